Source: an optimization exercise on an open RTL-to-GDS flow (aim: small area). Production flows keep margins and buffers that such runs may drop. At most, simulation tests tie the RTL to the original design; equivalence was not proved. Order is by start time. A run may have started before the one above it ended, and the first run may already hold edits. The series may have gaps, and a smaller design here may also do less where the tests do not look. The RTL of run 4 was laid out without a check of its function. Power figures rest on the tool's default switching activity, not on a simulated workload.

$ cat design/flow/run.sh
#!/bin/bash
# synth_recipe.tcl (not shown) runs the flow's synth.tcl, then flattens the netlist and writes it again
# the make line also repeats each setting of config.mk as NAME=value (left out here)
make -C /OpenROAD-flow-scripts/flow DESIGN_CONFIG=/design/flow/config.mk WORK_HOME=/design/flow/orfs CLKGATE_MAP_FILE= SYNTH_SCRIPT=/design/flow/synth_recipe.tcl finish
$ cat design/flow/config.mk
export PLATFORM = sky130hd
export DESIGN_NAME = VerilogFile
export DESIGN_NICKNAME = VerilogFile
export VERILOG_FILES = /design/flow/design.v
export SDC_FILE = /design/flow/constraint.sdc
export NUM_CORES = 4
export LEC_CHECK = 0
export CAP_MARGIN = 20
export CORE_MARGIN = 2
export CORE_UTILIZATION = 40
export SLEW_MARGIN = 20
$ cat design/flow/constraint.sdc
create_clock -name core_clock -period 10.0 [get_ports {clock}]
set_input_delay 2.0000 -clock core_clock [delete_from_list [all_inputs] [get_ports {clock}]]
set_output_delay 2.0000 -clock core_clock [all_outputs]
set_load 0.01 [all_outputs]
$ cat design/flow/design.v
module StateMain(
     input clock,
     input reset,
     input StrobeIn,
     input LDistIn,
     input RDistIn,
     output [15:0] LED,
     output reg IN1,
     output reg IN2,
     output reg IN3,
     output reg IN4,
     output PWM,
     input colorsense, 
     output reg [1:0] filter_select,  
     output reg [2:0] color_out,
     output reg [3:0] an,
     output reg [6:0] seg
     );
localparam TURN_CYCLES    = 14000;    
localparam STROBE_CYCLES  = 999;      
localparam PWM_PERIOD     = 16666;    
localparam COLOR_WINDOW   = 5000;     
localparam FLICKER_CYCLES = 2000;     
localparam DISP_CYCLES    = 20000;    
parameter S0 = 0,  
          S1 = 1,  
          S2 = 2,  
          S3 = 3,  
          S4 = 4;  
reg [3:0] state;
reg [30:0] TurnCounter;
reg [15:11] LEDstate;
reg [10:9] LEDstrobe;
reg [1:0] strobe;
reg [7:0] PWMVal;
assign LED = {LEDstate, LEDstrobe, 9'b0};
reg [27:0] StrobeCounter;
reg [10:0]morse;
reg flip;
parameter GO = 11'b11101110100, STOP = 11'b10101000000, PAUSE = 11'b10111011101, RESUME = 11'b10111010000;
     always @ (posedge clock) begin
       if (reset) begin
          state <= S0;
          TurnCounter <= 0;
          LEDstate <= 0;
          IN1 <= 0;
          IN2 <= 0;
          IN3 <= 0;
          IN4 <= 0;
          PWMVal <= 0;
       end
       else
          case(state)
               S0:  
                    if(strobe==2'b10) begin  
                        state <= S2;  
                    end
                    else begin
                        LEDstate <= 5'b10000;  
                        IN1 <= 1;
                        IN3 <= 0;
                        IN2 <= 0;
                        IN4 <= 1;
                        PWMVal <= 0;
                    end
               S1:  
                    if(strobe==2'b11) begin  
                        state <= S2;  
                    end
                    else begin
                        LEDstate <= 5'b01000;  
                        IN1 <= 1;
                        IN3 <= 0;
                        IN2 <= 0;
                        IN4 <= 1;
                        PWMVal <= 0;
                    end
               S2:  
                    if(strobe==2'b00) begin    
                        state <= S0;
                    end
                    else if(strobe==2'b01) begin
                        state <= S1;  
                    end
                    else if(LDistIn==1) begin
                        state <= S3;  
                    end
                    else if(RDistIn==1) begin
                        state <= S4;  
                    end
                    else begin
                        LEDstate <= 5'b00100;  
                        IN1 <= 1;
                        IN2 <= 0;
                        IN3 <= 0;
                        IN4 <= 1;
                        PWMVal <= 50;
                    end
                 S3: 
                        begin
                        LEDstate <= 5'b00010;  
                        IN1 <= 0;
                        IN2 <= 1;
                        IN3 <= 0;
                        IN4 <= 1;
                        PWMVal <= 35;
                        if(TurnCounter>=TURN_CYCLES) begin  
                             TurnCounter <= 0;  
                             state <= S2;  
                             end
                        else begin
                             TurnCounter <= TurnCounter +1;
                             end
                         end
                 S4: 
                        begin
                        LEDstate <= 5'b00001;  
                        IN1 <= 1;
                        IN2 <= 0;
                        IN3 <= 1;
                        IN4 <= 0;
                        PWMVal <= 35;
                        if(TurnCounter>=TURN_CYCLES) begin  
                             TurnCounter <= 0;  
                             state <= S2;  
                             end
                        else begin
                             TurnCounter <= TurnCounter +1;
                             end
                         end
                 default: ;
          endcase
     end
wire flip_rise = (StrobeCounter > STROBE_CYCLES) && !flip;
wire [10:0] morse_next = {morse[9:0], StrobeIn};
always@(posedge clock) begin
    if (reset) begin
         StrobeCounter <= 0;
         flip <= 0;
    end
    else if(StrobeCounter > STROBE_CYCLES)
         begin
            StrobeCounter <= 0;
            flip <= !flip;
         end
    else
            StrobeCounter <= StrobeCounter + 1;
 end
    always@ (posedge clock) begin
        if (reset) begin
            morse <= 0;
            strobe <= 2'b10;
            LEDstrobe <= 0;
        end
        else if (flip_rise) begin
            morse <= morse_next;
            case(morse_next)
               STOP:
                    begin
                    strobe <= 2'b00;
                    LEDstrobe <= 2'b00;
                    morse <= 0;
                    end
               PAUSE:
                    begin
                    strobe <= 2'b01;
                    LEDstrobe <= 2'b01;
                    morse <= 0;
                    end
               GO:
                    begin
                    strobe <= 2'b10;
                    LEDstrobe <= 2'b10;
                    morse <= 0;
                    end
               RESUME:
                    begin
                    strobe <= 2'b11;
                    LEDstrobe <= 2'b11;
                    morse <= 0;
                    end
               default: ;
            endcase
        end
    end
reg[20:0]counter; 
reg[20:0]width;  
reg PWMtemp;
always@(posedge clock)begin
        if (reset) begin
            counter <= 0;
            PWMtemp <= 0;
        end
        else begin
            if(counter == PWM_PERIOD)
                counter <= 0;
            else
                counter <= counter +1;
            if(counter < width)
                PWMtemp <= 1;
            else
                PWMtemp <= 0;
        end
    end
    always@(posedge clock)begin
        if (reset)
            width <= 0;
        else
        case(PWMVal)
                7'd0:width <= 21'd0;          
                7'd5:width <= 21'd833;        
                7'd10:width <= 21'd1666;      
                7'd15:width <= 21'd2499;      
                7'd20:width <= 21'd3333;      
                7'd25:width <= 21'd4166;      
                7'd30:width <= 21'd4999;      
                7'd35:width <= 21'd5833;      
                7'd40:width <= 21'd6666;      
                7'd45:width <= 21'd7499;      
                7'd50:width <= 21'd8333;      
                7'd55:width <= 21'd9166;      
                7'd60:width <= 21'd9999;      
                7'd65:width <= 21'd10833;     
                7'd70:width <= 21'd11666;     
                7'd75:width <= 21'd12500;     
                7'd80:width <= 21'd13333;     
                7'd85:width <= 21'd14166;     
                7'd90:width <= 21'd15000;     
                7'd95:width <= 21'd15833;     
                7'b100:width <= 21'd16665;    
                default: ;
        endcase
 end
 assign PWM = PWMtemp;
reg sig_dly;
reg [20:0] freq_count; 
reg [26:0] clr_counter;  
reg enable;
reg done;
reg all_filters_done;
reg [20:0] frequency;
reg [1:0] filter_count;
reg [20:0] red_freq;
reg [20:0] blue_freq;
reg [20:0] clear_freq;
reg [20:0] green_freq;
wire pe;
always @(posedge clock)
    if (reset) sig_dly <= 0;
    else sig_dly <= colorsense;
assign pe = colorsense & ~sig_dly;
always @ (posedge clock)
          if (reset)
          begin
               frequency <= 0;
               freq_count <= 0;
               clr_counter <= 0;
               done <= 0;
               filter_count <= 0;
          end
          else if(~enable)
          begin
               frequency <= 0;
               freq_count <= 0;
               clr_counter <= 0;
               done <= 0;
          end
          else begin
               if (clr_counter < COLOR_WINDOW)
               begin
                    clr_counter <= clr_counter + 1;
                    if(pe)
                    begin
                        freq_count <= freq_count + 1;
                    end
               end
               else begin
                    frequency <= freq_count * 20;
                    freq_count <= 0;
                    clr_counter <= 0;
                    done <= 1;
                    filter_count <= filter_count +1;
               end
          end
always @ (posedge clock)
begin
    if (reset) begin
        filter_select <= 2'b00;
        red_freq <= 0;
        blue_freq <= 0;
        clear_freq <= 0;
        green_freq <= 0;
        enable <= 1;
        all_filters_done <= 0;
        color_out <= 3'b000;
    end
    else begin
            all_filters_done <= 0;
            case(filter_count)
                    1:
                        begin
                        if (done)
                        begin
                            filter_select <= 2'b01;  
                            red_freq <= frequency;
                            enable <= 0;
                        end
                        else enable <= 1;
                        end
                    2:
                        begin
                        if (done)
                        begin
                            filter_select <= 2'b10; 
                            blue_freq <= frequency;
                            enable <=0;
                        end
                        else enable <= 1;
                        end
                    3:
                        begin
                        if (done)
                        begin
                            filter_select <= 2'b11; 
                            clear_freq <= frequency;
                            enable <=0;
                        end
                        else enable <= 1;
                        end
                    0:
                        begin
                        if (done)
                        begin
                            filter_select <= 2'b00;  
                            green_freq <= frequency;
                            enable <= 0;
                            all_filters_done <= 1;
                        end
                        else enable <= 1;
                        end
            endcase
    if (all_filters_done)
    begin
        if (red_freq < 4500 && blue_freq < 4500 && clear_freq < 9000 && green_freq < 4200)
            begin
                color_out <= 3'b000;   
            end
            else if (green_freq > (red_freq - 1000) && green_freq > (blue_freq - 500))
            begin
                if ((green_freq > 6000))
                color_out <= 3'b100;
            end
            else if (red_freq > blue_freq && red_freq > green_freq)
            begin
                if ((red_freq > 9000)&&(green_freq < 7000)&&(blue_freq < 7000))
                color_out <= 3'b001;
            end
            else if (blue_freq > red_freq && blue_freq > green_freq)
            begin
                if ((blue_freq > 6500)&&(red_freq < 5000))
                color_out <= 3'b010;
            end
            else
            begin
                color_out <= 3'b000;
            end
        enable <= 1;
    end
    end
end
 reg [10:0] count;    
 always @ (posedge clock)
   if (reset) count <= 0;
   else count <= count + 1;
     wire [1:0] refresh;
     assign refresh = count[10:9];
     reg [1:0] DispState;
     reg [30:0] DispCounter;  
     reg [30:0] FlickerCounter;  
     reg [2:0] LatentDispColor;  
     always @ (posedge clock)begin  
       if (reset) begin
            DispState <= 0;
            DispCounter <= 0;
            FlickerCounter <= 0;
            LatentDispColor <= 0;
       end
       else
        case(DispState)
            0:
                    if(color_out==3'b001||color_out==3'b010||color_out==3'b100) begin
                        LatentDispColor <= color_out;
                        DispState <= 1;
                    end
                    else begin
                        DispState<=0;
                    end
            1:
                        if(FlickerCounter>=FLICKER_CYCLES) begin
                             if(color_out==3'b001||color_out==3'b010||color_out==3'b100) begin
                                LatentDispColor <= color_out;
                                DispState <= 2;
                             end
                             else begin
                             FlickerCounter <= 0;  
                             DispState <= 0;
                             end
                        end
                        else begin
                             FlickerCounter <= FlickerCounter +1;
                        end
            2:
                        if(DispCounter>=DISP_CYCLES) begin  
                             DispCounter <= 0;  
                             LatentDispColor <= 0;
                             DispState <= 0;
                        end
                        else begin
                             DispCounter <= DispCounter +1;
                        end
            default: ;
        endcase
     end
     always @ (posedge clock)begin
     if (reset) begin
          an <= 4'b1111;
          seg <= 7'b0000000;
     end
     else if ((strobe==2'b10 || strobe==2'b11) && (DispState==2 && LatentDispColor==3'b001))begin  
          case(refresh)
          2'b00: begin an <= 4'b0111; seg <= 7'b0101111; end
          2'b01: begin an <= 4'b1011; seg <= 7'b0000110; end
          2'b10: begin an <= 4'b1101; seg <= 7'b0100001; end
          2'b11: begin an <= 4'b1110; seg <= 7'b1111111; end
          endcase
          end
       else if ((strobe==2'b10 || strobe==2'b11) && (DispState==2 && LatentDispColor==3'b010))begin  
          case(refresh)
          2'b00: begin an <= 4'b0111; seg <= 7'b0000011; end
          2'b01: begin an <= 4'b1011; seg <= 7'b1000111; end
          2'b10: begin an <= 4'b1101; seg <= 7'b1100011; end
          2'b11: begin an <= 4'b1110; seg <= 7'b0000110; end
          endcase
          end
        else if ((strobe==2'b10 || strobe==2'b11) && (DispState==2 && LatentDispColor==3'b100))begin  
          case(refresh)
          2'b00: begin an <= 4'b0111; seg <= 7'b0010000; end
          2'b01: begin an <= 4'b1011; seg <= 7'b0101111; end
          2'b10: begin an <= 4'b1101; seg <= 7'b0101011; end
          2'b11: begin an <= 4'b1110; seg <= 7'b1111111; end
          endcase
          end
          else begin
          case(refresh)
          2'b00: begin an <= 4'b0111; seg <= 7'b0000000; end
          2'b01: begin an <= 4'b1011; seg <= 7'b0000000; end
          2'b10: begin an <= 4'b1101; seg <= 7'b0000000; end
          2'b11: begin an <= 4'b1110; seg <= 7'b0000000; end
          endcase
          end
      end
endmodule
module VerilogFile(
input SW0,
input SW1,
input clock,
input reset,
output IN1,
output IN2,
output IN3,
output IN4,
output PWMA,
output PWMB,
output [15:0] LED,
output[3:0] an,
output[6:0] seg,
input LDistIn,
input RDistIn,
input StrobeIn,
output [1:0]filter_select,
input colorsense,
output [2:0] color_out
);
StateMain u4(.clock(clock),.reset(reset),.IN1(IN1),.IN2(IN2),.IN3(IN3),.IN4(IN4),.LDistIn(LDistIn),.RDistIn(RDistIn),.LED(LED),.StrobeIn(StrobeIn),.PWM(PWMA),
.filter_select(filter_select),.colorsense(colorsense),.color_out(color_out),.an(an),.seg(seg));
assign PWMB = PWMA;
endmodule
==> metrics.md, run 1 <==
| Metric | Value |
|---|---|
| Status | no timing/DRC/antenna violations |
| Clock buffer depth | 3 |
| CP arrival | 4850 ps |
| Post-synth EDFFs | 0 |
| # port buffers | 34 |
| Peak fanout along the critical path | 7 |
| Max_cap viols | 0 |
| Sequential share of the synthesized area | 39.97% |
| H-tree levels | 2 |
| TritonCTS clock tree | done |
| Worst rel slew slack | 37.15% |
| Clock transition at the registers of the reported paths | 60 ps |
| Worst Setup SP | u4.red_freq[3]$_SDFFE_PP0P_ |
| Rows | 76 |
| Top_reg_cell synth | dfxtp_1 |
| RSZ-0062 raised after global routing | no |
| Starting DRT DRC Count | 884 |
| Cell Area, Placed | 18510 sq um |
| Final Skew | 16.24 ps |
| Pwr Density | 155.7 nW/um^2 |
| Least-Margin Pin Slew | 929.6 ps |
| Crit share post-route | 43.96% |
| Ratio of cells with drive above 1 in the final layout | 4.531% |
| Synth Area per Inst | 8.501 sq um |
| DRT antenna net count | 0 |
| Startpoint Class | register |
| Vias in the first global route | 13654 |
| Synth Cell Area | 17630 sq um |
| Routed WL per cell | 14.52 um |
| Via density | 5.206 |
| Achievable frequency | 0.2275 GHz |
| Most frequent cells in the layout | dfxtp_1, nand2_1, nor2_1 |
| # hold bufs at CTS | 0 |
| DIE WIDTH | 213.9 um |
| Core area | 43270 sq um |
| Period minus WS final | 4396 ps |
| Leakage power | 7.921 nW |
| Yosys reg bits | 352 |
| Remaining DRCs | 0 |
| GP Congestion | 0.8895 |
| Post-CTS setup buffer count | 0 |
| Initial antenna violation count | 0 |
| R2r startpoint | u4.red_freq[3]$_SDFFE_PP0P_ |
| Setup TNS | 0 ps |
| Top cell type by total area after synthesis | dfxtp_1 |
| WP data required | 10450 ps |
| Cell family with most CP delay | simple AND/OR/NAND/NOR gates |
| Die footprint | 45770 sq um |
| Pin count of the biggest net entering global routing | 83 |
| WS Path Type | register to register |
| Post-CTS sizing | 0 |
| First-pass GRT wire length | 66810 um |
| HPWL Detailed | 28330 um |
| Most common cell after layout, fill and taps aside | dfxtp_1 |
| Mapped Cells | 2074 |
| Post-synthesis async set-or-reset flop share | 0% |
| Synth-to-layout area growth | 13.16% |
| Clk Latency, worst-skew pair | 580 ps |
| CP max stage cell | nor4_1 |
| Hold Crit Class | register to register |
| Synth top area share | 39.97% |
| Synth cell types | 81 |
| Gr usage total | 17.27% |
| CP Buf/Inv Count | 1 |
| CTS buffer count | 40 |
| Initial Util | 40.75% |
| Yosys warns | 1 |
| Crit-path cells | inv_1, ha_1, and3b_1, a21boi_1, nor3b_1, xnor2_1, ha_1, nand2_1, nor4_1, nand4b_1, nand4_1, a211o_1, o21ai_1, a31o_2, mux2_1 |
| Worst Setup End Kind | register |
| Nets | 2284 |
| Vias after detailed routing | 14192 |
| ANT cells | 0 |
| Num ports | 46 |
| Main area contributors after synthesis | dfxtp_1, ha_1, a21oi_1 |
| Worst hold start | u4.flip$_SDFFE_PP0N_ |
| 1st-pass router iterations | 5 |
| Root Driver | clkbuf_16 |
| Slew Limit Fails | 0 |
| CP max stage delay | 610 ps |
| Clk sinks | 352 |
| Final Hold Viols | 0 |
| Grt ovf | 0 |
| Peak VDD IR | 0.0001362 V |
| Setup violators final | 0 |
| # fillers | 4193 |
| WL final | 39590 um |
| Die height | 213.9 um |
| Crit path top cell by count | ha_1 |
| Post-route cell area | 19950 sq um |
-- kinds of logic after synthesis --
kind of cell,share of synthesized area (%)
AOI/OAI and AO/OA,14.18
muxes,1.313
and+or+nand+nor,23.50
xor gates and xnor gates,5.166
DFF,39.97
adders and majority gates,11.89
buffers and inverters,3.953
other,0.02127
-- synth_stat cells, types with 5 or more instances --
library cell and n:
nor3_1 32, and4_1 12, xnor2_1 57, dfxtp_1 352
clkbuf_1 67, or3_1 21, a21o_1 23, o21a_1 6
nand2_1 252, nor4b_1 5, a22oi_1 13, nor3b_1 5
o211ai_1 8, nand3_1 62, o31ai_1 5, xor2_1 47
buf_4 12, a221oi_1 6, nor2_1 227, and3_1 41
or4_1 11, nand3b_1 9, nor2b_1 16, a311oi_1 11
ha_1 166, and2_1 43, nand4_1 33, nor3b_2 6
a211oi_1 13, buf_2 5, a21oi_1 189, nand2b_1 12
nor4_1 37, a31oi_1 17, inv_1 78, o31a_1 5
o21ai_1 11, o21ai_0 65, mux2i_1 22
-- power by group --
part | switching [mW] | internal (mW) | total (mW)
Combinational | 0.0846 | 0.0414 | 0.126
Clock | 0.604 | 0.934 | 1.54
Sequential | 0.0182 | 1.42 | 1.44
Total | 0.706 | 2.40 | 3.11
-- through the flow --
| step | setup slack, ps | instances | power [mW] | util (%) | hold slack (ps) |
|---|---|---|---|---|---|
| floorplan | 6427 | 2114 | 1.565 | - | 410.8 |
| global placement | 5634 | 2651 | 1.597 | 42.79 | 429.1 |
| detailed placement | 5639 | 2651 | 1.600 | 42.79 | 441.0 |
| CTS | 5616 | 2725 | 3.155 | 46.08 | 452.5 |
| global route | 5401 | 2726 | 3.231 | 46.11 | 470.1 |
| finish | 5604 | 2726 | 3.106 | 46.11 | 447.7 |
-- worst register-to-register path: stages, from the launching register on --
cell and delay [ps]:
dfxtp_1 370, inv_1 140, ha_1 270, and3b_1 270
a21boi_1 430, nor3b_1 300, xnor2_1 100, ha_1 330
nand2_1 90, nor4_1 610, nand4b_1 260, nand4_1 160
a211o_1 230, o21ai_1 140, a31o_2 280, mux2_1 310
-- per-layer routing --
metal / vias up / global-route usage, % / share of wire [%]
li1: 7317 / - / -
met1: 6637 / 22.76 / 48
met2: 186 / 28.54 / 46
met3: 52 / 3.195 / 3.8
met4: 0 / 5.548 / 2.4
met5: - / 0 / 0
-- path summary, 6_finish.rpt --
| path | endpoint | slack, ps | cells after the start |
|---|---|---|---|
| setup / recovery | u4.color_out[0]$_SDFFE_PP0P_ | 5600 | 15 |
| hold / removal | u4.flip$_SDFFE_PP0N_ | 450 | 2 |
| setup reg to reg | u4.color_out[0]$_SDFFE_PP0P_ | 5600 | 15 |
| hold reg to reg | u4.flip$_SDFFE_PP0N_ | 450 | 2 |
-- sequential cells by signal, summed over array words and instances, names as in the netlist, 4 cells and up --
name and count:
u4.counter 21, u4.an 4, u4.FlickerCounter 31, u4.StrobeCounter 28
u4.count 11, u4.freq_count 19, u4.red_freq 19, u4.blue_freq 19
u4.seg 7, u4.TurnCounter 31, u4.frequency 19, u4.clear_freq 18
u4.LEDstate 4, u4.green_freq 19, u4.morse 10, u4.DispCounter 31
u4.clr_counter 27
-- cell type report --
| type | instances | area (sq um) | area share (%) |
|---|---|---|---|
| multi-input combinational | 1592 | 10050 | 50.36 |
| sequential | 352 | 7047 | 35.32 |
| clock buffer | 58 | 1180 | 5.914 |
| tap | 585 | 732.0 | 3.669 |
| timing repair buffer | 39 | 386.6 | 1.938 |
| inverter | 84 | 315.3 | 1.580 |
| clock inverter | 16 | 242.7 | 1.217 |
==> run 2: changes to the inputs <==
==> design/flow/design.v (replaced) <==
module StateMain(
     input clock,
     input reset,
     input StrobeIn,
     input LDistIn,
     input RDistIn,
     output [15:0] LED,
     output IN1,
     output IN2,
     output IN3,
     output IN4,
     output PWM,
     input colorsense,
     output reg [1:0] filter_select,
     output [2:0] color_out,
     output [3:0] an,
     output [6:0] seg
     );
reg [10:0] bt;
wire bt_end = bt[10] & bt[9] & bt[8] & bt[7] & bt[6] & bt[4] & bt[0];  
reg [9:0] morse;
wire [10:0] mnext = {morse, StrobeIn};
reg [1:0] strobe;    
reg       cmd_seen;  
always @(posedge clock) begin
    if (reset | bt_end) bt <= (reset ? 11'd1001 : 11'd0);
    else bt <= bt + 11'd1;
end
wire m_stop   = (mnext == 11'b10101000000);
wire m_pause  = (mnext == 11'b10111011101);
wire m_go     = (mnext == 11'b11101110100);
wire m_resume = (mnext == 11'b10111010000);
wire m_any = m_stop | m_pause | m_go | m_resume;
always @(posedge clock) begin
    if (reset) begin
        morse <= 10'd0;
        strobe <= 2'b10;
        cmd_seen <= 1'b0;
    end else if (bt_end) begin
        morse <= m_any ? 10'd0 : mnext[9:0];
        if (m_any) begin
            strobe <= {m_go | m_resume, m_pause | m_resume};
            cmd_seen <= 1'b1;
        end
    end
end
localparam S0 = 3'd0, S1 = 3'd1, S2 = 3'd2, S3 = 3'd3, S4 = 3'd4;
reg [2:0] state;
localparam OR = 3'd5;
reg [2:0] ostate;
reg [13:0] tc;
wire tc_end = tc[13] & tc[12] & tc[10] & tc[9] & tc[7] & tc[5] & tc[4];  
wire turning = (state == S3) | (state == S4);
always @(posedge clock) begin
    if (reset) begin
        state <= S0;
        ostate <= OR;
    end else case (state)
        S0: if (strobe == 2'b10) state <= S2; else ostate <= S0;
        S1: if (strobe == 2'b11) state <= S2; else ostate <= S1;
        S2: if (strobe == 2'b00) state <= S0;
            else if (strobe == 2'b01) state <= S1;
            else if (LDistIn) state <= S3;
            else if (RDistIn) state <= S4;
            else ostate <= S2;
        default: begin
            ostate <= state;
            if (tc_end) state <= S2;
        end
    endcase
end
always @(posedge clock) begin
    if (reset | ~turning | tc_end) tc <= 14'd0;
    else tc <= tc + 14'd1;
end
assign LED[15] = (ostate == S0);
assign LED[14] = (ostate == S1);
assign LED[13] = (ostate == S2);
assign LED[12] = (ostate == S3);
assign LED[11] = (ostate == S4);
assign LED[10:9] = cmd_seen ? strobe : 2'b00;
assign LED[8:0] = 9'b0;
assign IN1 = (ostate == S0) | (ostate == S1) | (ostate == S2) | (ostate == S4);
assign IN2 = (ostate == S3);
assign IN3 = (ostate == S4);
assign IN4 = (ostate == S0) | (ostate == S1) | (ostate == S2) | (ostate == S3);
reg [1:0] wsel;  
reg [14:0] pc;
reg pwm_r;
wire pc_end = pc[14] & pc[8] & pc[4] & pc[3] & pc[1];  
always @(posedge clock) begin
    if (reset) begin
        wsel <= 2'd0;
        pc <= 15'd0;
        pwm_r <= 1'b0;
    end else begin
        wsel <= (ostate == S2) ? 2'd2 : (ostate == S3 || ostate == S4) ? 2'd1 : 2'd0;
        pc <= pc_end ? 15'd0 : pc + 15'd1;
        pwm_r <= (wsel == 2'd1) ? (pc < 15'd5833) : (wsel == 2'd2) ? (pc < 15'd8333) : 1'b0;
    end
end
assign PWM = pwm_r;
reg sig_dly;
wire pe = colorsense & ~sig_dly;
reg [12:0] cw;           
reg [11:0] fc;           
reg [11:0] rc, bc;       
reg clr_lo;              
reg [1:0] cc;            
wire cw_count = ~(cw[12] & cw[9] & cw[8] & cw[7] & cw[3]);  
wire cw_5001 = ~cw_count & ~cw[1] & cw[0];
wire cw_5002 = ~cw_count & cw[1] & ~cw[0];
wire cw_5003 = ~cw_count & cw[1] & cw[0];
wire decide = cw_5002 & (filter_select == 2'b00);
wire [11:0] g = fc;
wire ground = (rc < 225) && (bc < 225) && clr_lo && (g < 210);
wire gwin = (rc >= 50) && (g + 12'd50 > rc) && (bc >= 25) && (g + 12'd25 > bc);
wire rwin = (rc > bc) && (rc > g);
wire bwin = (bc > rc) && (bc > g);
reg [1:0] cc_new;
always @* begin
    cc_new = cc;
    if (ground) cc_new = 2'd0;
    else if (gwin) begin if (g > 300) cc_new = 2'd3; end
    else if (rwin) begin if (rc > 450 && g < 350 && bc < 350) cc_new = 2'd1; end
    else if (bwin) begin if (bc > 325 && rc < 250) cc_new = 2'd2; end
    else cc_new = 2'd0;
end
always @(posedge clock) begin
    sig_dly <= reset ? 1'b0 : colorsense;
    if (cw == 13'd0) fc <= {11'd0, pe};
    else if (cw_count) fc <= fc + {11'd0, pe};
    if (cw_5001) begin
        if (filter_select == 2'b00) rc <= fc;
        if (filter_select == 2'b01) bc <= fc;
        if (filter_select == 2'b10) clr_lo <= (fc < 450);
    end
    if (reset) begin
        cw <= 13'd0;
        filter_select <= 2'b00;
        cc <= 2'd0;
    end else begin
        cw <= (decide | cw_5003) ? 13'd0 : cw + 13'd1;
        if (cw_5001) filter_select <= filter_select + 2'd1;
        if (decide) cc <= cc_new;
    end
end
assign color_out = {cc == 2'd3, cc == 2'd2, cc == 2'd1};
localparam A0 = 2'd0, A1 = 2'd1, F1 = 2'd2, D2 = 2'd3;
reg [1:0] ds;
reg [14:0] dx;       
reg [1:0] ldc;       
reg [1:0] sel;       
reg [10:0] rcnt;     
reg rflag;           
wire cv = (cc != 2'd0);
wire f_end = dx[10] & dx[9] & dx[8] & dx[7] & dx[6] & dx[4];    
wire d_end = dx[14] & dx[11] & dx[10] & dx[9] & dx[5];          
always @(posedge clock) begin
    rflag <= reset;
    if (reset) begin
        ds <= A0;
        dx <= 15'd0;
        sel <= 2'd0;
        rcnt <= 11'h7ff;
    end else begin
        rcnt <= rcnt + 11'd1;
        sel <= (strobe[1] && ds == D2) ? ldc : 2'd0;
        case (ds)
            A0: begin dx <= 15'd0; if (cv) ds <= F1; end
            A1: if (cv) begin ds <= F1; dx <= 15'd2000; end
            F1: if (f_end) begin
                    dx <= 15'd0;
                    if (cv) begin ds <= D2; ldc <= cc; end
                    else ds <= A0;
                end else dx <= dx + 15'd1;
            D2: if (d_end) begin dx <= 15'd0; ds <= A1; end
                else dx <= dx + 15'd1;
        endcase
    end
end
wire [1:0] rf = rcnt[10:9];
assign an = rflag ? 4'b1111 :
            (rf == 2'd0) ? 4'b0111 : (rf == 2'd1) ? 4'b1011 : (rf == 2'd2) ? 4'b1101 : 4'b1110;
reg [6:0] seg_c;
always @* begin
    case ({sel, rf})
        4'b01_00: seg_c = 7'b0101111;
        4'b01_01: seg_c = 7'b0000110;
        4'b01_10: seg_c = 7'b0100001;
        4'b01_11: seg_c = 7'b1111111;
        4'b10_00: seg_c = 7'b0000011;
        4'b10_01: seg_c = 7'b1000111;
        4'b10_10: seg_c = 7'b1100011;
        4'b10_11: seg_c = 7'b0000110;
        4'b11_00: seg_c = 7'b0010000;
        4'b11_01: seg_c = 7'b0101111;
        4'b11_10: seg_c = 7'b0101011;
        4'b11_11: seg_c = 7'b1111111;
        default:  seg_c = 7'b0000000;
    endcase
end
assign seg = seg_c;
endmodule
module VerilogFile(
input SW0,
input SW1,
input clock,
input reset,
output IN1,
output IN2,
output IN3,
output IN4,
output PWMA,
output PWMB,
output [15:0] LED,
output[3:0] an,
output[6:0] seg,
input LDistIn,
input RDistIn,
input StrobeIn,
output [1:0]filter_select,
input colorsense,
output [2:0] color_out
);
StateMain u4(.clock(clock),.reset(reset),.IN1(IN1),.IN2(IN2),.IN3(IN3),.IN4(IN4),.LDistIn(LDistIn),.RDistIn(RDistIn),.LED(LED),.StrobeIn(StrobeIn),.PWM(PWMA),
.filter_select(filter_select),.colorsense(colorsense),.color_out(color_out),.an(an),.seg(seg));
assign PWMB = PWMA;
endmodule
==> run 2 against run 1 <==
Compared with the run above: hold slack worse by 33 ps; register-to-register slack better by 820 ps; power is 53% lower; maximum frequency is 4.5% higher; worst setup slack better by 190 ps; die area is 51% lower; global-route usage is 0.26 points higher; sequential power is 54% lower; count of clock-buffer cells in the layout is 40 lower; sequential share of layout area is 1.5 points lower; via count is 52% lower; clock skew is 5.8 ps lower; largest power group is now registers; highest routed layer unchanged.
==> metrics.md, run 2 <==
| Metric | Value |
|---|---|
| TritonCTS clock tree | done (unchanged) |
| Synth Area per Inst | 8.854 sq um (was 8.501 sq um) |
| RSZ-0062 raised after global routing | no (unchanged) |
| Die height | 150.5 um (was 213.9 um) |
| 1st-pass router iterations | 5 (unchanged) |
| ANT cells | 0 (unchanged) |
| Synth cell types | 70 (was 81) |
| Via density | 5.283 (was 5.206) |
| Mapped Cells | 969 (was 2074) |
| Least-Margin Pin Slew | 843.1 ps (was 929.6 ps) |
| Dpl cells | 1249 (was 2651) |
| Core area | 21020 sq um (was 43270 sq um) |
| Most common cell after layout, fill and taps aside | dfxtp_1 (unchanged) |
| WP data required | 8000 ps (was 10450 ps) |
| Final Skew | 10.40 ps (was 16.24 ps) |
| # hold bufs at CTS | 0 (unchanged) |
| Top_reg_cell synth | dfxtp_1 (unchanged) |
| Root Driver | clkbuf_16 (unchanged) |
| DIE WIDTH | 150.5 um (was 213.9 um) |
| Vias in the first global route | 6378 (was 13654) |
| WL final | 19010 um (was 39590 um) |
| Pwr Density | 148.7 nW/um^2 (was 155.7 nW/um^2) |
| Peak VDD IR | 0.0001232 V (was 0.0001362 V) |
| Cell family with most CP delay | buffers and inverters (was simple AND/OR/NAND/NOR gates) |
| Commonest cells in the synthesized netlist | dfxtp_1, nor2_1, ha_1, nand2_1, nand3_1 (was dfxtp_1, nand2_1, nor2_1, a21oi_1, ha_1) |
| Synth top area share | 28.47% (was 39.97%) |
| DRT antenna net count | 0 (unchanged) |
| Post-synth EDFFs | 28 (was 0) |
| Starting DRT DRC Count | 414 (was 884) |
| CP max stage cell | clkdlybuf4s50_1 (was nor4_1) |
| CP arrival | 2210 ps (was 4850 ps) |
| Hold Crit Class | register to register (unchanged) |
| Vias after detailed routing | 6768 (was 14192) |
| Status | no timing/DRC/antenna violations (unchanged) |
| Initial antenna violation count | 0 (unchanged) |
| # port buffers | 34 (unchanged) |
| Period minus WS final | 4209 ps (was 4396 ps) |
| Leakage power | 3.831 nW (was 7.921 nW) |
| Sequential share of the synthesized area | 38.27% (was 39.97%) |
| Remaining DRCs | 0 (unchanged) |
| Synth-to-layout area growth | 13.30% (was 13.16%) |
| Gr usage total | 17.53% (was 17.27%) |
| Final Hold Viols | 0 (unchanged) |
| WS Path Type | register to output pin (was register to register) |
| Num ports | 46 (unchanged) |
| Initial Util | 40.81% (was 40.75%) |
| Max_cap viols | 0 (unchanged) |
| Routed WL per cell | 14.84 um (was 14.52 um) |
| Worst rel slew slack | 43.32% (was 37.15%) |
| Grt ovf | 0 (unchanged) |
| Post-CTS sizing | 0 (unchanged) |
| CTS buffer count | 17 (was 40) |
| Setup TNS | 0 ps (unchanged) |
| Pin count of the biggest net entering global routing | 30 (was 83) |
| Top cell type by total area after synthesis | dfxtp_1 (unchanged) |
| Slew Limit Fails | 0 (unchanged) |
| Power Total | 1.445 mW (was 3.106 mW) |
| Setup violators final | 0 (unchanged) |
| Ratio of cells with drive above 1 in the final layout | 5.268% (was 4.531%) |
| Worst Setup End Kind | output pin (was register) |
| Yosys warns | 1 (unchanged) |
| Crit share post-route | 42.09% (was 43.96%) |
| HPWL Detailed | 13780 um (was 28330 um) |
| GP Congestion | 0.9013 (was 0.8895) |
| H-tree levels | 4 (was 2) |
| Rows | 53 (was 76) |
| Clock transition at the registers of the reported paths | 60 ps (about the same) |
| Clock buffer depth | 2 (was 3) |
| Yosys reg bits | 150 (was 352) |
| Achievable frequency | 0.2376 GHz (was 0.2275 GHz) |
| Most frequent cells in the layout | dfxtp_1, nor2_1, ha_1 (was dfxtp_1, nand2_1, nor2_1) |
| Synth Cell Area | 8579 sq um (was 17630 sq um) |
| Die footprint | 22640 sq um (was 45770 sq um) |
| Fin cells | 1281 (was 2726) |
| Startpoint Class | register (unchanged) |
| Nets | 1083 (was 2284) |
| CP max stage delay | 580 ps (was 610 ps) |
| Hold_ws | 414.8 ps (was 447.7 ps) |
| Clk sinks | 150 (was 352) |
| Post-synthesis async set-or-reset flop share | 0% (unchanged) |
| Peak fanout along the critical path | 7 (unchanged) |
| Post-CTS setup buffer count | 0 (unchanged) |
| Main area contributors after synthesis | dfxtp_1, ha_1, edfxtp_1 (was dfxtp_1, ha_1, a21oi_1) |
| Most common cell in the netlist | dfxtp_1 (unchanged) |
| Clk Latency, worst-skew pair | 430 ps (was 580 ps) |
| First-pass GRT wire length | 31410 um (was 66810 um) |
| Crit-path cells | inv_1, ha_1, mux2i_1, nand2_1, o31ai_1, clkdlybuf4s50_1 (was inv_1, ha_1, and3b_1, a21boi_1, nor3b_1, xnor2_1, ha_1, nand2_1, nor4_1, nand4b_1, nand4_1, a211o_1, o21ai_1, a31o_2, mux2_1) |
| Top flop regs | u4.dx: 15 flops, u4.pc: 15 flops, u4.tc: 14 flops (was u4.DispCounter: 31 flops, u4.FlickerCounter: 31 flops, u4.TurnCounter: 31 flops) |
| CP Buf/Inv Count | 2 (was 1) |
[run 2: area by class of cell]
class	instances	area [sq um]
Clock buffer	18	439.2
Clock inverter	14	165.2
Fill cell	2061	11300
Inverter	61	231.5
Multi-Input combinational cell	727	4902
Sequential cell	150	3283
Tap cell	275	344.1
Timing Repair Buffer	36	355.3
[run 2: cells by family (layout without fill, tap and decap cells)]
family | Yosys count | after routing | synth area share (%)
and+or+nand+nor | 372 | 372 | 21.93
AOI/OAI and AO/OA | 180 | 180 | 14.20
DFF | 150 | 150 | 38.27
buffers and inverters | 100 | 129 | 4.944
adders and majority gates | 82 | 82 | 11.96
xor gates and xnor gates | 80 | 80 | 8.167
muxes | 4 | 4 | 0.4813
other | 1 | 9 | 0.04371
[run 2: per-stage QoR]
stage               instance area, sq um  utilization, %  setup slack (ps)
finish                              9721           46.24              5791
global placement                    9116           43.37              5904
global route                        9721           46.24              5635
detailed placement                  9116           43.37              5914
CTS                                 9721           46.24              5753
floorplan                           8610               -              6627
[run 2: worst paths after layout]
kind | start | to | slack (ps) | cells after the start
min reg2reg | u4.rcnt[0]$_SDFF_PP1_ | u4.rcnt[0]$_SDFF_PP1_ | 410 | 1
max reg2reg | u4.fc[2]$_SDFFE_PP0N_ | u4.cc[0]$_SDFFE_PP0P_ | 6420 | 14
max | u4.rcnt[9]$_SDFF_PP1_ | seg[0] | 5790 | 6
min | u4.rcnt[0]$_SDFF_PP1_ | u4.rcnt[0]$_SDFF_PP1_ | 410 | 1
[run 2: where the power goes]
part           total [mW]  switching, mW  leakage [nW]  internal, mW
Sequential          0.666         0.0305          1.24         0.635
Combinational       0.128         0.0663          2.30        0.0620
Clock               0.651          0.270         0.292         0.381
Total                1.45          0.367          3.83          1.08
[run 2: per-layer routing]
layer  up-vias  routed length, um  track usage, %
met1      3154               9161           23.28
met3        21                687           4.000
met5         -                  0               0
li1       3490                  -               -
met4         0                242           4.623
met2       103               8915           28.73
==> run 3: changes to the inputs <==
==> design/flow/flow/run.sh (new file) <==
#!/bin/bash
# Standard layout with minimum-size port buffers and a lighter clock tree.
set -e
export BUFFER_PORTS_ARGS="-buffer_cell sky130_fd_sc_hd__buf_1"
export CTS_ARGS="-sink_clustering_enable -repair_clock_nets -dont_use_dummy_load -buf_list sky130_fd_sc_hd__clkbuf_8"
bash standard.sh > standard.log 2>&1
==> design/flow/standard.sh (new file) <==
#!/bin/bash
# synth_recipe.tcl (not shown) runs the flow's synth.tcl, then flattens the netlist and writes it again
# the make line also repeats each setting of config.mk as NAME=value (left out here)
make -C /OpenROAD-flow-scripts/flow DESIGN_CONFIG=/design/flow/config.mk WORK_HOME=/design/flow/orfs CLKGATE_MAP_FILE= SYNTH_SCRIPT=/design/flow/synth_recipe.tcl "${@:-finish}"
removed: design/flow/run.sh
==> run 3 against run 2 <==
Compared with the run above: core utilization fell by 2.8 points; critical path depth unchanged; power decreased by 22%; largest power group unchanged; count of clock-buffer cells in the layout decreased by 1; routed wire length down 2.6%; clock power is 47% lower; register-to-register slack worse by 40 ps; critical endpoint is now seg[3]; synthesized cell count unchanged.
==> metrics.md, run 3 <==
| Metric | Value |
|---|---|
| CP Buf/Inv Count | 3 (was 2) |
| Nets | 1083 (unchanged) |
| Peak VDD IR | 0.00006509 V (was 0.0001232 V) |
| CTS buffer count | 17 (unchanged) |
| Post-synth EDFFs | 28 (unchanged) |
| Crit-path cells | inv_1, ha_1, inv_1, o21ai_0, a21oi_1, buf_1 (was inv_1, ha_1, mux2i_1, nand2_1, o31ai_1, clkdlybuf4s50_1) |
| Final Skew | 24.98 ps (was 10.40 ps) |
| RSZ-0062 raised after global routing | no (unchanged) |
| Post-CTS sizing | 0 (unchanged) |
| Mapped Cells | 969 (unchanged) |
| Yosys reg bits | 150 (unchanged) |
| Routed WL per cell | 14.63 um (was 14.84 um) |
| Yosys warns | 1 (unchanged) |
| Vias in the first global route | 6188 (was 6378) |
| Commonest cells in the synthesized netlist | dfxtp_1, nor2_1, ha_1, nand2_1, nand3_1 (unchanged) |
| Clock buffer depth | 2 (unchanged) |
| Hold Crit Class | register to register (unchanged) |
| Clk sinks | 150 (unchanged) |
| PnR worst setup slack | 6151 ps (was 5791 ps) |
| Main area contributors after synthesis | dfxtp_1, ha_1, edfxtp_1 (unchanged) |
| GP Congestion | 0.9113 (was 0.9013) |
| Setup TNS | 0 ps (unchanged) |
| Remaining DRCs | 0 (unchanged) |
| Vias after detailed routing | 6770 (was 6768) |
| Cell family with most CP delay | flip-flops (was buffers and inverters) |
| CP arrival | 1850 ps (was 2210 ps) |
| M3 GR Usage | 3.121% (was 4.000%) |
| CP max stage delay | 490 ps (was 580 ps) |
| Num ports | 46 (unchanged) |
| ANT cells | 0 (unchanged) |
| # fillers | 2133 (was 2061) |
| Synth-to-layout area growth | 6.504% (was 13.30%) |
| Ratio of cells with drive above 1 in the final layout | 3.835% (was 5.268%) |
| Synth top area share | 28.47% (unchanged) |
| WP data required | 8000 ps (about the same) |
| H-tree levels | 4 (unchanged) |
| Initial Util | 40.81% (unchanged) |
| HPWL Detailed | 13730 um (was 13780 um) |
| Via density | 5.348 (was 5.283) |
| # port buffers | 34 (unchanged) |
| Initial antenna violation count | 0 (unchanged) |
| Final Hold Viols | 0 (unchanged) |
| Root Driver | clkbuf_8 (was clkbuf_16) |
| Post-synthesis async set-or-reset flop share | 0% (unchanged) |
| Achievable frequency | 0.2598 GHz (was 0.2376 GHz) |
| Most frequent cells in the layout | dfxtp_1, nor2_1, ha_1 (unchanged) |
| # hold bufs at CTS | 0 (unchanged) |
| Die footprint | 22640 sq um (unchanged) |
| Clock transition at the registers of the reported paths | 80 ps (was 60 ps) |
| Starting DRT DRC Count | 366 (was 414) |
| Die height | 150.5 um (unchanged) |
| Top Usage Layer GRT | met2 (unchanged) |
| Multi-input gate area | 4902 sq um (unchanged) |
| Dpl cells | 1249 (unchanged) |
| Pre-CTS setup slack | 6298 ps (was 5914 ps) |
| Leakage power | 3.579 nW (was 3.831 nW) |
| Crit share post-route | 38.49% (was 42.09%) |
| Synth Cell Area | 8579 sq um (unchanged) |
| 1st-pass router iterations | 5 (unchanged) |
| Startpoint Class | register (unchanged) |
| Synth cell types | 70 (unchanged) |
| Status | no timing/DRC/antenna violations (unchanged) |
| Slew Limit Fails | 0 (unchanged) |
| Post-CTS setup buffer count | 0 (unchanged) |
| Top_reg_cell synth | dfxtp_1 (unchanged) |
| Met2 Use GR | 27.18% (was 28.73%) |
| Grt met1 use | 23.48% (was 23.28%) |
| WS Path Type | register to output pin (unchanged) |
| Register area | 3283 sq um (unchanged) |
| Top flop regs | u4.dx: 15 flops, u4.pc: 15 flops, u4.tc: 14 flops (unchanged) |
| WL final | 18520 um (was 19010 um) |
| Rows | 53 (unchanged) |
| Pin count of the biggest net entering global routing | 30 (unchanged) |
| Worst Setup End Kind | output pin (unchanged) |
| Most common cell in the netlist | dfxtp_1 (unchanged) |
| Grt ovf | 0 (unchanged) |
| Top cell type by total area after synthesis | dfxtp_1 (unchanged) |
| Fin cells | 1266 (was 1281) |
| Core area | 21020 sq um (unchanged) |
| DRT antenna net count | 0 (unchanged) |
| Synth Area per Inst | 8.854 sq um (unchanged) |
| Least-Margin Pin Slew | 845.6 ps (was 843.1 ps) |
| CP max stage cell | dfxtp_1 (was clkdlybuf4s50_1) |
| First-pass GRT wire length | 30550 um (was 31410 um) |
| Pwr Density | 123.2 nW/um^2 (was 148.7 nW/um^2) |
| Worst rel slew slack | 43.16% (was 43.32%) |
| DIE WIDTH | 150.5 um (unchanged) |
| Period minus WS final | 3849 ps (was 4209 ps) |
| Most common cell after layout, fill and taps aside | dfxtp_1 (unchanged) |
| Gr usage total | 16.94% (was 17.53%) |
| Hold_ws | 414.3 ps (was 414.8 ps) |
| Sequential share of the synthesized area | 38.27% (unchanged) |
| TritonCTS clock tree | done (unchanged) |
| Peak fanout along the critical path | 7 (unchanged) |
| Max_cap viols | 0 (unchanged) |
| Crit path top cell by count | inv_1 |
| Power Total | 1.126 mW (was 1.445 mW) |
| Setup violators final | 0 (unchanged) |
| Clk Latency, worst-skew pair | 430 ps (about the same) |
run 3: cell counts after synthesis:
No cell type changed its count.
run 3: path summary, 6_finish.rpt:
| path | endpoint | start | slack, ps | cells past startpoint |
|---|---|---|---|---|
| setup reg to reg | u4.cc[0]$_SDFFE_PP0P_ | u4.fc[2]$_SDFFE_PP0N_ | 6380 | 14 |
| hold reg to reg | u4.rcnt[0]$_SDFF_PP1_ | u4.rcnt[0]$_SDFF_PP1_ | 410 | 1 |
| setup / recovery | seg[3] | u4.rcnt[9]$_SDFF_PP1_ | 6150 | 6 |
| hold / removal | u4.rcnt[0]$_SDFF_PP1_ | u4.rcnt[0]$_SDFF_PP1_ | 410 | 1 |
run 3: worst reg2reg max path: cells and delay by family (launching register included):
kind,cells,cell delay (ps)
DFF,1,660
AOI/OAI and AO/OA,5,1020
adders and majority gates,2,710
and+or+nand+nor,6,1020
xor gates and xnor gates,1,90
run 3: final cells by class:
class	instances	area share, %
multi-input combinational	727	53.65
sequential	150	35.93
tap	275	3.766
clock buffer	17	2.561
inverter	61	2.533
timing repair buffer	36	1.561
run 3: logic make-up after synthesis:
kind of cell | synth area share, %
AOI/OAI and AO/OA | 14.20
xor gates and xnor gates | 8.167
buffers and inverters | 4.944
other | 0.04371
DFF | 38.27
adders and majority gates | 11.96
muxes | 0.4813
and+or+nand+nor | 21.93
run 3: power breakdown:
part	switching [mW]	total, mW	internal [mW]
logic	0.0658	0.119	0.0531
clock network	0.192	0.342	0.150
registers	0.0302	0.665	0.635
run 3: through the flow:
step | cell area (sq um) | util, %
after floorplan | 8610 | -
after global placement | 8904 | 42.35
after detailed placement | 8904 | 42.35
after CTS | 9138 | 43.47
after global routing | 9138 | 43.47
final | 9138 | 43.47
run 3: routing by layer:
metal	share of wire [%]	up-vias	wire length, um
met4	0.78	0	144
met2	46	132	8580
met3	4.8	15	880
met5	0	-	0
li1	-	3468	-
met1	48	3155	8915
==> run 4: changes to the inputs <==
==> design/flow/design.v (replaced) <==
module StateMain(
     input clock,
     input reset,
     input StrobeIn,
     input LDistIn,
     input RDistIn,
     output [15:0] LED,
     output IN1,
     output IN2,
     output IN3,
     output IN4,
     output PWM,
     input colorsense,
     output [1:0] filter_select,
     output [2:0] color_out,
     output [3:0] an,
     output [6:0] seg
     );
wire [1:0] strobe;
wire [1:0] cc;
strobe_dec u_sd(.clock(clock), .reset(reset), .StrobeIn(StrobeIn),
                .strobe(strobe), .led_strobe(LED[10:9]));
drive u_dr(.clock(clock), .reset(reset), .strobe(strobe), .LDistIn(LDistIn), .RDistIn(RDistIn),
           .led_state(LED[15:11]), .IN1(IN1), .IN2(IN2), .IN3(IN3), .IN4(IN4), .PWM(PWM));
colour u_co(.clock(clock), .reset(reset), .colorsense(colorsense),
            .filter_select(filter_select), .cc(cc));
display u_di(.clock(clock), .reset(reset), .cc(cc), .strobe_hi(strobe[1]), .an(an), .seg(seg));
assign color_out = {cc == 2'd3, cc == 2'd2, cc == 2'd1};
assign LED[8:0] = 9'b0;
endmodule
module strobe_dec(input clock, input reset, input StrobeIn,
                  output reg [1:0] strobe, output [1:0] led_strobe);
localparam BT_T = 11'h7ff;    
localparam BT_S = 11'h3fd;    
localparam BT_R = 11'h281;    
reg [10:0] bt;
wire bt_end = &bt;
reg [9:0] morse;
wire [10:0] mnext = {morse, StrobeIn};
reg       cmd_seen;  
always @(posedge clock) begin
    if (reset) bt <= BT_R;
    else if (bt_end) bt <= BT_S;
    else bt <= {bt[9:0], bt[10] ^ bt[8]};
end
wire m_stop   = (mnext == 11'b10101000000);
wire m_pause  = (mnext == 11'b10111011101);
wire m_go     = (mnext == 11'b11101110100);
wire m_resume = (mnext == 11'b10111010000);
wire m_any = m_stop | m_pause | m_go | m_resume;
always @(posedge clock) begin
    if (reset) begin
        morse <= 10'd0;
        strobe <= 2'b10;
        cmd_seen <= 1'b0;
    end else if (bt_end) begin
        morse <= m_any ? 10'd0 : mnext[9:0];
        if (m_any) begin
            strobe <= {m_go | m_resume, m_pause | m_resume};
            cmd_seen <= 1'b1;
        end
    end
end
assign led_strobe = cmd_seen ? strobe : 2'b00;
endmodule
module drive(input clock, input reset, input [1:0] strobe, input LDistIn, input RDistIn,
             output [15:11] led_state, output IN1, output IN2, output IN3, output IN4,
             output PWM);
localparam S0 = 3'd0, S1 = 3'd1, S2 = 3'd2, S3 = 3'd3, S4 = 3'd4;
reg [2:0] state;
localparam OR = 3'd5;
reg [2:0] ostate;
localparam TC_T = 14'h3fff;
localparam TC_S = 14'h29d5;
reg [13:0] tc;
wire tc_end = &tc;
wire turning = (state == S3) | (state == S4);
always @(posedge clock) begin
    if (reset) begin
        state <= S0;
        ostate <= OR;
    end else case (state)
        S0: if (strobe == 2'b10) state <= S2; else ostate <= S0;
        S1: if (strobe == 2'b11) state <= S2; else ostate <= S1;
        S2: if (strobe == 2'b00) state <= S0;
            else if (strobe == 2'b01) state <= S1;
            else if (LDistIn) state <= S3;
            else if (RDistIn) state <= S4;
            else ostate <= S2;
        default: begin
            ostate <= state;
            if (tc_end) state <= S2;
        end
    endcase
end
always @(posedge clock) begin
    if (reset | ~turning | tc_end) tc <= TC_S;
    else tc <= {tc[12:0], tc[13] ^ tc[4] ^ tc[2] ^ tc[0]};
end
assign led_state[15] = (ostate == S0);
assign led_state[14] = (ostate == S1);
assign led_state[13] = (ostate == S2);
assign led_state[12] = (ostate == S3);
assign led_state[11] = (ostate == S4);
assign IN1 = (ostate == S0) | (ostate == S1) | (ostate == S2) | (ostate == S4);
assign IN2 = (ostate == S3);
assign IN3 = (ostate == S4);
assign IN4 = (ostate == S0) | (ostate == S1) | (ostate == S2) | (ostate == S3);
reg [1:0] wsel;  
localparam PC_T  = 14'h3fff;
localparam PC_SA = 14'h2606;  
localparam PC_SB = 14'h0545;  
localparam PC_SC = 14'h3d65;  
reg [13:0] pc;
reg [1:0] rg;    
reg pwm_r;
wire pc_end = &pc;
always @(posedge clock) begin
    if (reset) begin
        wsel <= 2'd0;
        pc <= PC_SA;
        rg <= 2'b00;
        pwm_r <= 1'b0;
    end else begin
        wsel <= (ostate == S2) ? 2'd2 : (ostate == S3 || ostate == S4) ? 2'd1 : 2'd0;
        if (pc_end) begin
            pc <= rg[1] ? PC_SA : rg[0] ? PC_SC : PC_SB;
            rg <= {rg[0], ~rg[1] & ~rg[0]};
        end else
            pc <= {pc[12:0], pc[13] ^ pc[4] ^ pc[2] ^ pc[0]};
        pwm_r <= ~rg[1] & (wsel[1] | (wsel[0] & ~rg[0]));
    end
end
assign PWM = pwm_r;
endmodule
module colour(input clock, input reset, input colorsense,
              output reg [1:0] filter_select, output reg [1:0] cc);
reg sig_dly;
wire pe = colorsense & ~sig_dly;
reg [12:0] cw;           
reg [11:0] rc, bc;       
reg [8:0] fc;            
reg f_ground, f_ok, f_redin, f_rgtb, f_bgtr, f_bluein;
wire cw_count = ~(cw[12] & cw[9] & cw[8] & cw[7] & cw[3]);  
wire cw_5001 = ~cw_count & ~cw[1] & cw[0];
wire cw_5002 = ~cw_count & cw[1] & ~cw[0];
wire cw_5003 = ~cw_count & cw[1] & cw[0];
wire decide = cw_5002 & (filter_select == 2'b00);
wire wrap = decide | cw_5003;
wire cnt_pe = cw_count & pe;
wire rz = (rc == 12'd0);
wire bz = (bc == 12'd0);
wire green = (filter_select == 2'b11);
wire ground = f_ground && (fc < 210);
wire gwin = f_ok && (rc < 50) && (bc < 25);
wire rwin = f_rgtb && !rz;
wire bwin = f_bgtr && !bz;
reg [1:0] cc_new;
always @* begin
    cc_new = cc;
    if (ground) cc_new = 2'd0;
    else if (gwin) begin if (fc > 300) cc_new = 2'd3; end
    else if (rwin) begin if (f_redin && fc < 350) cc_new = 2'd1; end
    else if (bwin) begin if (f_bluein) cc_new = 2'd2; end
    else cc_new = 2'd0;
end
wire r_up = cnt_pe & (filter_select == 2'b00);
wire b_up = cnt_pe & (filter_select == 2'b01);
wire r_dn = cnt_pe & green & ~rz;
wire b_dn = cnt_pe & green & ~bz;
reg [11:0] rt, bt; integer i;
always @* begin
    rt[0] = r_up | r_dn; bt[0] = b_up | b_dn;
    for (i = 1; i < 12; i = i + 1) begin
        rt[i] = rt[i-1] & (rc[i-1] ^ green);
        bt[i] = bt[i-1] & (bc[i-1] ^ green);
    end
end
reg [8:0] ft;
always @* begin
    ft[0] = cnt_pe & ~(&fc);
    for (i = 1; i < 9; i = i + 1) ft[i] = ft[i-1] & fc[i-1];
end
always @(posedge clock) begin
    if (cw_5001 && filter_select == 2'b10) begin
        f_ground <= (rc < 225) && (bc < 225) && (fc < 450);
        f_ok <= (rc >= 50) && (bc >= 25);
        f_redin <= (rc > 450) && (bc < 350);
        f_rgtb <= rc > bc;
        f_bgtr <= bc > rc;
        f_bluein <= (bc > 325) && (rc < 250);
    end
    if (reset) begin
        sig_dly <= 1'b0;
        cw <= 13'd0;
        filter_select <= 2'b00;
        cc <= 2'd0;
    end else begin
        sig_dly <= colorsense;
        cw <= wrap ? 13'd0 : cw + 13'd1;
        if (cw_5001) filter_select <= filter_select + 2'd1;
        if (decide) cc <= cc_new;
    end
    if (reset | wrap) fc <= 9'd0; else fc <= fc ^ ft;
    if (reset | decide) begin rc <= 12'd0; bc <= 12'd0; end
    else begin rc <= rc ^ rt; bc <= bc ^ bt; end
end
endmodule
module display(input clock, input reset, input [1:0] cc, input strobe_hi,
               output [3:0] an, output [6:0] seg);
localparam A0 = 2'd0, A1 = 2'd1, F1 = 2'd2, D2 = 2'd3;
localparam DX_T  = 15'h7fff;
localparam DX_SF = 15'h1504;
localparam DX_SD = 15'h61df;
reg [1:0] ds;
reg [14:0] dx;
reg [1:0] ldc;       
reg [1:0] sel;       
reg [8:0] pre;       
reg [1:0] rf;        
reg rflag;           
wire cv = (cc != 2'd0);
wire dx_end = &dx;
wire pre_end = &pre;
always @(posedge clock) begin
    rflag <= reset;
    if (reset) begin
        ds <= A0;
        sel <= 2'd0;
        pre <= 9'h1ff;
        rf <= 2'b11;
    end else begin
        pre <= {pre[7:0], pre[8] ^ pre[4] ^ (pre[7:0] == 8'd0)};
        if (pre_end) rf <= rf + 2'd1;
        sel <= (strobe_hi && ds == D2) ? ldc : 2'd0;
        case (ds)
            A0: if (cv) ds <= F1;
            A1: if (cv) ds <= F1;
            F1: if (dx_end) begin
                    if (cv) begin ds <= D2; ldc <= cc; end
                    else ds <= A0;
                end
            D2: if (dx_end) ds <= A1;
        endcase
    end
    case (ds)
        A0: dx <= DX_SF;
        A1: dx <= DX_T;
        F1: dx <= dx_end ? DX_SD : {dx[13:0], dx[14] ^ dx[13]};
        D2: dx <= {dx[13:0], dx[14] ^ dx[13]};
    endcase
end
assign an = rflag ? 4'b1111 :
            (rf == 2'd0) ? 4'b0111 : (rf == 2'd1) ? 4'b1011 : (rf == 2'd2) ? 4'b1101 : 4'b1110;
reg [6:0] seg_c;
always @* begin
    case ({sel, rf})
        4'b01_00: seg_c = 7'b0101111;
        4'b01_01: seg_c = 7'b0000110;
        4'b01_10: seg_c = 7'b0100001;
        4'b01_11: seg_c = 7'b1111111;
        4'b10_00: seg_c = 7'b0000011;
        4'b10_01: seg_c = 7'b1000111;
        4'b10_10: seg_c = 7'b1100011;
        4'b10_11: seg_c = 7'b0000110;
        4'b11_00: seg_c = 7'b0010000;
        4'b11_01: seg_c = 7'b0101111;
        4'b11_10: seg_c = 7'b0101011;
        4'b11_11: seg_c = 7'b1111111;
        default:  seg_c = 7'b0000000;
    endcase
end
assign seg = seg_c;
endmodule
module VerilogFile(
input SW0,
input SW1,
input clock,
input reset,
output IN1,
output IN2,
output IN3,
output IN4,
output PWMA,
output PWMB,
output [15:0] LED,
output[3:0] an,
output[6:0] seg,
input LDistIn,
input RDistIn,
input StrobeIn,
output [1:0]filter_select,
input colorsense,
output [2:0] color_out
);
StateMain u4(.clock(clock),.reset(reset),.IN1(IN1),.IN2(IN2),.IN3(IN3),.IN4(IN4),.LDistIn(LDistIn),.RDistIn(RDistIn),.LED(LED),.StrobeIn(StrobeIn),.PWM(PWMA),
.filter_select(filter_select),.colorsense(colorsense),.color_out(color_out),.an(an),.seg(seg));
assign PWMB = PWMA;
endmodule
==> design/flow/flow/run.sh (replaced) <==
#!/bin/bash
# Standard layout with minimum-size port buffers and a lighter clock tree.
set -e
export BUFFER_PORTS_ARGS="-buffer_cell sky130_fd_sc_hd__buf_1"
export CTS_ARGS="-sink_clustering_enable -repair_clock_nets -dont_use_dummy_load -buf_list {sky130_fd_sc_hd__clkbuf_4 sky130_fd_sc_hd__clkbuf_8}"
bash standard.sh > standard.log 2>&1
==> run 4 against run 3 <==
Compared with the run above: die area shrank 17%; power shrank 0.41%; critical path depth grew 7; non-clock buffer count grew 1; count of clock-buffer cells in the layout is the same; cell area shrank 17%; sequential power grew 0.6%.
==> metrics.md, run 4 <==
| Metric | Value |
|---|---|
| Clock buffer depth | 2 (unchanged) |
| Clk Latency, worst-skew pair | 440 ps (was 430 ps) |
| ANT cells | 0 (unchanged) |
| Hold Path Sink | u4.u_dr.tc[4]$_SDFF_PP1_ (was u4.rcnt[0]$_SDFF_PP1_) |
| Hold Crit Class | register to register (unchanged) |
| First-pass GRT wire length | 21790 um (was 30550 um) |
| Peak VDD IR | 0.00008405 V (was 0.00006509 V) |
| WP data required | 10330 ps (was 8000 ps) |
| R2R depth | 12 (was 14) |
| Top_reg_cell synth | dfxtp_1 (unchanged) |
| Setup violators final | 0 (unchanged) |
| Pwr Density | 148.5 nW/um^2 (was 123.2 nW/um^2) |
| Status | no timing/DRC/antenna violations (unchanged) |
| DRT antenna net count | 0 (unchanged) |
| Remaining DRCs | 0 (unchanged) |
| Post-synthesis async set-or-reset flop share | 0% (unchanged) |
| Pin count of the biggest net entering global routing | 55 (was 30) |
| HPWL Detailed | 9049 um (was 13730 um) |
| Cell family with most CP delay | adder cells (was flip-flops) |
| Via density | 5.002 (was 5.348) |
| TritonCTS clock tree | done (unchanged) |
| R2R setup slack | 7130 ps (was 6380 ps) |
| Root Driver | clkbuf_8 (unchanged) |
| Slew Limit Fails | 0 (unchanged) |
| Final Skew | 24.32 ps (was 24.98 ps) |
| RSZ-0062 raised after global routing | no (unchanged) |
| Setup TNS | 0 ps (unchanged) |
| Post-synth EDFFs | 8 (was 28) |
| Grt ovf | 0 (unchanged) |
| R2r startpoint | u4.u_co.cw[7]$_SDFF_PP0_ (was u4.fc[2]$_SDFFE_PP0N_) |
| CP arrival | 4270 ps (was 1850 ps) |
| Period minus WS final | 3944 ps (was 3849 ps) |
| Reg-to-reg endpoint | u4.u_co.fc[7]$_SDFF_PP0_ (was u4.cc[0]$_SDFFE_PP0P_) |
| Sequential share of the synthesized area | 44.48% (was 38.27%) |
| WL final | 12690 um (was 18520 um) |
| Crit path top cell by count | ha_1 (was inv_1) |
| Rows | 48 (was 53) |
| # hold bufs at CTS | 0 (unchanged) |
| Leakage power | 2.940 nW (was 3.579 nW) |
| CP max stage cell | a311oi_4 (was dfxtp_1) |
| CP Buf/Inv Count | 2 (was 3) |
| Synth top area share | 41.08% (was 28.47%) |
| Synth Area per Inst | 8.979 sq um (was 8.854 sq um) |
| 1st-pass router iterations | 5 (unchanged) |
| Gr usage total | 14.42% (was 16.94%) |
| Vias after detailed routing | 5157 (was 6770) |
| Initial Util | 40.86% (was 40.81%) |
| Starting DRT DRC Count | 224 (was 366) |
| Core area | 17300 sq um (was 21020 sq um) |
| Die footprint | 18750 sq um (was 22640 sq um) |
| Synth-to-layout area growth | 6.870% (was 6.504%) |
| Max_cap viols | 0 (unchanged) |
| Post-CTS setup buffer count | 0 (unchanged) |
| WS Path Type | input port to register (was register to output pin) |
| Commonest cells in the synthesized netlist | dfxtp_1, nand2_1, nor2_1, a21oi_1, ha_1 (was dfxtp_1, nor2_1, ha_1, nand2_1, nand3_1) |
| Hold Path Depth | 1 (unchanged) |
| Peak fanout along the critical path | 7 (unchanged) |
| Startpoint Class | input port (was register) |
| Most common cell after layout, fill and taps aside | dfxtp_1 (unchanged) |
| Main area contributors after synthesis | dfxtp_1, ha_1, nand2_1 (was dfxtp_1, ha_1, edfxtp_1) |
| Post-CTS sizing | 0 (unchanged) |
| Vias in the first global route | 4702 (was 6188) |
| Initial antenna violation count | 0 (unchanged) |
| Clock transition at the registers of the reported paths | 70 ps (was 80 ps) |
| Yosys warns | 4 (was 1) |
| Crit-path cells | buf_1, inv_1, a311oi_4, o31a_2, ha_1, ha_1, ha_1, ha_1, ha_1, ha_1, ha_1, ha_1, and2_1 (was inv_1, ha_1, inv_1, o21ai_0, a21oi_1, buf_1) |
| Post-layout util | 43.66% (was 43.47%) |
| Worst Setup End Kind | register (was output pin) |
| Worst hold start | u4.u_dr.tc[3]$_SDFF_PP0_ (was u4.rcnt[0]$_SDFF_PP1_) |
| Max reg flops | 15 |
| Achievable frequency | 0.2535 GHz (was 0.2598 GHz) |
| Die height | 136.9 um (was 150.5 um) |
| Nets | 849 (was 1083) |
| DIE WIDTH | 136.9 um (was 150.5 um) |
| Mapped Cells | 787 (was 969) |
| Worst rel slew slack | 48.87% (was 43.16%) |
| Clk sinks | 153 (was 150) |
| Top flop regs | u4.u_di.dx: 15 flops, u4.u_dr.pc: 14 flops, u4.u_dr.tc: 14 flops (was u4.dx: 15 flops, u4.pc: 15 flops, u4.tc: 14 flops) |
| Yosys reg bits | 153 (was 150) |
| CTS buffer count | 17 (unchanged) |
| Final Hold Viols | 0 (unchanged) |
| Synth Cell Area | 7067 sq um (was 8579 sq um) |
| Routed WL per cell | 12.31 um (was 14.63 um) |
| H-tree levels | 4 (unchanged) |
| Most common cell in the netlist | dfxtp_1 (unchanged) |
| Ratio of cells with drive above 1 in the final layout | 6.700% (was 3.835%) |
| # port buffers | 34 (unchanged) |
| GP Congestion | 0.8382 (was 0.9113) |
| Synth cell types | 68 (was 70) |
| Least-Margin Pin Slew | 764.2 ps (was 845.6 ps) |
| Most flop-heavy register | u4.u_di.dx |
| Crit share post-route | 39.44% (was 38.49%) |
| Num ports | 46 (unchanged) |
| CP max stage delay | 510 ps (was 490 ps) |
| Top cell type by total area after synthesis | dfxtp_1 (unchanged) |
| Most frequent cells in the layout | dfxtp_1, nand2_1, nor2_1 (was dfxtp_1, nor2_1, ha_1) |
## run 4: cell types whose count changed after synthesis, sizes merged, moves of 10 or more
cell / previous run / this run
a21oi: 50 / 34
and2: 12 / 27
and3: 23 / 7
dfxtp: 122 / 145
edfxtp: 28 / 8
ha: 82 / 33
inv: 60 / 31
nand2: 67 / 81
nand2b: 8 / 27
nand3: 54 / 24
nor2: 98 / 76
or2: 4 / 14
xnor2: 48 / 25
## run 4: worst reg2reg max path, cell delays in order (launching register included)
cell and delay [ps]:
dfxtp_1 390, and3_4 240, a311oi_4 170, o31a_2 170, ha_1 200, ha_1 200
ha_1 190, ha_1 190, ha_1 200, ha_1 200, ha_1 190, ha_1 280
and2_1 130
## run 4: worst max-delay path by stage
stage                                     from  slack [ps]                       end  depth (start not counted)
floorplan                           colorsense        5860  u4.u_co.fc[7]$_SDFF_PP0_                         12
global placement                    colorsense        5610  u4.u_co.fc[8]$_SDFF_PP0_                         14
detailed placement                  colorsense        5580  u4.u_co.fc[7]$_SDFF_PP0_                         13
CTS                 u4.u_di.rf[0]$_SDFFE_PP1P_        6050                    seg[6]                          5
global route                        colorsense        5860  u4.u_co.fc[8]$_SDFF_PP0_                         14
finish                              colorsense        6060  u4.u_co.fc[7]$_SDFF_PP0_                         13
## run 4: through the flow
step	instances	total power, mW	setup WS, ps	cell area [sq um]	hold slack [ps]
2_1_floorplan	795	0.7706	5859	7097	410.5
3_3_place_gp	1014	0.7968	5606	7318	418.0
3_5_place_dp	1014	0.7967	5579	7318	428.6
4_1_cts	1031	1.141	6055	7552	428.5
5_1_grt	1031	1.187	5859	7552	459.0
6_report	1031	1.121	6056	7552	425.3
## run 4: final cells by class
class                   count  area [sq um]
fillers                  1700          9744
multi-input cells         568          3626
flip-flops and latches    153          3143
well taps                 225         281.5
clock buffers              17         234.0
repair buffers             37         151.4
inverters                  31         116.4
## run 4: metal layers
| metal | global-route usage, % | vias up | wire length, um |
|---|---|---|---|
| li1 | - | 2715 | - |
| met1 | 18.95 | 2359 | 6433 |
| met2 | 22.94 | 69 | 5628 |
| met3 | 4.037 | 14 | 467 |
| met4 | 4.639 | 0 | 162 |
| met5 | 0 | - | 0 |
## run 4: cell families after synthesis
kind of cell               count (synthesis)  share of synthesized area [%]
DFF                                      153                          44.48
AOI/OAI and AO/OA                        128                          13.03
buffers and inverters                     74                          4.639
muxes                                      8                          1.151
xor gates and xnor gates                  54                          6.693
other                                      1                        0.05307
adders and majority gates                 33                          5.843
and+or+nand+nor                          336                          24.11
## run 4: power breakdown
group	internal [mW]	switching [mW]
clock network	0.150	0.189
registers	0.641	0.0281
logic	0.0490	0.0641
total	0.840	0.282
==> run 5: changes to the inputs <==
--- a/design/flow/design.v
+++ b/design/flow/design.v
@@ -106,29 +106,32 @@
 assign IN2 = (ostate == S3);
 assign IN3 = (ostate == S4);
 assign IN4 = (ostate == S0) | (ostate == S1) | (ostate == S2) | (ostate == S3);
-reg [1:0] wsel;  
 localparam PC_T  = 14'h3fff;
 localparam PC_SA = 14'h2606;  
 localparam PC_SB = 14'h0545;  
 localparam PC_SC = 14'h3d65;  
+localparam PC_R  = 14'h0c0c;  
 reg [13:0] pc;
 reg [1:0] rg;    
+reg p;
 reg pwm_r;
 wire pc_end = &pc;
+wire c50 = (ostate == S2);
+wire c35 = (ostate == S3) | (ostate == S4);
 always @(posedge clock) begin
     if (reset) begin
-        wsel <= 2'd0;
-        pc <= PC_SA;
+        pc <= PC_R;
         rg <= 2'b00;
+        p <= 1'b0;
         pwm_r <= 1'b0;
     end else begin
-        wsel <= (ostate == S2) ? 2'd2 : (ostate == S3 || ostate == S4) ? 2'd1 : 2'd0;
         if (pc_end) begin
             pc <= rg[1] ? PC_SA : rg[0] ? PC_SC : PC_SB;
             rg <= {rg[0], ~rg[1] & ~rg[0]};
         end else
             pc <= {pc[12:0], pc[13] ^ pc[4] ^ pc[2] ^ pc[0]};
-        pwm_r <= ~rg[1] & (wsel[1] | (wsel[0] & ~rg[0]));
+        p <= ~rg[1] & (c50 | (c35 & ~rg[0]));
+        pwm_r <= p;
     end
 end
 assign PWM = pwm_r;
@@ -137,43 +140,56 @@
               output reg [1:0] filter_select, output reg [1:0] cc);
 reg sig_dly;
 wire pe = colorsense & ~sig_dly;
-reg [12:0] cw;           
-reg [11:0] rc, bc;       
-reg [8:0] fc;            
-reg f_ground, f_ok, f_redin, f_rgtb, f_bgtr, f_bluein;
-wire cw_count = ~(cw[12] & cw[9] & cw[8] & cw[7] & cw[3]);  
-wire cw_5001 = ~cw_count & ~cw[1] & cw[0];
-wire cw_5002 = ~cw_count & cw[1] & ~cw[0];
-wire cw_5003 = ~cw_count & cw[1] & cw[0];
-wire decide = cw_5002 & (filter_select == 2'b00);
+localparam CW_S = 13'h1f0b;
+reg [12:0] cw;
+reg gp;
+wire cw_end = &cw;
+wire cw_5001 = gp & cw[2] & ~cw[1];
+wire cw_5002 = gp & cw[3] & ~cw[2];
+wire cw_5003 = gp & ~cw[3];
+wire w_red   = (filter_select == 2'b00);
+wire w_blue  = (filter_select == 2'b01);
+wire w_clear = (filter_select == 2'b10);
+wire w_green = (filter_select == 2'b11);
+wire decide = cw_5002 & w_red;         
 wire wrap = decide | cw_5003;
-wire cnt_pe = cw_count & pe;
-wire rz = (rc == 12'd0);
-wire bz = (bc == 12'd0);
-wire green = (filter_select == 2'b11);
-wire ground = f_ground && (fc < 210);
-wire gwin = f_ok && (rc < 50) && (bc < 25);
-wire rwin = f_rgtb && !rz;
-wire bwin = f_bgtr && !bz;
+wire cnt_pe = ~gp & pe;
+reg [11:0] rc, bc;
+reg [8:0] fc;            
+reg f_ground, f_ok, f_redin, f_bluein;  
+reg f_rgtb, f_bgtr;      
+localparam [11:0] SAT = 12'd903;
+wire r_sat = (rc == SAT);
+wire b_sat = (bc == SAT);
+wire r_one = &rc;
+wire b_one = &bc;
+wire inv = cw_5003 & w_clear;           
+function ltf; input [11:0] x, k; integer i; reg r; begin
+  r = 1'b0;
+  for (i = 0; i < 12; i = i + 1) r = (~x[i] & k[i]) | ((~x[i] | k[i]) & r);
+  ltf = r; end endfunction
+wire ground = f_ground && ltf({3'b0,fc}, 12'd210);
+wire gwin = f_ok && !ltf(rc, 12'd854) && !ltf(SAT, rc) && !ltf(bc, 12'd879) && !ltf(SAT, bc);
+wire rwin = f_rgtb && !r_sat;
+wire bwin = f_bgtr && !b_sat;
 reg [1:0] cc_new;
 always @* begin
     cc_new = cc;
     if (ground) cc_new = 2'd0;
-    else if (gwin) begin if (fc > 300) cc_new = 2'd3; end
-    else if (rwin) begin if (f_redin && fc < 350) cc_new = 2'd1; end
+    else if (gwin) begin if (ltf(12'd300, {3'b0,fc})) cc_new = 2'd3; end
+    else if (rwin) begin if (f_redin && ltf({3'b0,fc}, 12'd350)) cc_new = 2'd1; end
     else if (bwin) begin if (f_bluein) cc_new = 2'd2; end
     else cc_new = 2'd0;
 end
-wire r_up = cnt_pe & (filter_select == 2'b00);
-wire b_up = cnt_pe & (filter_select == 2'b01);
-wire r_dn = cnt_pe & green & ~rz;
-wire b_dn = cnt_pe & green & ~bz;
+wire race = ~gp & w_clear;
+wire r_inc = (cnt_pe & w_red) | race | (cnt_pe & w_green & ~r_sat);
+wire b_inc = (cnt_pe & w_blue) | race | (cnt_pe & w_green & ~b_sat);
 reg [11:0] rt, bt; integer i;
 always @* begin
-    rt[0] = r_up | r_dn; bt[0] = b_up | b_dn;
+    rt[0] = r_inc; bt[0] = b_inc;
     for (i = 1; i < 12; i = i + 1) begin
-        rt[i] = rt[i-1] & (rc[i-1] ^ green);
-        bt[i] = bt[i-1] & (bc[i-1] ^ green);
+        rt[i] = rt[i-1] & rc[i-1];
+        bt[i] = bt[i-1] & bc[i-1];
     end
 end
 reg [8:0] ft;
@@ -182,28 +198,36 @@
     for (i = 1; i < 9; i = i + 1) ft[i] = ft[i-1] & fc[i-1];
 end
 always @(posedge clock) begin
-    if (cw_5001 && filter_select == 2'b10) begin
-        f_ground <= (rc < 225) && (bc < 225) && (fc < 450);
-        f_ok <= (rc >= 50) && (bc >= 25);
-        f_redin <= (rc > 450) && (bc < 350);
-        f_rgtb <= rc > bc;
-        f_bgtr <= bc > rc;
-        f_bluein <= (bc > 325) && (rc < 250);
+    if (cw_5001 && w_blue) begin
+        f_ground <= ltf(rc, 12'd225) && ltf(bc, 12'd225);
+        f_ok <= !ltf(rc, 12'd50) && !ltf(bc, 12'd25);
+        f_redin <= ltf(12'd450, rc) && ltf(bc, 12'd350);
+        f_bluein <= ltf(12'd325, bc) && ltf(rc, 12'd250);
+    end
+    if (cw_5001 && w_clear && !ltf({3'b0,fc}, 12'd450)) f_ground <= 1'b0;
+    if (inv) begin
+        f_rgtb <= 1'b0;
+        f_bgtr <= 1'b0;
+    end else if (race) begin
+        if (r_one & ~b_one & ~f_rgtb) f_bgtr <= 1'b1;
+        if (b_one & ~r_one & ~f_bgtr) f_rgtb <= 1'b1;
     end
     if (reset) begin
         sig_dly <= 1'b0;
-        cw <= 13'd0;
+        cw <= CW_S;
+        gp <= 1'b0;
         filter_select <= 2'b00;
         cc <= 2'd0;
     end else begin
         sig_dly <= colorsense;
-        cw <= wrap ? 13'd0 : cw + 13'd1;
-        if (cw_5001) filter_select <= filter_select + 2'd1;
+        cw <= wrap ? CW_S : {cw[11:0], cw[12] ^ cw[9]};
+        if (cw_end) gp <= 1'b1; else if (wrap) gp <= 1'b0;
+        if (cw_5001) filter_select <= {filter_select[1] ^ filter_select[0], ~filter_select[0]};
         if (decide) cc <= cc_new;
     end
     if (reset | wrap) fc <= 9'd0; else fc <= fc ^ ft;
     if (reset | decide) begin rc <= 12'd0; bc <= 12'd0; end
-    else begin rc <= rc ^ rt; bc <= bc ^ bt; end
+    else begin rc <= rc ^ (rt | {12{inv}}); bc <= bc ^ (bt | {12{inv}}); end
 end
 endmodule
 module display(input clock, input reset, input [1:0] cc, input strobe_hi,
@@ -215,7 +239,7 @@
 reg [1:0] ds;
 reg [14:0] dx;
 reg [1:0] ldc;       
-reg [1:0] sel;       
+reg show_d;          
 reg [8:0] pre;       
 reg [1:0] rf;        
 reg rflag;           
@@ -226,13 +250,13 @@
     rflag <= reset;
     if (reset) begin
         ds <= A0;
-        sel <= 2'd0;
+        show_d <= 1'b0;
         pre <= 9'h1ff;
         rf <= 2'b11;
     end else begin
         pre <= {pre[7:0], pre[8] ^ pre[4] ^ (pre[7:0] == 8'd0)};
         if (pre_end) rf <= rf + 2'd1;
-        sel <= (strobe_hi && ds == D2) ? ldc : 2'd0;
+        show_d <= strobe_hi && ds == D2;
         case (ds)
             A0: if (cv) ds <= F1;
             A1: if (cv) ds <= F1;
@@ -254,7 +278,7 @@
             (rf == 2'd0) ? 4'b0111 : (rf == 2'd1) ? 4'b1011 : (rf == 2'd2) ? 4'b1101 : 4'b1110;
 reg [6:0] seg_c;
 always @* begin
-    case ({sel, rf})
+    case ({ldc, rf})
         4'b01_00: seg_c = 7'b0101111;
         4'b01_01: seg_c = 7'b0000110;
         4'b01_10: seg_c = 7'b0100001;
@@ -270,7 +294,7 @@
         default:  seg_c = 7'b0000000;
     endcase
 end
-assign seg = seg_c;
+assign seg = {7{show_d}} & seg_c;
 endmodule
 module VerilogFile(
 input SW0,
==> design/flow/flow/run.sh (replaced) <==
#!/bin/bash
# Standard ORFS layout, with: the standard synthesis's combinational logic
# re-mapped by ABC for area (registers untouched), minimum-size port
# buffers, and a clock tree of clkbuf_8 without dummy loads.
set -euo pipefail
F=$(pwd)/flow
R=orfs/results/sky130hd/VerilogFile/base
export LIB=$FLOW_HOME/platforms/sky130hd/lib/sky130_fd_sc_hd__tt_025C_1v80.lib
export BUFFER_PORTS_ARGS="-buffer_cell sky130_fd_sc_hd__buf_1"
export CTS_ARGS="-sink_clustering_enable -repair_clock_nets -dont_use_dummy_load -buf_list sky130_fd_sc_hd__clkbuf_8"
bash standard.sh synth > synth.log 2>&1
cp $R/1_2_yosys.v std_netlist.v
if DONTUSE=$F/dont_use_args.txt IN=std_netlist.v OUT=$(pwd)/remap_netlist.v yosys -c $F/remap.tcl > remap.log 2>&1 \
   && GOLD=std_netlist.v GATE=remap_netlist.v yosys -c $F/eqchk.tcl > eqchk.log 2>&1 \
   && ! grep -q '[:/]' <(grep -o '\\[^ ]*' remap_netlist.v); then
  cp remap_netlist.v $R/1_2_yosys.v
  rm -f $R/1_synth.odb $R/1_synth.sdc
  echo "using re-mapped netlist" > remap_used.txt
else
  echo "using standard netlist" > remap_used.txt
fi
bash standard.sh finish > finish.log 2>&1
==> design/flow/flow/dont_use_args.txt (new file) <==
-dont_use sky130_fd_sc_hd__lpflow_bleeder_1 -dont_use sky130_fd_sc_hd__lpflow_clkbufkapwr_1 -dont_use sky130_fd_sc_hd__lpflow_clkbufkapwr_16 -dont_use sky130_fd_sc_hd__lpflow_clkbufkapwr_2 -dont_use sky130_fd_sc_hd__lpflow_clkbufkapwr_4 -dont_use sky130_fd_sc_hd__lpflow_clkbufkapwr_8 -dont_use sky130_fd_sc_hd__lpflow_clkinvkapwr_1 -dont_use sky130_fd_sc_hd__lpflow_clkinvkapwr_16 -dont_use sky130_fd_sc_hd__lpflow_clkinvkapwr_2 -dont_use sky130_fd_sc_hd__lpflow_clkinvkapwr_4 -dont_use sky130_fd_sc_hd__lpflow_clkinvkapwr_8 -dont_use sky130_fd_sc_hd__lpflow_decapkapwr_12 -dont_use sky130_fd_sc_hd__lpflow_decapkapwr_3 -dont_use sky130_fd_sc_hd__lpflow_decapkapwr_4 -dont_use sky130_fd_sc_hd__lpflow_decapkapwr_6 -dont_use sky130_fd_sc_hd__lpflow_decapkapwr_8 -dont_use sky130_fd_sc_hd__lpflow_inputiso0n_1 -dont_use sky130_fd_sc_hd__lpflow_inputiso0p_1 -dont_use sky130_fd_sc_hd__lpflow_inputiso1n_1 -dont_use sky130_fd_sc_hd__lpflow_inputiso1p_1 -dont_use sky130_fd_sc_hd__lpflow_inputisolatch_1 -dont_use sky130_fd_sc_hd__lpflow_isobufsrc_1 -dont_use sky130_fd_sc_hd__lpflow_isobufsrc_16 -dont_use sky130_fd_sc_hd__lpflow_isobufsrc_2 -dont_use sky130_fd_sc_hd__lpflow_isobufsrc_4 -dont_use sky130_fd_sc_hd__lpflow_isobufsrc_8 -dont_use sky130_fd_sc_hd__lpflow_isobufsrckapwr_16 -dont_use sky130_fd_sc_hd__lpflow_lsbuf_lh_hl_isowell_tap_1 -dont_use sky130_fd_sc_hd__lpflow_lsbuf_lh_hl_isowell_tap_2 -dont_use sky130_fd_sc_hd__lpflow_lsbuf_lh_hl_isowell_tap_4 -dont_use sky130_fd_sc_hd__lpflow_lsbuf_lh_isowell_4 -dont_use sky130_fd_sc_hd__lpflow_lsbuf_lh_isowell_tap_1 -dont_use sky130_fd_sc_hd__lpflow_lsbuf_lh_isowell_tap_2 -dont_use sky130_fd_sc_hd__lpflow_lsbuf_lh_isowell_tap_4 -dont_use sky130_fd_sc_hd__probe_p_8 -dont_use sky130_fd_sc_hd__probec_p_8 
==> design/flow/flow/eqchk.tcl (new file) <==
# Prove the re-mapped netlist equal to the standard one (registers paired by name).
yosys -import
read_liberty -ignore_miss_func $::env(LIB)
read_verilog $::env(GOLD)
rename VerilogFile gold
read_verilog $::env(GATE)
rename VerilogFile gate
flatten
opt_clean
equiv_make gold gate equiv
hierarchy -top equiv
equiv_simple -seq 2
equiv_status -assert
==> design/flow/flow/remap.tcl (new file) <==
# Re-map the combinational logic of the standard synthesis netlist for area.
# Flip-flop instances (names and cell types) and ports are kept as they are.
yosys -import
set lib $::env(LIB)
set du [split [string trim [exec cat $::env(DONTUSE)]] " "]
read_liberty -ignore_miss_func $lib
read_verilog $::env(IN)
hierarchy -top VerilogFile
foreach c {dfxtp_1 edfxtp_1 conb_1} { catch { setattr -mod -set keep_hierarchy 1 sky130_fd_sc_hd__$c } }
flatten
opt_clean -purge
abc -liberty $lib {*}$du -script "+strash;&get,-n;&dch,-f;&nf,-a,-R,1000;&put;topo"
opt_clean -purge
setundef -zero
hilomap -singleton -hicell sky130_fd_sc_hd__conb_1 HI -locell sky130_fd_sc_hd__conb_1 LO
splitnets
opt_clean -purge
tee -o $::env(OUT).stat stat -liberty $lib
select VerilogFile
write_verilog -noattr -nohex -nodec -selected $::env(OUT)
==> run 5 against run 4 <==
Compared with the run above: still clean; largest cell class unchanged; maximum frequency fell by 0.41%; synthesized area fell by 5.8%; cell count fell by 5.7%.
==> metrics.md, run 5 <==
| Metric | Value |
|---|---|
| Commonest cells in the synthesized netlist | dfxtp_1, nor2_1, nand2_1, a21oi_1, and2_1 (was dfxtp_1, nand2_1, nor2_1, a21oi_1, ha_1) |
| WS Path Type | register to output pin (was input port to register) |
| Worst Setup End Kind | output pin (was register) |
| Most common cell in the netlist | dfxtp_1 (unchanged) |
| Clk sinks | 152 (was 153) |
| Synth-to-layout area growth | 7.199% (was 6.870%) |
| Achievable frequency | 0.2525 GHz (was 0.2535 GHz) |
| WP data required | 8000 ps (was 10330 ps) |
| WL final | 12450 um (was 12690 um) |
| DIE WIDTH | 133 um (was 136.9 um) |
| Mapped Cells | 733 (was 787) |
| Core area | 16410 sq um (was 17300 sq um) |
| Peak fanout along the critical path | 7 (unchanged) |
| R2r startpoint | u4.u_co.fc[8]$_SDFF_PP0_ (was u4.u_co.cw[7]$_SDFF_PP0_) |
| Adder-Cell Fraction of Synth Area | 3.947% (was 5.843%) |
| Setup violators final | 0 (unchanged) |
| CP max stage cell | dfxtp_1 (was a311oi_4) |
| Post-route cell area | 7136 sq um (was 7552 sq um) |
| Top_reg_cell synth | dfxtp_1 (unchanged) |
| Simple-gate share of the synthesized area | 26.26% (was 24.11%) |
| Yosys reg bits | 152 (was 153) |
| Slew Limit Fails | 0 (unchanged) |
| Worst Setup SP | u4.u_di.rf[0]$_SDFFE_PP1P_ (was colorsense) |
| Max reg flops | 15 (unchanged) |
| HPWL Detailed | 8773 um (was 9049 um) |
| Top cell type by total area after synthesis | dfxtp_1 (unchanged) |
| Top flop regs | u4.u_di.dx: 15 flops, u4.u_dr.pc: 14 flops, u4.u_dr.tc: 14 flops (unchanged) |
| Die footprint | 17690 sq um (was 18750 sq um) |
| 1st-pass router iterations | 4 (was 5) |
| Starting DRT DRC Count | 257 (was 224) |
| Synth Area per Inst | 9.081 sq um (was 8.979 sq um) |
| CP arrival | 1960 ps (was 4270 ps) |
| CTS buffer count | 17 (unchanged) |
| Main area contributors after synthesis | dfxtp_1, ha_1, nor2_1 (was dfxtp_1, ha_1, nand2_1) |
| Synth cell types | 73 (was 68) |
| Clock transition at the registers of the reported paths | 80 ps (was 70 ps) |
| Most common cell after layout, fill and taps aside | dfxtp_1 (unchanged) |
| Synth top area share | 44.21% (was 41.08%) |
| Grt ovf | 0 (unchanged) |
| Rows | 47 (was 48) |
| Power Total | 1.056 mW (was 1.121 mW) |
| Post-CTS setup buffer count | 0 (unchanged) |
| Status | no timing/DRC/antenna violations (unchanged) |
| Clk Latency, worst-skew pair | 450 ps (was 440 ps) |
| Dpl cells | 955 (was 1014) |
| Pwr Density | 148.0 nW/um^2 (was 148.5 nW/um^2) |
| XOR/XNOR share of the synthesized area | 4.079% (was 6.693%) |
| Crit share post-route | 39.60% (was 39.44%) |
| R2R setup slack | 7220 ps (was 7130 ps) |
| First-pass GRT wire length | 21270 um (was 21790 um) |
| Pin count of the biggest net entering global routing | 58 (was 55) |
| Peak VDD IR | 0.00008430 V (was 0.00008405 V) |
| Final Skew | 19.40 ps (was 24.32 ps) |
| Post-synthesis async set-or-reset flop share | 0% (unchanged) |
| Routed WL per cell | 12.80 um (was 12.31 um) |
| Num ports | 46 (unchanged) |
| Hold Path Sink | u4.u_dr.tc[6]$_SDFF_PP1_ (was u4.u_dr.tc[4]$_SDFF_PP1_) |
| Sequential share of the synthesized area | 46.47% (was 44.48%) |
| # port buffers | 34 (unchanged) |
| Post-CTS sizing | 0 (unchanged) |
| Largest family of logic cells by synthesized area | simple AND/OR/NAND/NOR gates (unchanged) |
| Area fraction in compound gates after synthesis | 13.05% (was 13.03%) |
| Hold Crit Class | register to register (unchanged) |
| Period minus WS final | 3960 ps (was 3944 ps) |
| Max_cap viols | 0 (unchanged) |
| Vias after detailed routing | 4970 (was 5157) |
| Die height | 133 um (was 136.9 um) |
| Hold Path Depth | 1 (unchanged) |
| RSZ-0062 raised after global routing | no (unchanged) |
| Initial antenna violation count | 0 (unchanged) |
| Worst hold start | u4.u_dr.tc[5]$_SDFF_PP0_ (was u4.u_dr.tc[3]$_SDFF_PP0_) |
| H-tree levels | 4 (unchanged) |
| Ratio of cells with drive above 1 in the final layout | 6.516% (was 6.700%) |
| Crit-path cells | inv_1, ha_1, nand2_1, o21ai_0, and2_1, buf_1 (was buf_1, inv_1, a311oi_4, o31a_2, ha_1, ha_1, ha_1, ha_1, ha_1, ha_1, ha_1, ha_1, and2_1) |
| Cell Area, Placed | 6902 sq um (was 7318 sq um) |
| Via density | 5.113 (was 5.002) |
| Final Hold Viols | 0 (unchanged) |
| Mux cell area share after synthesis | 1.372% (was 1.151%) |
| Least-Margin Pin Slew | 890.0 ps (was 764.2 ps) |
| Clock buffer depth | 2 (unchanged) |
| Gr usage total | 14.59% (was 14.42%) |
| Vias in the first global route | 4619 (was 4702) |
| Startpoint Class | register (was input port) |
| TritonCTS clock tree | done (unchanged) |
| Reg-to-reg endpoint | u4.u_co.fc[8]$_SDFF_PP0_ (was u4.u_co.fc[7]$_SDFF_PP0_) |
| DRT antenna net count | 0 (unchanged) |
| Leakage power | 2.748 nW (was 2.940 nW) |
| ANT cells | 0 (unchanged) |
| Nets | 783 (was 849) |
| Most frequent cells in the layout | dfxtp_1, nor2_1, nand2_1 (was dfxtp_1, nand2_1, nor2_1) |
| R2R depth | 13 (was 12) |
| Fin cells | 972 (was 1031) |
| Post-synth EDFFs | 5 (was 8) |
| CP max stage delay | 480 ps (was 510 ps) |
| Setup TNS | 0 ps (unchanged) |
| Yosys warns | 4 (unchanged) |
| Remaining DRCs | 0 (unchanged) |
| Root Driver | clkbuf_8 (unchanged) |
| Initial Util | 40.57% (was 40.86%) |
| Worst rel slew slack | 40.53% (was 48.87%) |
| # hold bufs at CTS | 0 (unchanged) |
| Hold_ws | 426.9 ps (was 425.3 ps) |
| Most flop-heavy register | u4.u_di.dx (unchanged) |
| Synth Cell Area | 6656 sq um (was 7067 sq um) |
| GP Congestion | 0.8316 (was 0.8382) |
## run 5: how the worst max path moves through the flow
stage | endpoint | slack [ps] | depth (start not counted)
final | seg[6] | 6040 | 6
after global routing | u4.u_co.fc[7]$_SDFF_PP0_ | 5790 | 6
after CTS | seg[6] | 5990 | 6
after detailed placement | u4.u_co.fc[8]$_SDFF_PP0_ | 5560 | 6
after global placement | u4.u_co.fc[8]$_SDFF_PP0_ | 5250 | 6
after floorplan | u4.u_co.fc[8]$_SDFF_PP0_ | 5950 | 12
## run 5: area by class of cell
cell class / count / area (sq um)
Clock buffer: 17 / 234.0
Fill cell: 1609 / 9271
Inverter: 26 / 97.59
Multi-Input combinational cell: 520 / 3284
Sequential cell: 152 / 3093
Tap cell: 220 / 275.3
Timing Repair Buffer: 37 / 151.4
## run 5: per-layer routing
metal	up-vias	GRT usage (%)	part of all wire (%)
li1	2566	-	-
met1	2313	18.43	49
met2	73	23.03	46
met3	18	4.406	3.0
met4	0	6.511	2.3
met5	-	0	0
## run 5: worst max-delay path, delay by kind of cell (launching register included)
family	cells	cell delay [ps]
flops	1	480
fa+ha+maj	1	390
buf+inv	2	310
simple gates	2	210
compound gates	1	130
## run 5: cells by family (layout without fill, tap and decap cells)
family,after synthesis,after routing
fa+ha+maj,21,21
simple gates,320,320
buf+inv,69,80
xor+xnor,31,31
mux,9,9
other cells,1,9
compound gates,130,130
flops,152,152
## run 5: where the power goes
| part | internal [mW] | switching [mW] | total, mW |
|---|---|---|---|
| combinational | 0.0326 | 0.0423 | 0.0749 |
| clock | 0.150 | 0.184 | 0.333 |
| sequential | 0.629 | 0.0193 | 0.648 |
## run 5: per-stage QoR
stage	util (%)	setup slack [ps]
2_1_floorplan	-	5954
3_3_place_gp	42.04	5253
3_5_place_dp	42.07	5562
4_1_cts	43.49	5991
5_1_grt	43.49	5794
6_report	43.49	6040
==> run 6: changes to the inputs <==
==> design/flow/run.sh (new file) <==
#!/bin/bash
# synth_recipe.tcl (not shown) runs the flow's synth.tcl, then flattens the netlist and writes it again
# the make line also repeats each setting of config.mk as NAME=value (left out here)
make -C /OpenROAD-flow-scripts/flow DESIGN_CONFIG=/design/flow/config.mk WORK_HOME=/design/flow/orfs CLKGATE_MAP_FILE= SYNTH_SCRIPT=/design/flow/synth_recipe.tcl finish
removed: design/flow/flow/run.sh
removed: design/flow/flow/dont_use_args.txt
removed: design/flow/flow/eqchk.tcl
removed: design/flow/flow/remap.tcl
removed: design/flow/standard.sh
==> run 6 against run 5 <==
Compared with the run above: highest routed layer unchanged; hold slack improved by 18 ps; worst setup slack got worse by 360 ps; clock power rose by 99%; maximum frequency fell by 8.2%; largest power group is now clock; die area did not move; non-clock buffer count did not move; flip-flop and latch count did not move; sequential power barely moved; largest cell class unchanged; count of clock-buffer cells in the layout rose by 1; cell area rose by 8.2%.
==> metrics.md, run 6 <==
| Metric | Value |
|---|---|
| Top Metal Used | met4 (unchanged) |
| Most common cell after layout, fill and taps aside | dfxtp_1 (unchanged) |
| Post-layout util | 47.08% (was 43.49%) |
| CP arrival | 2320 ps (was 1960 ps) |
| Top flop regs | u4.u_di.dx: 15 flops, u4.u_dr.pc: 14 flops, u4.u_dr.tc: 14 flops (unchanged) |
| Nets | 783 (unchanged) |
| Synth Cell Area | 6656 sq um (unchanged) |
| Final Hold Viols | 0 (unchanged) |
| Synth top area share | 44.21% (unchanged) |
| Status | no timing/DRC/antenna violations (unchanged) |
| Grt ovf | 0 (unchanged) |
| WS Path Type | register to output pin (unchanged) |
| XOR/XNOR share of the synthesized area | 4.079% (unchanged) |
| # hold bufs at CTS | 0 (unchanged) |
| CTS buffer count | 17 (unchanged) |
| Commonest cells in the synthesized netlist | dfxtp_1, nor2_1, nand2_1, a21oi_1, and2_1 (unchanged) |
| Slew Limit Fails | 0 (unchanged) |
| Gr usage total | 14.99% (was 14.59%) |
| Initial antenna violation count | 0 (unchanged) |
| Root Driver | clkbuf_16 (was clkbuf_8) |
| Die height | 133 um (unchanged) |
| Crit share post-route | 43.16% (was 39.60%) |
| Yosys reg bits | 152 (unchanged) |
| Clock buffer depth | 2 (unchanged) |
| Most flop-heavy register | u4.u_di.dx (unchanged) |
| Reg-to-reg endpoint | u4.u_co.fc[8]$_SDFF_PP0_ (unchanged) |
| R2R setup slack | 7250 ps (was 7220 ps) |
| Routed WL per cell | 13.06 um (was 12.80 um) |
| Top_reg_cell synth | dfxtp_1 (unchanged) |
| HPWL Detailed | 8989 um (was 8773 um) |
| Remaining DRCs | 0 (unchanged) |
| Synth Area per Inst | 9.081 sq um (unchanged) |
| R2r startpoint | u4.u_co.fc[8]$_SDFF_PP0_ (unchanged) |
| Worst rel slew slack | 36.84% (was 40.53%) |
| Peak VDD IR | 0.0001216 V (was 0.00008430 V) |
| DRT antenna net count | 0 (unchanged) |
| Pin count of the biggest net entering global routing | 58 (unchanged) |
| Starting DRT DRC Count | 278 (was 257) |
| Hold Crit Class | register to register (unchanged) |
| Worst Setup SP | u4.u_di.rf[0]$_SDFFE_PP1P_ (unchanged) |
| Largest family of logic cells by synthesized area | simple AND/OR/NAND/NOR gates (unchanged) |
| Hold_ws | 445.2 ps (was 426.9 ps) |
| 1st-pass router iterations | 5 (was 4) |
| DIE WIDTH | 133 um (unchanged) |
| Ratio of cells with drive above 1 in the final layout | 8.214% (was 6.516%) |
| Least-Margin Pin Slew | 945.1 ps (was 890.0 ps) |
| Clk sinks | 152 (unchanged) |
| Top cell type by total area after synthesis | dfxtp_1 (unchanged) |
| Num ports | 46 (unchanged) |
| Clock transition at the registers of the reported paths | 60 ps (was 80 ps) |
| Synth-to-layout area growth | 16.03% (was 7.199%) |
| Period minus WS final | 4316 ps (was 3960 ps) |
| Rows | 47 (unchanged) |
| Mux cell area share after synthesis | 1.372% (unchanged) |
| Setup TNS | 0 ps (unchanged) |
| WL met2 | 5856 um (was 5697 um) |
| Max reg flops | 15 (unchanged) |
| Post-CTS sizing | 0 (unchanged) |
| # fillers | 1507 (was 1609) |
| Simple-gate share of the synthesized area | 26.26% (unchanged) |
| # port buffers | 34 (unchanged) |
| Core area | 16410 sq um (unchanged) |
| Vias in the first global route | 4801 (was 4619) |
| Vias after detailed routing | 5104 (was 4970) |
| GP Congestion | 0.8290 (was 0.8316) |
| Most frequent cells in the layout | dfxtp_1, nor2_1, nand2_1 (unchanged) |
| Clk Latency, worst-skew pair | 420 ps (was 450 ps) |
| Leakage power | 3.002 nW (was 2.748 nW) |
| Startpoint Class | register (unchanged) |
| Worst Setup End Kind | output pin (unchanged) |
| Post-synth EDFFs | 5 (unchanged) |
| Via density | 5.171 (was 5.113) |
| Critical Path End | seg[6] (unchanged) |
| Final Skew | 9.154 ps (was 19.40 ps) |
| Peak fanout along the critical path | 7 (unchanged) |
| First-pass GRT wire length | 21890 um (was 21270 um) |
| RSZ-0062 raised after global routing | no (unchanged) |
| Pwr Density | 180.9 nW/um^2 (was 148.0 nW/um^2) |
| Die footprint | 17690 sq um (unchanged) |
| Adder-Cell Fraction of Synth Area | 3.947% (unchanged) |
| WL final | 12890 um (was 12450 um) |
| Max_cap viols | 0 (unchanged) |
| Most common cell in the netlist | dfxtp_1 (unchanged) |
| WP data required | 8000 ps (about the same) |
| Achievable frequency | 0.2317 GHz (was 0.2525 GHz) |
| Sequential share of the synthesized area | 46.47% (unchanged) |
| Initial Util | 40.57% (unchanged) |
| Mapped Cells | 733 (unchanged) |
| ANT cells | 0 (unchanged) |
| H-tree levels | 4 (unchanged) |
| Yosys warns | 4 (unchanged) |
| Synth cell types | 73 (unchanged) |
| TritonCTS clock tree | done (unchanged) |
| Post-CTS setup buffer count | 0 (unchanged) |
| Setup violators final | 0 (unchanged) |
| Area fraction in compound gates after synthesis | 13.05% (unchanged) |
| Wl on met1 | 6365 um (was 6084 um) |
| Main area contributors after synthesis | dfxtp_1, ha_1, nor2_1 (unchanged) |
| Met3 wire len | 395 um (was 371 um) |
| R2R depth | 13 (unchanged) |
| Post-synthesis async set-or-reset flop share | 0% (unchanged) |
run 6: layout make-up:
class                   count  area [sq um]  area share [%]
multi-input cells         520          3284           42.52
flip-flops and latches    152          3093           40.05
clock buffers              18         429.2           5.556
repair buffers             37         357.8           4.633
well taps                 220         275.3           3.564
clock inverters            14         186.4           2.414
inverters                  26         97.59           1.264
run 6: worst min-delay path by stage:
stage	startpoint	end	cells after the start
after detailed placement	u4.u_dr.tc[1]$_SDFF_PP0_	u4.u_dr.tc[2]$_SDFF_PP1_	1
after global placement	u4.u_dr.tc[5]$_SDFF_PP0_	u4.u_dr.tc[6]$_SDFF_PP1_	1
after floorplan	u4.u_co.cw[0]$_SDFF_PP1_	u4.u_co.cw[1]$_SDFF_PP1_	1
final	u4.u_co.cw[0]$_SDFF_PP1_	u4.u_co.cw[1]$_SDFF_PP1_	1
after CTS	u4.u_dr.tc[1]$_SDFF_PP0_	u4.u_dr.tc[2]$_SDFF_PP1_	1
after global routing	u4.u_dr.pc[1]$_SDFF_PP0_	u4.u_dr.pc[2]$_SDFF_PP1_	1
run 6: report_power, final:
part / switching, mW / total (mW) / internal (mW) / leakage (nW)
Clock: 0.263 / 0.663 / 0.400 / 0.297
Sequential: 0.0194 / 0.648 / 0.629 / 1.24
Combinational: 0.0437 / 0.0859 / 0.0422 / 1.46
Total: 0.326 / 1.40 / 1.07 / 3.00
run 6: routing by layer:
layer,up-vias,GRT usage [%]
li1,2589,-
met1,2405,19.35
met2,83,23.98
met3,27,3.448
met4,0,6.691
met5,-,0
run 6: cells by family (layout without fill, tap and decap cells):
kind of cell / count (synthesis) / after routing
xor gates and xnor gates: 31 / 31
and+or+nand+nor: 320 / 320
other: 1 / 9
muxes: 9 / 9
adders and majority gates: 21 / 21
DFF: 152 / 152
AOI/OAI and AO/OA: 130 / 130
buffers and inverters: 69 / 95
run 6: through the flow:
step	area [sq um]	total power [mW]	instances	worst slack, ps
finish	7724	1.397	987	5684
global route	7724	1.451	987	5527
CTS	7724	1.415	987	5637
detailed placement	7108	0.7474	955	5281
global placement	7104	0.7441	955	5151
floorplan	6686	0.7206	741	5954
run 6: worst max-delay path, stage by stage, from the launching register on:
cell and delay [ps]:
dfxtp_1 480, inv_1 170, ha_1 390, nand2_1 60, o21ai_0 140, and2_1 140
clkdlybuf4s50_1 530

## static timing again, ports no longer ideal
No port has a modelled driver above. Below, the same layouts with a new extraction and two added sets of constraints.
Step 1: set_driving_cell puts a clkbuf_16 on clock and a buf_2 on each other input, an assumption about the parent block.
Step 2 moves the port delays by t, midway between the first and last clock arrival at a register: inputs arrive t later, outputs are due t later. That takes back most of the time a late clock gives input paths.
Three values: no drivers, after step 1, after step 2; two values: the first two.
run | t (ns) | setup WS [ns] | worst setup path at the end
run 1 | 0.621 | 5.604 / 5.604 / 5.604 | register to register
run 2 | 0.463 | 5.791 / 5.748 / 5.936 | input to register
run 3 | 0.460 | 6.151 / 6.115 / 6.285 | input to register
run 4 | 0.465 | 6.056 / 6.066 / 5.603 | input to register
run 5 | 0.473 | 6.040 / 6.003 / 5.679 | input to register
run 6 | 0.454 | 5.684 / 5.645 / 5.310 | input to register
After both steps setup and hold are still met in every run listed. For run 4, which loses most, drivers alone change the setup slack by +0.010 ns; drivers and shift together by -0.453 ns.
